What follows belongs to an exercise in optimizing a design on an open flow for small area; a production flow would make more cautious choices.
In this exercise RTL edits were held to simulation tests only and were not proved equivalent to the original.
Runs are listed by start time; runs that overlapped did not see each other's results, and the first one shown may already differ from the original design.
Not every run is shown, and edits may drop behaviour that the tests do not exercise.

==> flow/run.sh <==
#!/bin/bash
# synth_recipe.tcl (not shown) runs the flow's synth.tcl, then flattens the netlist and writes it again
# the make line also repeats each setting of config.mk as NAME=value (left out here)
make -C /OpenROAD-flow-scripts/flow DESIGN_CONFIG=/design/flow/config.mk WORK_HOME=/design/flow/orfs CLKGATE_MAP_FILE= SYNTH_SCRIPT=/design/flow/synth_recipe.tcl finish
==> flow/config.mk <==
export PLATFORM = sky130hd
export DESIGN_NAME = Fx3HostInterface
export DESIGN_NICKNAME = Fx3HostInterface
export VERILOG_FILES = /design/flow/design.v
export SDC_FILE = /design/flow/constraint.sdc
export NUM_CORES = 4
export LEC_CHECK = 0
export CAP_MARGIN = 20
export CORE_MARGIN = 2
export CORE_UTILIZATION = 40
export SLEW_MARGIN = 20
==> flow/constraint.sdc <==
create_clock -name core_clock -period 10.0 [get_ports {ifclk}]
set_input_delay 2.0000 -clock core_clock [delete_from_list [all_inputs] [get_ports {ifclk}]]
set_output_delay 2.0000 -clock core_clock [all_outputs]
set_load 0.01 [all_outputs]
==> flow/design.v <==
module Fx3HostInterface
  (
   input wire 	     ifclk,
   input wire 	     resetb,
   input wire 	     fx3_hics_b,
   input 	     fx3_dma_rdy_b,
   output reg 	     fx3_sloe_b,
   output reg 	     fx3_slrd_b,
   output reg 	     fx3_slwr_b,
   output reg 	     fx3_pktend_b,
   output reg [1:0]  fx3_fifo_addr,
   input [31:0]      fx3_fd_in,
   output reg [31:0] fx3_fd_out,
   output 	     fx3_fd_oe,
   output [15:0]     di_term_addr,
   output reg [31:0] di_reg_addr,
   output [31:0]     di_len,
   output reg 	     di_read_mode,
   output reg 	     di_read_req,
   output reg 	     di_read,
   input wire 	     di_read_rdy,
   input [31:0]      di_reg_datao,
   output reg 	     di_write,
   input wire 	     di_write_rdy,
   output reg 	     di_write_mode,
   output [31:0]     di_reg_datai,
   input [15:0]      di_transfer_status
   );
   reg 	      slrd_b_internal;
   wire [31:0] transfer_len;
   reg  cmd_start;
   reg 	dma_rdy_b;
   wire dma_rdy = !dma_rdy_b;
   reg [31:0] fd_in, fd_out;
   reg [31:0] cmd_buf[0:3];
   reg 	      sloe_b_internal;
   assign fx3_fd_oe = sloe_b_internal;
   always @(posedge ifclk or negedge resetb) begin
      if(!resetb) begin
         dma_rdy_b <= 0;
         fd_in <= 0;
         cmd_start <= 1;
      end else begin
         dma_rdy_b <= fx3_dma_rdy_b;
         fd_in <= fx3_fd_in;
         cmd_start <= fx3_hics_b;
      end
   end
   parameter [1:0] WRITE_EP = 3;
   parameter [1:0] CMD_EP   = 2;
   parameter [1:0] READ_EP  = 0;
   parameter 
     IDLE          = 0,
     RCV_CMD       = 1,
     PROCESS_CMD   = 2,
     SEND_ACK      = 3;
   reg [1:0] state;
   reg [31:0] tcount;  
   wire [31:0] next_tcount = tcount + 4;
   reg [15:0] bcount;  
   wire [15:0] next_bcount = bcount + 4;
   parameter [15:0] READ_CMD = 16'hC301;
   parameter [15:0] WRITE_CMD= 16'hC302;
   wire [31:0] di_starting_reg_addr;
   wire [15:0] cmd             = cmd_buf[0][15:0];
   wire [15:0] buffer_length   = cmd_buf[0][31:16];
   assign di_term_addr         = cmd_buf[1][15:0];
   assign di_starting_reg_addr = cmd_buf[2];
   assign di_len               = cmd_buf[3];
   reg [15:0] checksum, status;
   reg 	      slrd_b_s, slrd_b_ss, slrd_b_sss;
   wire       write_in_process =  !fx3_slrd_b || !slrd_b_s || !slrd_b_ss || !slrd_b_sss || di_write;
   wire       latch_fd_in = !slrd_b_sss;
   wire [31:0] fifo_rdata;
   wire        fifo_full, fifo_empty;
   reg 	       pktend;
   reg 	       first_write;
   reg         di_read_s;
   always @(posedge ifclk or negedge resetb) begin
      if(!resetb) begin
         state            <= IDLE;
         di_read_mode     <= 0;
         di_write_mode    <= 0;
         di_write         <= 0;
         di_read          <= 0;
         di_read_req      <= 0;
         tcount           <= 0;
         bcount           <= 0;
	 di_reg_addr      <= 0;
         fx3_sloe_b       <= 0;  
         sloe_b_internal  <= 0;  
         fx3_slrd_b       <= 1;  
         slrd_b_internal  <= 1;  
         fx3_slwr_b       <= 1;  
         fx3_pktend_b     <= 1;
         pktend           <= 0;
         fx3_fifo_addr    <= 2'b11;
         fd_out           <= 0;
         fx3_fd_out       <= 0;
         checksum         <= 0;
         status           <= 0;
	 cmd_buf[0] <= 0;
	 cmd_buf[1] <= 0;
	 cmd_buf[2] <= 0;
	 cmd_buf[3] <= 0;
	 slrd_b_s   <= 1;
	 slrd_b_ss  <= 1;
	 slrd_b_sss <= 1;
	 first_write <= 1;
         di_read_s <= 0;
      end else begin
         di_read_s        <= di_read;
         di_read_mode     <= ((state == PROCESS_CMD) || (state == SEND_ACK)) && (cmd == READ_CMD);
         di_write_mode    <= ((state == PROCESS_CMD) || (state == SEND_ACK)) && (cmd == WRITE_CMD);
         status           <= di_transfer_status;
	 slrd_b_s  <= slrd_b_internal;
	 slrd_b_ss <= slrd_b_s;
	 slrd_b_sss <= slrd_b_ss;
         if(cmd_start) begin
            state         <= RCV_CMD;
            tcount        <= 0;
            bcount        <= 0;
            fx3_sloe_b    <= 0; 
            sloe_b_internal <= 0; 
            fx3_slrd_b    <= 1;  
            slrd_b_internal<= 1;  
            fx3_slwr_b    <= 1;  
            fx3_pktend_b  <= 1; 
            pktend        <= 0; 
            fx3_fifo_addr <= CMD_EP;
            checksum      <= 0;
            di_read_mode  <= 0;
            di_write_mode <= 0;
            di_write      <= 0;
            di_read       <= 0;
            di_read_req   <= 0;
	    di_reg_addr   <= 0;
            fd_out        <= 0;
            fx3_fd_out    <= 0;
	    cmd_buf[0]    <= 0;
	    cmd_buf[1]    <= 0;
	    cmd_buf[2]    <= 0;
	    cmd_buf[3]    <= 0;
            first_write   <= 1;
         end else begin
            case(state)
              IDLE: begin
                 fx3_sloe_b    <= 0;  
                 sloe_b_internal <= 0;  
                 fx3_slrd_b    <= 1;  
                 slrd_b_internal<= 1;  
                 fx3_slwr_b    <= 1;  
                 fx3_pktend_b  <= 1;  
                 pktend        <= 0;  
                 fx3_fifo_addr <= CMD_EP;
                 tcount        <= 0;
		 bcount        <= 0;
                 checksum      <= 0;
              end
              RCV_CMD: begin
                 if(tcount >= 16) begin  
		    if(!dma_rdy) begin  
                       state  <= PROCESS_CMD;
                       tcount <= 0;
		       bcount <= 0;
		       di_reg_addr <= di_starting_reg_addr;
		       if (cmd == WRITE_CMD) begin
			  fx3_fifo_addr  <= WRITE_EP;
		       end else begin
			  fx3_fifo_addr  <= READ_EP;
		       end
		    end
                 end else begin
                    if(dma_rdy && (bcount < 16)) begin
                       fx3_slrd_b <= 0;          
                       slrd_b_internal <= 0;          
		       bcount <= next_bcount;
                    end else begin
		       fx3_slrd_b <= 1;
		       slrd_b_internal <= 1;
		    end
                    if(latch_fd_in) begin
                       cmd_buf[tcount[3:2]] <= fd_in;  
                       tcount <= next_tcount;       
		    end
		 end
              end
              SEND_ACK: begin  
                 fx3_sloe_b    <= 1;  
                 sloe_b_internal <= 1;  
                 if (dma_rdy || (|tcount[1:0])) begin
                    fx3_slwr_b <= 0;  
                    tcount     <= tcount + 1;
                    case(tcount)
		      0: begin
			 fd_out <= { checksum, 16'hA50F };
			 fx3_fd_out <= { checksum, 16'hA50F };
		      end
		      1: begin
			 fd_out <= { 16'h0001, status   };
			 fx3_fd_out <= { 16'h0001, status   };
			 state        <= IDLE;
			 fx3_pktend_b <= 0;  
		      end
		      default:begin
			 fd_out <= 0;
			 fx3_fd_out <= 0;
		      end
                    endcase
		 end else begin  
                    fx3_slwr_b <= 1;
		 end
              end
              PROCESS_CMD: begin
                 case(cmd)
                    READ_CMD: begin
                       fx3_sloe_b     <= 1;      
                       sloe_b_internal <= 1;      
                       fx3_slwr_b     <= !di_read;                       
		       fx3_pktend_b   <= !pktend;
                       if(di_read) begin
                          fd_out      <= di_reg_datao;
                          fx3_fd_out  <= di_reg_datao;
                       end
                       if(di_read_s) begin
                          checksum <= checksum + fd_out[15:0] + fd_out[31:16];
                       end
                       if(!di_read_mode) begin  
                          di_read_req <= 1;
                          di_read     <= 0;
                       end else if(tcount >= di_len) begin  
                          di_read      <= 0;
                          di_read_req  <= 0;
			  pktend       <= 0;
			  if(!dma_rdy) begin
			     state  <= SEND_ACK;
			     bcount <= 0;
			     tcount <= 0;
			  end
                       end else begin
			  if(dma_rdy && (bcount < buffer_length) && di_read_rdy) begin
			     di_read <= 1;
			     bcount <= next_bcount;
			     tcount <= next_tcount;
                             di_reg_addr       <= di_reg_addr + 1;
                             di_read_req       <= (next_tcount < di_len) && (next_bcount < buffer_length);
			     if (next_tcount >= di_len && next_bcount < buffer_length) begin
				pktend <= 1;  
			     end
			  end else begin
			     di_read_req <= 0;
			     di_read     <= 0;
			     if(!dma_rdy) begin
				bcount <= 0;
			     end
			  end
                       end
                    end
                   WRITE_CMD: begin
                      fx3_sloe_b    <= 0;  
                      sloe_b_internal    <= 0;  
		      if(tcount >= di_len) begin
			 fx3_slrd_b <= 1;
			 slrd_b_internal <= 1;
			 if(fifo_empty && !dma_rdy && !write_in_process && di_write_rdy) begin
			    fx3_fifo_addr <= READ_EP;
			    state <= SEND_ACK;
			    tcount <= 0;
			    bcount <= 0;
			 end
		      end else if(dma_rdy && (bcount < buffer_length) && !fifo_full) begin
			 fx3_slrd_b <= 0;
			 slrd_b_internal <= 0;
			 bcount <= next_bcount;
			 tcount <= next_tcount;
                      end else begin
			 fx3_slrd_b <= 1;
			 slrd_b_internal <= 1;
			 if(!dma_rdy) begin
			    bcount <= 0;
			 end
		      end
		      if(latch_fd_in) begin
                         checksum <= checksum + fd_in[15:0];  
		      end
		      if(!fifo_empty && di_write_rdy) begin
			 di_write     <= 1;
			 if(!first_write) begin
			    di_reg_addr  <= di_reg_addr + 1;
			 end
			 first_write <= 0;
		      end else begin
			 di_write <= 0;
		      end
                   end
                   default: begin
                      state <= IDLE;
                   end
                 endcase
              end
            endcase
         end
      end
   end
   wire fifo_we = di_write_mode && latch_fd_in;
   fx3_fifo fx3_fifo
     (.clk   (ifclk),
      .resetb(di_write_mode),
      .we    (fifo_we),
      .wdata (fd_in),
      .re    (di_write),
      .rdata (di_reg_datai),  
      .full  (fifo_full),
      .empty (fifo_empty)
      );
endmodule
module fx3_fifo
  #(parameter LOG2_DEPTH=3)
  (
   input clk,
   input resetb,
   input we,
   input [31:0] wdata,
   input re,
   output [31:0] rdata,
   output full,
   output empty
   );
   reg [31:0] data[0:(1<<LOG2_DEPTH)-1];
   reg [LOG2_DEPTH-1:0] waddr, raddr, count;
   wire [LOG2_DEPTH-1:0] next_waddr = waddr + 1;
   wire [LOG2_DEPTH-1:0] next_raddr = raddr + 1;
   assign rdata = data[raddr];
   assign full = count > 1;
   assign empty = ((count == 0) || (count == 1 && re)) && !we;
   always@(posedge clk) begin
      if(!resetb) begin
	 waddr <= 0;
	 raddr <= 0;
	 count <= 0;
      end else begin
	 if(we) begin
	    data[waddr] <= wdata;
	       waddr <= next_waddr;
	 end
	 if(re) begin
	       raddr <= next_raddr;
	 end
	 if(we || re) begin
	    if(we && re) begin
	    end else if(re) begin
	       count <= count - 1;
	    end else begin
	       count <= count + 1;
	    end
	 end
      end
   end  
endmodule
==> results of run 1 <==
cell families after synthesis:
logic type	after synthesis
AND/OR/NAND/NOR	762
AO/OA/AOI/OAI	616
flip-flops	577
buffers and inverters	216
adder cells (fa/ha/maj)	156
multiplexers	106
XOR/XNOR	74
cell usage in the layout, fill, tap and decap left out, types with 31 or more instances in the layout:
cell / netlist / final
nand2_1: 293 / 293
xnor2_1: 46 / 46
mux4_2: 64 / 64
clkbuf_16: 0 / 61
dfrtp_1: 299 / 299
clkdlybuf4s50_1: 0 / 240
buf_4: 3 / 36
nor2_1: 182 / 174
nand3_1: 72 / 72
ha_1: 139 / 139
inv_1: 80 / 79
edfxtp_1: 256 / 256
mux2_2: 34 / 34
nor3_1: 33 / 31
a21oi_1: 139 / 134
o21ai_0: 222 / 222
area by class of cell:
type                       instances  share of cell area [%]
timing repair buffer             277                    7.84
antenna                            2                  0.0146
inverter                          82                   0.898
sequential                       577                    45.7
tap                              950                    3.47
clock inverter                    41                    1.41
multi-input combinational       1714                    35.8
clock buffer                      75                    4.81
critical path, stage by stage, from the launching register on:
cell and delay (ns):
dfxtp_4 0.53, buf_4 0.79, mux4_2 0.60, mux2_2 0.29, clkdlybuf4s50_1 0.49
state kept, by name, indices dropped and copies added, names as in the netlist, 2 cells and up, named ones only:
register and count:
fx3_fifo.waddr 3, fx3_fifo.raddr 3, checksum 16, cmd_buf 112
tcount 32, state 2, fx3_fifo.data 256, fx3_fifo.count 3
status 16, di_reg_addr 32, fx3_fifo_addr 2, bcount 16
fx3_fd_out 32, fd_in 32
worst min path at each step:
stage / startpoint / end / slack, ns / depth (start not counted)
after detailed placement: slrd_b_s$_DFF_PN1_ / slrd_b_ss$_DFF_PN1_ / 0.36 / 0
final: slrd_b_s$_DFF_PN1_ / slrd_b_ss$_DFF_PN1_ / 0.37 / 0
after global placement: slrd_b_s$_DFF_PN1_ / slrd_b_ss$_DFF_PN1_ / 0.36 / 0
after floorplan: slrd_b_ss$_DFF_PN1_ / slrd_b_sss$_DFF_PN1_ / 0.35 / 0
after global routing: slrd_b_ss$_DFF_PN1_ / slrd_b_sss$_DFF_PN1_ / 0.38 / 0
after CTS: slrd_b_s$_DFF_PN1_ / slrd_b_ss$_DFF_PN1_ / 0.37 / 0
layer usage:
layer  GRT usage [%]  vias to the layer above
met1            33.7                    10500
li1                -                     9699
met5               0                        -
met3            4.17                      134
met2            37.1                      735
met4            6.03                        2
metrics by stage:
stage	setup slack, ns	utilization (%)	std cells	cell area [sq um]	hold slack [ns]
CTS	4.44	48.1	3716	34200	0.373
finish	4.55	48.1	3718	34300	0.371
global placement	5.08	45.1	3600	32100	0.365
detailed placement	4.92	45.1	3600	32100	0.361
global route	4.32	48.1	3718	34300	0.376
floorplan	5.87	-	2507	28600	0.354
==> qor.yml, run 1 <==
worst_setup_path:
  critPathCaptureType: "primary output"
  required_ns: 8.00
  crit_arrival_ns: 3.45
  reg2regPathDepth: 17
  path_class: "flip-flop to primary output"
  r2r_end: "pktend$_DFFE_PN0P_"
  r2r_slack_ns: 4.81
  worstSetupStartpointType: "flip-flop"
  path_max_fanout: 50
  critPathCapture: "di_reg_datai[26]"
  r2r-start: "tcount[2]$_DFFE_PN0P_"
finish:
  nNetsFinal: 2955
  area_delta_synth_final_pct: 19.6
  fillers: 6384
  multi_input_area_sq_mm: 0.0123
  drive_above_1_share_pct: 11.1
  ff_latch_area_sq_mm: 0.0157
outcome:
  status: "complete, no violations"
global_routing:
  overflow: 0
  grt_pass1_vias: 20800
  grt_max_degree: 113
  grt_pass1_wl_mm: 133
  grt_usage_pct: 23.5
  antenna_found_initial: 3
timing:
  slew_viol_final: 0
  hold_viol: 0
  tightest_slew_ns: 1.06
  fin_crit_ns: 5.45
  rsz0062_at_grt: "no"
  clock_skew_ns: 0.0380
  tns_ns: 0
  fin_crit_sh_pct: 54.5
  setup_viol: 0
  relSlewSlack_pct: 29.1
  max_freq_ghz: 0.183
drt:
  drt_iter0_drc: 2120
  route.detailed.drc: 0
  wl_per_cell_um: 23.6
  wl_met2_mm: 40.7
  dr.pass1.iters: 8
  routed_wl_mm: 87.9
  drtAntennaViolNets: 0
  viasPerCell: 5.68
  wl_met3_mm: 5.59
  drt-met1-wl_mm: 39.6
  vias: 21100
  dr.max_layer_used: "met5"
die:
  die_w_um: 272
  dieHeight_um: 272
  num_rows: 98
  core_area_sq_mm: 0.0712
  die_area_sq_mm: 0.0738
  start_util_pct: 40.2
  ios: 242
synth:
  synth-simple-area-share_pct: 12.4
  syn-cell-area_sq_mm: 0.0286
  muxShareOfSynthArea_pct: 6.65
  synth_nets: 2749
  ys.flop_type: "dfrtp_1"
  synth_common_cells: "dfrtp_1 (299), nand2_1 (293), edfxtp_1 (256)"
  synth_top_area_share_pct: 26.8
  synth-edff-count: 256
  synth_cell_type_count: 93
  synth.area.top_cells: "edfxtp_1 (27%), dfrtp_1 (26%), ha_1 (6.1%)"
  synth-seq-cells: 577
  yosys.area_share.adder_pct: 7.26
  synth_compound_area_share_pct: 13.8
  syn_avg_cell_area_sq_um: 11.4
  syn_inst: 2507
  async_reset_ff_share_pct: 53.6
  yosys_warnings: 3
  yosysTopAreaCell: "edfxtp_1"
  yosysSeqAreaShare_pct: 54.7
  synth_xor_area_share_pct: 2.26
  post-synth-top-count-cell: "dfrtp_1"
  synth_top_family_by_area: "compound AO/OA/AOI/OAI gates"
hold_path:
  hp-class: "flip-flop to flip-flop"
clock_network:
  clk_pin_slew_ns: 0.06
  cts_tree: "built"
  clock_latency_ns: 0.66
  htreeDepth: 2
  cts_made_buffers: 61
  clockBufferDepth: 3
  ctsResizeCount: 0
  postCtsSetupBuffers: 0
  cts_sinks: 577
  cts_hold_buf: 0
  cts_root_buf: "clkbuf_16"
place:
  io_buffer_count: 241
  gp_congestion: 0.938
  dp.final_hpwl_mm: 62.1
flow_run:
  max_cap_violations: 0
Power of run 1 is not shown: the default activity estimate is doubtful for this run.
==> inputs of run 2 (changes only) <==
==> flow/design.v (replaced) <==
module Fx3HostInterface
  (
   input wire 	     ifclk,
   input wire 	     resetb,
   input wire 	     fx3_hics_b,
   input 	     fx3_dma_rdy_b,
   output reg 	     fx3_sloe_b,
   output reg 	     fx3_slrd_b,
   output reg 	     fx3_slwr_b,
   output reg 	     fx3_pktend_b,
   output reg [1:0]  fx3_fifo_addr,
   input [31:0]      fx3_fd_in,
   output reg [31:0] fx3_fd_out,
   output 	     fx3_fd_oe,
   output reg [15:0] di_term_addr,
   output reg [31:0] di_reg_addr,
   output reg [31:0] di_len,
   output reg 	     di_read_mode,
   output reg 	     di_read_req,
   output reg 	     di_read,
   input wire 	     di_read_rdy,
   input [31:0]      di_reg_datao,
   output reg 	     di_write,
   input wire 	     di_write_rdy,
   output reg 	     di_write_mode,
   output [31:0]     di_reg_datai,
   input [15:0]      di_transfer_status
   );
   localparam [2:0] IDLE = 3'd0, RCV_CMD = 3'd1, PROC = 3'd2, ACK0 = 3'd3, ACK1 = 3'd4;
   localparam [1:0] WRITE_EP = 3, CMD_EP = 2, READ_EP = 0;
   localparam [15:0] READ_CMD = 16'hC301, WRITE_CMD = 16'hC302;
   reg        cmd_start, dma_rdy_b;
   reg [2:0]  state;
   reg [29:0] tw;           
   reg [13:0] bw;           
   reg        is_rd, is_wr;  
   reg [15:0] blen;         
   reg [15:0] checksum;     
   reg        slrd_b_s, slrd_b_ss, slrd_b_sss;
   reg        pktend, first_write, di_read_s;
   reg        t_ge;         
   reg        b_lt;         
   reg [31:0] fdata [0:5];
   reg [2:0]  wp;           
   reg [2:0]  rp, cnt;
   wire dma_rdy = !dma_rdy_b;
   wire latch = !slrd_b_sss;
   wire [31:0] tcount = {tw, 2'b00};
   wire [15:0] bcount = {bw, 2'b00};
   wire [31:0] next_tcount = tcount + 32'd4;
   wire [15:0] next_bcount = bcount + 16'd4;
   wire [31:0] reg_addr_inc = di_reg_addr + 32'd1;
   assign fx3_fd_oe = fx3_sloe_b;
   assign di_reg_datai = fdata[rp];
   wire fifo_we = di_write_mode && latch;
   wire fifo_re = di_write;
   wire fifo_full = cnt > 3'd1;
   wire fifo_empty = ((cnt == 3'd0) || (cnt == 3'd1 && fifo_re)) && !fifo_we;
   wire write_in_process = !fx3_slrd_b || !slrd_b_s || !slrd_b_ss || !slrd_b_sss || di_write;
   wire cmd_we = (state == RCV_CMD) && !tw[2] && latch;
   reg [2:0]  state_n;
   reg [29:0] tw_n;
   reg [13:0] bw_n;
   reg        sloe_n, slrd_n, slwr_n, pktend_b_n, pktend_n, first_write_n;
   reg [1:0]  fifo_addr_n;
   reg        rmode_n, wmode_n, dwrite_n, dread_n, dreq_n;
   reg [31:0] reg_addr_n, fd_out_n, len_n;
   reg [15:0] term_n, cks_base;
   reg        cks_add;
   reg [31:0] t_cmp_a;
   reg [15:0] b_cmp_a;
   wire [15:0] cks_sum = checksum + (is_wr ? fx3_fd_in[15:0] : fx3_fd_out[15:0])
                                  + (is_wr ? 16'd0 : fx3_fd_out[31:16]);
   wire t_ge_n = {tw_n, 2'b00} >= len_n;
   wire b_lt_n = {bw_n, 2'b00} < blen_n;
   reg [15:0] blen_n;
   always @* begin
      state_n = state;
      tw_n = tw;
      bw_n = bw;
      sloe_n = fx3_sloe_b;
      slrd_n = fx3_slrd_b;
      slwr_n = fx3_slwr_b;
      pktend_b_n = fx3_pktend_b;
      pktend_n = pktend;
      first_write_n = first_write;
      fifo_addr_n = fx3_fifo_addr;
      rmode_n = ((state == PROC) || (state == ACK0) || (state == ACK1)) && is_rd;
      wmode_n = ((state == PROC) || (state == ACK0) || (state == ACK1)) && is_wr;
      dwrite_n = di_write;
      dread_n = di_read;
      dreq_n = di_read_req;
      reg_addr_n = di_reg_addr;
      fd_out_n = fx3_fd_out;
      len_n = di_len;
      term_n = di_term_addr;
      cks_base = checksum;
      cks_add = 1'b0;
      if (cmd_start) begin
         state_n = RCV_CMD;
         tw_n = 0;
         bw_n = 0;
         sloe_n = 0;
         slrd_n = 1;
         slwr_n = 1;
         pktend_b_n = 1;
         pktend_n = 0;
         fifo_addr_n = CMD_EP;
         cks_base = 0;
         rmode_n = 0;
         wmode_n = 0;
         dwrite_n = 0;
         dread_n = 0;
         dreq_n = 0;
         reg_addr_n = 0;
         fd_out_n = 0;
         len_n = 0;
         term_n = 0;
         first_write_n = 1;
      end else begin
         case (state)
           IDLE: begin
              sloe_n = 0;
              slrd_n = 1;
              slwr_n = 1;
              pktend_b_n = 1;
              pktend_n = 0;
              fifo_addr_n = CMD_EP;
              tw_n = 0;
              bw_n = 0;
              cks_base = 0;
           end
           RCV_CMD: begin
              if (tw[2]) begin
                 if (!dma_rdy) begin
                    state_n = PROC;
                    tw_n = 0;
                    bw_n = 0;
                    reg_addr_n = fdata[2];
                    fifo_addr_n = is_wr ? WRITE_EP : READ_EP;
                 end
              end else begin
                 if (dma_rdy && !bw[2]) begin
                    slrd_n = 0;
                    bw_n = bw + 14'd1;
                 end else begin
                    slrd_n = 1;
                 end
                 if (latch) begin
                    tw_n = tw + 30'd1;
                    if (tw[1:0] == 2'd1) term_n = fdata[1][15:0];
                    if (tw[1:0] == 2'd3) len_n = fdata[3];
                 end
              end
           end
           ACK0: begin
              sloe_n = 1;
              if (dma_rdy) begin
                 slwr_n = 0;
                 fd_out_n = {checksum, 16'hA50F};
                 cks_base = di_transfer_status;
                 state_n = ACK1;
              end else begin
                 slwr_n = 1;
              end
           end
           ACK1: begin
              sloe_n = 1;
              slwr_n = 0;
              fd_out_n = {16'h0001, checksum};
              state_n = IDLE;
              pktend_b_n = 0;
           end
           PROC: begin
              if (is_rd) begin
                 sloe_n = 1;
                 slwr_n = !di_read;
                 pktend_b_n = !pktend;
                 if (di_read) fd_out_n = di_reg_datao;
                 if (di_read_s) cks_add = 1'b1;
                 if (!di_read_mode) begin
                    dreq_n = 1;
                    dread_n = 0;
                 end else if (t_ge) begin
                    dread_n = 0;
                    dreq_n = 0;
                    pktend_n = 0;
                    if (!dma_rdy) begin
                       state_n = ACK0;
                       bw_n = 0;
                       tw_n = 0;
                    end
                 end else begin
                    if (dma_rdy && b_lt && di_read_rdy) begin
                       dread_n = 1;
                       bw_n = bw + 14'd1;
                       tw_n = tw + 30'd1;
                       reg_addr_n = reg_addr_inc;
                       dreq_n = !t_ge_n && b_lt_n;
                       if (t_ge_n && b_lt_n) pktend_n = 1;
                    end else begin
                       dreq_n = 0;
                       dread_n = 0;
                       if (!dma_rdy) bw_n = 0;
                    end
                 end
              end else if (is_wr) begin
                 sloe_n = 0;
                 if (t_ge) begin
                    slrd_n = 1;
                    if (fifo_empty && !dma_rdy && !write_in_process && di_write_rdy) begin
                       fifo_addr_n = READ_EP;
                       state_n = ACK0;
                       tw_n = 0;
                       bw_n = 0;
                    end
                 end else if (dma_rdy && b_lt && !fifo_full) begin
                    slrd_n = 0;
                    bw_n = bw + 14'd1;
                    tw_n = tw + 30'd1;
                 end else begin
                    slrd_n = 1;
                    if (!dma_rdy) bw_n = 0;
                 end
                 if (!fifo_empty && di_write_rdy) begin
                    dwrite_n = 1;
                    if (!first_write) reg_addr_n = reg_addr_inc;
                    first_write_n = 0;
                 end else begin
                    dwrite_n = 0;
                 end
              end else begin
                 state_n = IDLE;
              end
           end
           default: ;
         endcase
      end
   end
   wire latch_n   = !slrd_b_ss;
   wire early_cmd = !fx3_hics_b && (state_n == RCV_CMD) && !tw_n[2] && latch_n;
   wire early_fifo = wmode_n && latch_n;
   wire early_cks = !fx3_hics_b && (state_n == PROC) && is_wr && latch_n;
   wire [1:0] early_idx = tw_n[1:0];
   always @* begin
      blen_n = blen;
      if (early_cmd && early_idx == 2'd0) blen_n = fx3_fd_in[31:16];
   end
   wire [15:0] cks_n = (early_cks || cks_add) ? cks_sum : cks_base;
   wire [2:0] wp_n = !wmode_n ? 3'd0 : (latch_n ? ((wp == 3'd5) ? 3'd0 : wp + 3'd1) : wp);
   wire [2:0] rp_inc = (rp == 3'd5) ? 3'd0 : rp + 3'd1;
   integer i;
   always @(posedge ifclk) begin
      for (i = 0; i < 6; i = i + 1)
        if ((early_fifo && wp == i) || (early_cmd && early_idx == i))
          fdata[i] <= fx3_fd_in;
      if (early_cmd && early_idx == 2'd0) begin
         is_rd <= fx3_fd_in[15:0] == READ_CMD;
         is_wr <= fx3_fd_in[15:0] == WRITE_CMD;
      end
      blen <= blen_n;
      tw <= tw_n;
      bw <= bw_n;
      checksum <= cks_n;
      t_ge <= t_ge_n;
      b_lt <= b_lt_n;
      di_read_s <= di_read;
      first_write <= first_write_n;
      wp <= wp_n;
      rp <= !di_write_mode ? 3'd0 : (fifo_re ? rp_inc : rp);
      cnt <= !di_write_mode ? 3'd0 : (cnt + {2'b00, fifo_we} - {2'b00, fifo_re});
   end
   always @(posedge ifclk or negedge resetb) begin
      if (!resetb) begin
         dma_rdy_b <= 0;
         cmd_start <= 1;
         state <= IDLE;
         di_read_mode <= 0;
         di_write_mode <= 0;
         di_write <= 0;
         di_read <= 0;
         di_read_req <= 0;
         di_reg_addr <= 0;
         fx3_sloe_b <= 0;
         fx3_slrd_b <= 1;
         fx3_slwr_b <= 1;
         fx3_pktend_b <= 1;
         pktend <= 0;
         fx3_fifo_addr <= 2'b11;
         fx3_fd_out <= 0;
         di_len <= 0;
         di_term_addr <= 0;
         slrd_b_s <= 1;
         slrd_b_ss <= 1;
         slrd_b_sss <= 1;
      end else begin
         dma_rdy_b <= fx3_dma_rdy_b;
         cmd_start <= fx3_hics_b;
         state <= state_n;
         di_read_mode <= rmode_n;
         di_write_mode <= wmode_n;
         di_write <= dwrite_n;
         di_read <= dread_n;
         di_read_req <= dreq_n;
         di_reg_addr <= reg_addr_n;
         fx3_sloe_b <= sloe_n;
         fx3_slrd_b <= slrd_n;
         fx3_slwr_b <= slwr_n;
         fx3_pktend_b <= pktend_b_n;
         pktend <= pktend_n;
         fx3_fifo_addr <= fifo_addr_n;
         fx3_fd_out <= fd_out_n;
         di_len <= len_n;
         di_term_addr <= term_n;
         slrd_b_s <= fx3_slrd_b;
         slrd_b_ss <= slrd_b_s;
         slrd_b_sss <= slrd_b_ss;
      end
   end
endmodule
==> run 2 against run 1 <==
Net effect:
- still clean on timing, DRC and antenna
- synthesized cell count shrank 17%
- sequential share of layout area shrank 3.0 points
- worst hold slack lost 0.0075 ns
- maximum frequency shrank 15%
- non-clock buffer count grew 7
==> qor.yml, run 2 <==
outcome:
  status: "complete, no violations"  # unchanged
synth:
  synth-simple-area-share_pct: 15.2  # was 12.4%
  synth.area.top_cells: "edfxtp_1 (30%), dfrtp_1 (15%), dfxtp_1 (6.9%)"  # was edfxtp_1 (27%), dfrtp_1 (26%), ha_1 (6.1%)
  synth_xor_area_share_pct: 0.915  # was 2.26%
  synth-edff-count: 210  # was 256
  syn_inst: 2078  # was 2507
  yosys.area_share.adder_pct: 5.60  # was 7.26%
  syn-cell-area_sq_mm: 0.0211  # was 0.0286 sq mm
  syn_avg_cell_area_sq_um: 10.1  # was 11.4 sq um
  synth_top_area_share_pct: 29.9  # was 26.8%
  synth_nets: 2248  # was 2749
  synth_compound_area_share_pct: 18.5  # was 13.8%
  synth_top_family_by_area: "compound AO/OA/AOI/OAI gates"  # unchanged
  synth_common_cells: "nor2_1 (214), edfxtp_1 (210), nand2_1 (181)"  # was dfrtp_1 (299), nand2_1 (293), edfxtp_1 (256)
  synth-seq-cells: 415  # was 577
  ys.flop_type: "edfxtp_1"  # was dfrtp_1
  post-synth-top-count-cell: "nor2_1"  # was dfrtp_1
  yosysSeqAreaShare_pct: 52.6  # was 54.7%
  yosys_warnings: 2  # was 3
  muxShareOfSynthArea_pct: 3.35  # was 6.65%
  async_reset_ff_share_pct: 31.8  # was 53.6%
  yosysTopAreaCell: "edfxtp_1"  # unchanged
  synth_cell_type_count: 85  # was 93
timing:
  fin_crit_ns: 6.38  # was 5.45 ns
  fin_crit_sh_pct: 63.8  # was 54.5%
  tns_ns: 0  # unchanged
  relSlewSlack_pct: 30.4  # was 29.1%
  max_freq_ghz: 0.157  # was 0.183 GHz
  hold_viol: 0  # unchanged
  rsz0062_at_grt: "no"  # unchanged
  setup_viol: 0  # unchanged
  slew_viol_final: 0  # unchanged
  clock_skew_ns: 0.0251  # was 0.0380 ns
  tightest_slew_ns: 1.04  # was 1.06 ns
drt:
  drtAntennaViolNets: 0  # unchanged
  viasPerCell: 5.92  # was 5.68
  routed_wl_mm: 74.8  # was 87.9 mm
  wl_per_cell_um: 24.7  # was 23.6 um
  route.detailed.drc: 0  # unchanged
  vias: 17900  # was 21100
  dr.pass1.iters: 5  # was 8
  drt_iter0_drc: 1771  # was 2120
die:
  core_area_sq_mm: 0.0523  # was 0.0712 sq mm
  start_util_pct: 40.2  # about the same
  ios: 242  # unchanged
  die_area_sq_mm: 0.0545  # was 0.0738 sq mm
  num_rows: 84  # was 98
  die_w_um: 233  # was 272 um
  dieHeight_um: 233  # was 272 um
finish:
  largest_reg_flops: 192  # was 256
  drive_above_1_share_pct: 9.18  # was 11.1%
  top_register: "fdata"  # was fx3_fifo.data
  area_delta_synth_final_pct: 23.1  # was 19.6%
  most-common-layout-cells: "clkdlybuf4s50_1 (240), nor2_1 (213), edfxtp_1 (210)"  # was dfrtp_1 (299), nand2_1 (293), edfxtp_1 (256)
  final_common_cell: "clkdlybuf4s50_1"  # was dfrtp_1
  nNetsFinal: 2463  # was 2955
worst_setup_path:
  path_max_fanout: 66  # was 50
  crit_arrival_ns: 4.38  # was 3.45 ns
  critPathSlowestCell: "nor3_2"  # was buf_4
  required_ns: 8.00  # about the same
  critPathCaptureType: "primary output"  # unchanged
  crit_path_max_incr_delay_ns: 1.12  # was 0.79 ns
  path_class: "flip-flop to primary output"  # unchanged
  cp_top_family: "buffers and inverters"  # unchanged
  worstSetupStartpointType: "flip-flop"  # unchanged
  path_cells: "clkinv_2, nor3_2, buf_4, a221oi_1, nor2_1, clkdlybuf4s50_1"  # was buf_4, mux4_2, mux2_2, clkdlybuf4s50_1
  crit_buf_inv: 3  # was 2
global_routing:
  grt_pass1_vias: 17500  # was 20800
  antenna_found_initial: 1  # was 3
  overflow: 0  # unchanged
  grt_usage_pct: 27.2  # was 23.5%
  grt_max_degree: 81  # was 113
  grt_pass1_wl_mm: 111  # was 133 mm
place:
  gp_congestion: 0.934  # was 0.938
  dp.final_hpwl_mm: 53.2  # was 62.1 mm
  io_buffer_count: 241  # unchanged
clock_network:
  clockBufferDepth: 3  # unchanged
  clock_latency_ns: 0.59  # was 0.66 ns
  clk_pin_slew_ns: 0.06  # about the same
  cts_hold_buf: 0  # unchanged
  cts_tree: "built"  # unchanged
  htreeDepth: 2  # unchanged
  postCtsSetupBuffers: 0  # unchanged
  cts_made_buffers: 47  # was 61
  ctsResizeCount: 0  # unchanged
  cts_root_buf: "clkbuf_16"  # unchanged
  cts_sinks: 415  # was 577
flow_run:
  max_cap_violations: 0  # unchanged
hold_path:
  hp-class: "flip-flop to flip-flop"  # unchanged
[run 2: cell types whose count changed in the layout (fill, tap and decap cells not counted), moves of 43 or more]
cell | before | now
o21ai_0 | 222 | 150
edfxtp_1 | 256 | 210
ha_1 | 139 | 66
a22oi_1 | 5 | 48
dfxtp_1 | 10 | 73
dfrtp_1 | 299 | 123
nand2_1 | 293 | 181
mux4_2 | 64 | 0
[run 2: layout make-up]
class	instances	area [sq um]
Timing Repair Buffer	284	2760
Sequential cell	415	11100
Clock inverter	22	279
Antenna cell	2	5.00
Multi-Input combinational cell	1456	9280
Tap cell	688	861
Fill cell	4824	26400
Inverter	89	335
Clock buffer	66	1330
[run 2: cell families (layout without fill, tap and decap cells)]
family | after synthesis | after routing
xor+xnor | 22 | 22
other cells | 0 | 2
mux | 68 | 68
simple gates | 680 | 680
flops | 415 | 415
compound gates | 602 | 602
buf+inv | 207 | 461
fa+ha+maj | 84 | 84
[run 2: routing by layer]
layer / global-route usage (%) / wire length (um) / share of wire, % / vias to the layer above
met5: 0 / 11 / 0.015 / -
met4: 8.94 / 2340 / 3.1 / 2
met3: 5.09 / 5730 / 7.7 / 125
met2: 44.5 / 35200 / 47 / 805
met1: 36.4 / 31400 / 42 / 8829
li1: - / - / - / 8135
[run 2: final timing paths]
| path | start | slack, ns | cells after the start | end |
|---|---|---|---|---|
| setup / recovery | rp[2]$_SDFFE_PN0P_ | 3.62 | 6 | di_reg_datai[2] |
| hold / removal | slrd_b_s$_DFF_PN1_ | 0.36 | 0 | slrd_b_ss$_DFF_PN1_ |
| setup reg to reg | state[1]$_DFF_PN0_ | 4.51 | 16 | di_read_req$_DFFE_PN0P_ |
| hold reg to reg | slrd_b_s$_DFF_PN1_ | 0.36 | 0 | slrd_b_ss$_DFF_PN1_ |
| max in group asynchronous | resetb | 7.18 | 2 | state[0]$_DFF_PN0_ |
| min in group asynchronous | resetb | 1.46 | 1 | di_len[13]$_DFF_PN0_ |
[run 2: stage by stage]
step | cells | setup WS, ns | hold WS [ns] | util, % | cell area, sq um
6_report | 3022 | 3.62 | 0.364 | 49.5 | 25900
5_1_grt | 3020 | 3.36 | 0.370 | 49.5 | 25900
4_1_cts | 3019 | 3.78 | 0.362 | 49.5 | 25900
3_5_place_dp | 2931 | 3.24 | 0.363 | 46.4 | 24300
3_3_place_gp | 2931 | 3.42 | 0.367 | 46.4 | 24300
2_1_floorplan | 2078 | 4.35 | 0.351 | - | 21100
Power of run 2 is not shown: the default activity estimate is doubtful for this run.
==> inputs of run 3 (changes only) <==
==> flow/flow/run.sh (new file) <==
#!/bin/bash
set -uo pipefail
bash standard.sh \
  "BUFFER_PORTS_ARGS=-buffer_cell sky130_fd_sc_hd__buf_1" \
  "CTS_ARGS=-sink_clustering_enable -repair_clock_nets -dont_use_dummy_load -buf_list {sky130_fd_sc_hd__clkbuf_4 sky130_fd_sc_hd__clkbuf_8}" \
  finish > flow.log 2>&1
==> flow/standard.sh (new file) <==
#!/bin/bash
# synth_recipe.tcl (not shown) runs the flow's synth.tcl, then flattens the netlist and writes it again
# the make line also repeats each setting of config.mk as NAME=value (left out here)
make -C /OpenROAD-flow-scripts/flow DESIGN_CONFIG=/design/flow/config.mk WORK_HOME=/design/flow/orfs CLKGATE_MAP_FILE= SYNTH_SCRIPT=/design/flow/synth_recipe.tcl "${@:-finish}"
--- a/flow/config.mk
+++ b/flow/config.mk
@@ -7,5 +7,5 @@
 export LEC_CHECK = 0
-export CAP_MARGIN = 20
+export CAP_MARGIN = 0
 export CORE_MARGIN = 2
-export CORE_UTILIZATION = 40
-export SLEW_MARGIN = 20
+export CORE_UTILIZATION = 60
+export SLEW_MARGIN = 0
removed: flow/run.sh
==> run 3 against run 2 <==
Net effect:
- still clean
- first-iteration DRC count up 17%
- synthesized cell count unchanged
- utilization up 18 points
- wire length down 8.4%
- clock skew up 0.033 ns
- global-route usage up 10 points
- final cell count down 8.7%
- area after synthesis unchanged
- clock-buffer cell count up 5
- design area down 9.8%
- critical path type is now flip-flop to flip-flop
- critical endpoint is now di_read_req$_DFFE_PN0P_
==> qor.yml, run 3 <==
outcome:
  status: "complete, no violations"  # unchanged
flow_run:
  max_cap_violations: 0  # unchanged
drt:
  vias: 18400  # was 17900
  drt_iter0_drc: 2069  # was 1771
  viasPerCell: 6.67  # was 5.92
  routed_wl_mm: 68.5  # was 74.8 mm
  wl_per_cell_um: 24.8  # was 24.7 um
  drtAntennaViolNets: 0  # unchanged
  dr.pass1.iters: 7  # was 5
  route.detailed.drc: 0  # unchanged
clock_network:
  clock_latency_ns: 0.63  # was 0.59 ns
  cts_hold_buf: 0  # unchanged
  clk_pin_slew_ns: 0.06  # about the same
  ctsResizeCount: 0  # unchanged
  cts_made_buffers: 71  # was 47
  postCtsSetupBuffers: 0  # unchanged
  cts_root_buf: "clkbuf_8"  # was clkbuf_16
  cts_tree: "built"  # unchanged
  cts_sinks: 415  # unchanged
  clockBufferDepth: 3  # unchanged
  htreeDepth: 3  # was 2
global_routing:
  grt_usage_pct: 37.3  # was 27.2%
  grt_max_degree: 76  # was 81
  antenna_found_initial: 0  # was 1
  overflow: 0  # unchanged
  gr-usage-met1_pct: 53.6  # was 36.4%
  gr-usage-met3_pct: 5.58  # was 5.09%
  top_usage_layer: "met2"  # unchanged
  grt_pass1_vias: 17200  # was 17500
  met2_usage_pct: 56.7  # was 44.5%
  grt_pass1_wl_mm: 103  # was 111 mm
finish:
  diodes: 0  # was 2
  drive_above_1_share_pct: 8.89  # was 9.18%
  nNetsFinal: 2477  # was 2463
  most-common-layout-cells: "buf_1 (240), nor2_1 (213), edfxtp_1 (210)"  # was clkdlybuf4s50_1 (240), nor2_1 (213), edfxtp_1 (210)
  final_common_cell: "buf_1"  # was clkdlybuf4s50_1
  largest_reg_flops: 192  # unchanged
  area_delta_synth_final_pct: 11.1  # was 23.1%
  fin_area_sq_mm: 0.0234  # was 0.0259 sq mm
  top_register: "fdata"  # unchanged
synth:
  post-synth-top-count-cell: "nor2_1"  # unchanged
  synth-edff-count: 210  # unchanged
  synth_common_cells: "nor2_1 (214), edfxtp_1 (210), nand2_1 (181)"  # unchanged
  ys.flop_type: "edfxtp_1"  # unchanged
  async_reset_ff_share_pct: 31.8  # unchanged
  yosys_warnings: 2  # unchanged
  yosysSeqAreaShare_pct: 52.6  # unchanged
  syn_avg_cell_area_sq_um: 10.1  # unchanged
  synth_nets: 2248  # unchanged
  yosysTopAreaCell: "edfxtp_1"  # unchanged
  synth_top_area_share_pct: 29.9  # unchanged
  synth.area.top_cells: "edfxtp_1 (30%), dfrtp_1 (15%), dfxtp_1 (6.9%)"  # unchanged
  syn-cell-area_sq_mm: 0.0211  # unchanged
  synth-seq-cells: 415  # unchanged
  synth_cell_type_count: 85  # unchanged
  syn_inst: 2078  # unchanged
timing:
  clock_skew_ns: 0.0582  # was 0.0251 ns
  tightest_slew_ns: 1.22  # was 1.04 ns
  rsz0062_at_grt: "no"  # unchanged
  tns_ns: 0  # unchanged
  slew_viol_final: 0  # unchanged
  fin_crit_ns: 6.00  # was 6.38 ns
  setup_viol: 0  # unchanged
  max_freq_ghz: 0.167  # was 0.157 GHz
  relSlewSlack_pct: 18.0  # was 30.4%
  hold_viol: 0  # unchanged
  fin_crit_sh_pct: 60.0  # was 63.8%
worst_setup_path:
  reg2regPathDepth: 15  # was 16
  cp_top_family: "simple AND/OR/NAND/NOR gates"  # was buffers and inverters
  crit_arrival_ns: 6.51  # was 4.38 ns
  path_class: "flip-flop to flip-flop"  # was flip-flop to primary output
  r2r_slack_ns: 4.00  # was 4.51 ns
  crit_path_max_incr_delay_ns: 1.02  # was 1.12 ns
  worstSetupStartpointType: "flip-flop"  # unchanged
  critPathSlowestCell: "nor3b_1"  # was nor3_2
  critPathCaptureType: "flip-flop"  # was primary output
  required_ns: 10.51  # was 8.00 ns
  path_cells: "nor3b_1, nand2_1, nand2_1, nor3_1, a311oi_1, ha_1, a21oi_1, nor2_1, o221ai_1, a21oi_1, nor4_1, o31ai_1, nor3_1, o211ai_2, a211oi_1"  # was clkinv_2, nor3_2, buf_4, a221oi_1, nor2_1, clkdlybuf4s50_1
  cp.depth: 15  # was 6
  path_max_fanout: 17  # was 66
  crit_buf_inv: 0  # was 3
place:
  gp_congestion: 0.990  # was 0.934
  dp.final_hpwl_mm: 48.3  # was 53.2 mm
  io_buffer_count: 241  # unchanged
  place_area_sq_mm: 0.0224  # was 0.0243 sq mm
die:
  num_rows: 68  # was 84
  core_area_sq_mm: 0.0345  # was 0.0523 sq mm
  start_util_pct: 61.0  # was 40.2%
  die_area_sq_mm: 0.0366  # was 0.0545 sq mm
  die_w_um: 191  # was 233 um
  ios: 242  # unchanged
  dieHeight_um: 191  # was 233 um
hold_path:
  hold_path_depth: 0  # unchanged
  hp-class: "flip-flop to flip-flop"  # unchanged
-- run 3: cell types whose count changed in the layout (fill, tap and decap cells not counted), sizes merged --
cell / change
clkdlybuf4s50: -240
diode: -2
inv: -2
clkinv: -14
clkbuf: +6
buf: +229
bufinv: -6
-- run 3: through the flow --
step,hold WS (ns),instances,utilization (%),setup WS [ns]
2_1_floorplan,0.351,2078,-,4.35
3_3_place_gp,0.353,2689,64.9,3.96
3_5_place_dp,0.360,2689,64.9,3.77
4_1_cts,0.366,2760,67.7,4.25
5_1_grt,0.374,2760,67.7,3.87
6_report,0.366,2760,67.7,4.00
-- run 3: layout make-up --
| type | instances | area, sq um |
|---|---|---|
| fillers | 2776 | 11100 |
| repair buffers | 274 | 1160 |
| well taps | 455 | 569 |
| multi-input cells | 1456 | 9280 |
| clock buffers | 71 | 977 |
| flip-flops and latches | 415 | 11100 |
| inverters | 89 | 334 |
-- run 3: cells by family (layout without fill, tap and decap cells) --
logic type               count (synthesis)  in the layout  share of synthesized area, %
flip-flops                             415            415                          52.6
AO/OA/AOI/OAI                          602            602                          18.5
XOR/XNOR                                22             22                         0.915
AND/OR/NAND/NOR                        680            680                          15.2
buffers and inverters                  207            434                          3.82
adder cells (fa/ha/maj)                 84             84                          5.60
multiplexers                            68             68                          3.35
-- run 3: worst register-to-register path, cell delays in order, from the launching register on --
cell and delay [ns]:
dfrtp_1 0.74, nor3b_1 1.02, nand2_1 0.62, nand2_1 0.54, nor3_1 0.27, a311oi_1 0.59
ha_1 0.35, a21oi_1 0.15, nor2_1 0.05, o221ai_1 0.17, a21oi_1 0.10, nor4_1 0.42
o31ai_1 0.24, nor3_1 0.28, o211ai_2 0.14, a211oi_1 0.24
-- run 3: per-layer routing --
layer | up-vias | wire [um]
li1 | 8125 | -
met1 | 8959 | 28400
met2 | 1122 | 30400
met3 | 191 | 6680
met4 | 0 | 2980
met5 | - | 0
-- run 3: path summary, 6_finish.rpt --
| check | from | endpoint |
|---|---|---|
| setup / recovery | state[0]$_DFF_PN0_ | di_read_req$_DFFE_PN0P_ |
| hold / removal | slrd_b_s$_DFF_PN1_ | slrd_b_ss$_DFF_PN1_ |
| setup reg to reg | state[0]$_DFF_PN0_ | di_read_req$_DFFE_PN0P_ |
| hold reg to reg | slrd_b_s$_DFF_PN1_ | slrd_b_ss$_DFF_PN1_ |
| max in group asynchronous | resetb | di_len[2]$_DFF_PN0_ |
| min in group asynchronous | resetb | di_write_mode$_DFF_PN0_ |
Power of run 3 is not shown: the default activity estimate is doubtful for this run.
==> inputs of run 4 (changes only) <==
--- a/flow/design.v
+++ b/flow/design.v
@@ -33,4 +33,4 @@
    reg [2:0]  state;
-   reg [29:0] tw;           
-   reg [13:0] bw;           
+   reg [32:2] tleft;
+   reg [16:2] bleft;
    reg        is_rd, is_wr;  
@@ -40,16 +40,12 @@
    reg        pktend, first_write, di_read_s;
-   reg        t_ge;         
-   reg        b_lt;         
    reg [31:0] fdata [0:5];
-   reg [2:0]  wp;           
-   reg [2:0]  rp, cnt;
+   reg [5:0]  wp;           
+   reg [5:0]  rp;           
+   reg [2:0]  cnt;
    wire dma_rdy = !dma_rdy_b;
    wire latch = !slrd_b_sss;
-   wire [31:0] tcount = {tw, 2'b00};
-   wire [15:0] bcount = {bw, 2'b00};
-   wire [31:0] next_tcount = tcount + 32'd4;
-   wire [15:0] next_bcount = bcount + 16'd4;
-   wire [31:0] reg_addr_inc = di_reg_addr + 32'd1;
    assign fx3_fd_oe = fx3_sloe_b;
-   assign di_reg_datai = fdata[rp];
+   assign di_reg_datai = ({32{rp[0]}} & fdata[0]) | ({32{rp[1]}} & fdata[1]) |
+                         ({32{rp[2]}} & fdata[2]) | ({32{rp[3]}} & fdata[3]) |
+                         ({32{rp[4]}} & fdata[4]) | ({32{rp[5]}} & fdata[5]);
    wire fifo_we = di_write_mode && latch;
@@ -59,6 +55,43 @@
    wire write_in_process = !fx3_slrd_b || !slrd_b_s || !slrd_b_ss || !slrd_b_sss || di_write;
-   wire cmd_we = (state == RCV_CMD) && !tw[2] && latch;
+   reg         t_16, t_len, t_dec, b_16, b_len, b_dec;
+   reg [32:2] tleft_dec;
+   reg [16:2] bleft_dec;
+   reg [31:0] reg_addr_inc;
+   reg        ripple_c;
+   integer    k;
+   always @* begin
+      ripple_c = t_dec;
+      for (k = 2; k <= 32; k = k + 1) begin
+         tleft_dec[k] = tleft[k] ^ ripple_c;
+         ripple_c = ripple_c & !tleft[k];
+      end
+   end
+   reg        ripple_b;
+   always @* begin
+      ripple_b = b_dec;
+      for (k = 2; k <= 16; k = k + 1) begin
+         bleft_dec[k] = bleft[k] ^ ripple_b;
+         ripple_b = ripple_b & !bleft[k];
+      end
+   end
+   reg        ripple_a;
+   always @* begin
+      ripple_a = ra_inc;
+      for (k = 0; k < 32; k = k + 1) begin
+         reg_addr_inc[k] = di_reg_addr[k] ^ ripple_a;
+         ripple_a = ripple_a & di_reg_addr[k];
+      end
+   end
+   wire len_huge  = (&di_len[31:2]) && (|di_len[1:0]);   
+   wire blen_huge = (&blen[15:2]) && (|blen[1:0]);       
+   wire rcv_done = !(|tleft[4:2]);                       
+   wire rcv_room = |bleft[4:2];                          
+   wire t_small = tleft[31:3] == 29'd0;
+   wire t_ge  = !len_huge && (tleft[32] || (t_small && !tleft[2] && di_len[1:0] == 2'd0));  
+   wire nt_ge = !len_huge && (tleft[32] || (t_small && (!tleft[2] || di_len[1:0] == 2'd0)));  
+   wire b_small = bleft[15:3] == 13'd0;
+   wire b_lt  = blen_huge || !(bleft[16] || (b_small && !bleft[2] && blen[1:0] == 2'd0));    
+   wire nb_lt = blen_huge || !(bleft[16] || (b_small && (!bleft[2] || blen[1:0] == 2'd0)));  
    reg [2:0]  state_n;
-   reg [29:0] tw_n;
-   reg [13:0] bw_n;
+   reg        ra_inc, ra_load, rd_issue;
    reg        sloe_n, slrd_n, slwr_n, pktend_b_n, pktend_n, first_write_n;
@@ -66,16 +99,9 @@
    reg        rmode_n, wmode_n, dwrite_n, dread_n, dreq_n;
-   reg [31:0] reg_addr_n, fd_out_n, len_n;
+   reg [31:0] fd_out_n, len_n;
    reg [15:0] term_n, cks_base;
    reg        cks_add;
-   reg [31:0] t_cmp_a;
-   reg [15:0] b_cmp_a;
-   wire [15:0] cks_sum = checksum + (is_wr ? fx3_fd_in[15:0] : fx3_fd_out[15:0])
-                                  + (is_wr ? 16'd0 : fx3_fd_out[31:16]);
-   wire t_ge_n = {tw_n, 2'b00} >= len_n;
-   wire b_lt_n = {bw_n, 2'b00} < blen_n;
-   reg [15:0] blen_n;
    always @* begin
       state_n = state;
-      tw_n = tw;
-      bw_n = bw;
+      t_16 = 0; t_len = 0; t_dec = 0;
+      b_16 = 0; b_len = 0; b_dec = 0;
       sloe_n = fx3_sloe_b;
@@ -92,3 +118,2 @@
       dreq_n = di_read_req;
-      reg_addr_n = di_reg_addr;
       fd_out_n = fx3_fd_out;
@@ -98,6 +123,9 @@
       cks_add = 1'b0;
+      ra_inc = 1'b0;
+      ra_load = 1'b0;
+      rd_issue = 1'b0;
       if (cmd_start) begin
          state_n = RCV_CMD;
-         tw_n = 0;
-         bw_n = 0;
+         t_16 = 1;
+         b_16 = 1;
          sloe_n = 0;
@@ -114,3 +142,2 @@
          dreq_n = 0;
-         reg_addr_n = 0;
          fd_out_n = 0;
@@ -128,4 +155,2 @@
               fifo_addr_n = CMD_EP;
-              tw_n = 0;
-              bw_n = 0;
               cks_base = 0;
@@ -133,8 +158,8 @@
            RCV_CMD: begin
-              if (tw[2]) begin
+              if (rcv_done) begin
                  if (!dma_rdy) begin
                     state_n = PROC;
-                    tw_n = 0;
-                    bw_n = 0;
-                    reg_addr_n = fdata[2];
+                    t_len = 1;
+                    b_len = 1;
+                    ra_load = 1'b1;
                     fifo_addr_n = is_wr ? WRITE_EP : READ_EP;
@@ -142,5 +167,5 @@
               end else begin
-                 if (dma_rdy && !bw[2]) begin
+                 if (dma_rdy && rcv_room) begin
                     slrd_n = 0;
-                    bw_n = bw + 14'd1;
+                    b_dec = 1;
                  end else begin
@@ -149,5 +174,5 @@
                  if (latch) begin
-                    tw_n = tw + 30'd1;
-                    if (tw[1:0] == 2'd1) term_n = fdata[1][15:0];
-                    if (tw[1:0] == 2'd3) len_n = fdata[3];
+                    t_dec = 1;
+                    if (tleft[3:2] == 2'd3) term_n = fdata[3][15:0];
+                    if (tleft[3:2] == 2'd1) len_n = fdata[1];
                  end
@@ -187,7 +212,3 @@
                     pktend_n = 0;
-                    if (!dma_rdy) begin
-                       state_n = ACK0;
-                       bw_n = 0;
-                       tw_n = 0;
-                    end
+                    if (!dma_rdy) state_n = ACK0;
                  end else begin
@@ -195,7 +216,6 @@
                        dread_n = 1;
-                       bw_n = bw + 14'd1;
-                       tw_n = tw + 30'd1;
-                       reg_addr_n = reg_addr_inc;
-                       dreq_n = !t_ge_n && b_lt_n;
-                       if (t_ge_n && b_lt_n) pktend_n = 1;
+                       b_dec = 1;
+                       t_dec = 1;
+                       ra_inc = 1'b1;
+                       rd_issue = 1'b1;    
                     end else begin
@@ -203,3 +223,3 @@
                        dread_n = 0;
-                       if (!dma_rdy) bw_n = 0;
+                       if (!dma_rdy) b_len = 1;
                     end
@@ -213,4 +233,2 @@
                        state_n = ACK0;
-                       tw_n = 0;
-                       bw_n = 0;
                     end
@@ -218,7 +236,7 @@
                     slrd_n = 0;
-                    bw_n = bw + 14'd1;
-                    tw_n = tw + 30'd1;
+                    b_dec = 1;
+                    t_dec = 1;
                  end else begin
                     slrd_n = 1;
-                    if (!dma_rdy) bw_n = 0;
+                    if (!dma_rdy) b_len = 1;
                  end
@@ -226,3 +244,3 @@
                     dwrite_n = 1;
-                    if (!first_write) reg_addr_n = reg_addr_inc;
+                    if (!first_write) ra_inc = 1'b1;
                     first_write_n = 0;
@@ -239,14 +257,28 @@
    end
-   wire latch_n   = !slrd_b_ss;
-   wire early_cmd = !fx3_hics_b && (state_n == RCV_CMD) && !tw_n[2] && latch_n;
+   wire [32:2] tleft_n = t_16 ? 31'd4 : t_len ? {1'b0, di_len[31:2]} : tleft_dec;
+   wire [16:2] bleft_n = b_16 ? 15'd4 : b_len ? {1'b0, blen[15:2]} : bleft_dec;
+   wire [31:0] reg_addr_n = cmd_start ? 32'd0 : ra_load ? fdata[2] : reg_addr_inc;
+   wire dreq_f   = rd_issue ? (!nt_ge && nb_lt) : dreq_n;
+   wire pktend_f = (rd_issue && nt_ge && nb_lt) || pktend_n;
+   wire latch_n    = !slrd_b_ss;
+   wire early_cmd  = !fx3_hics_b && (state_n == RCV_CMD) && (|tleft_n[4:2]) && latch_n;
    wire early_fifo = wmode_n && latch_n;
-   wire early_cks = !fx3_hics_b && (state_n == PROC) && is_wr && latch_n;
-   wire [1:0] early_idx = tw_n[1:0];
+   wire early_cks  = !fx3_hics_b && (state_n == PROC) && is_wr && latch_n;
+   wire [1:0] early_idx = tleft_n[3:2];
+   wire early_w0   = early_cmd && (tleft_n[4] == 1'b1);    
+   wire [15:0] cks_a = fx3_fd_out[15:0] | ({16{is_wr}} & fx3_fd_in[15:0]);
+   wire [15:0] cks_b = fx3_fd_out[31:16];
+   reg  [15:0] cks_sum, cs_s, cs_c;
+   reg         cks_c;
    always @* begin
-      blen_n = blen;
-      if (early_cmd && early_idx == 2'd0) blen_n = fx3_fd_in[31:16];
+      cs_s = checksum ^ cks_a ^ cks_b;
+      cs_c = {(checksum[14:0] & cks_a[14:0]) | (checksum[14:0] & cks_b[14:0]) | (cks_a[14:0] & cks_b[14:0]), 1'b0};
+      cks_c = 1'b0;
+      for (k = 0; k < 16; k = k + 1) begin
+         cks_sum[k] = cs_s[k] ^ cs_c[k] ^ cks_c;
+         cks_c = (cs_s[k] & cs_c[k]) | (cs_s[k] & cks_c) | (cs_c[k] & cks_c);
+      end
    end
    wire [15:0] cks_n = (early_cks || cks_add) ? cks_sum : cks_base;
-   wire [2:0] wp_n = !wmode_n ? 3'd0 : (latch_n ? ((wp == 3'd5) ? 3'd0 : wp + 3'd1) : wp);
-   wire [2:0] rp_inc = (rp == 3'd5) ? 3'd0 : rp + 3'd1;
+   wire [5:0] wp_n = !wmode_n ? 6'd1 : (latch_n ? {wp[4:0], wp[5]} : wp);
    integer i;
@@ -254,5 +286,6 @@
       for (i = 0; i < 6; i = i + 1)
-        if ((early_fifo && wp == i) || (early_cmd && early_idx == i))
+        if ((early_fifo && wp[i]) || (early_cmd && !early_w0 && early_idx == i))
           fdata[i] <= fx3_fd_in;
-      if (early_cmd && early_idx == 2'd0) begin
+      if (early_w0) begin
+         blen  <= fx3_fd_in[31:16];
          is_rd <= fx3_fd_in[15:0] == READ_CMD;
@@ -260,8 +293,5 @@
       end
-      blen <= blen_n;
-      tw <= tw_n;
-      bw <= bw_n;
+      tleft <= tleft_n;
+      bleft <= bleft_n;
       checksum <= cks_n;
-      t_ge <= t_ge_n;
-      b_lt <= b_lt_n;
       di_read_s <= di_read;
@@ -269,3 +299,3 @@
       wp <= wp_n;
-      rp <= !di_write_mode ? 3'd0 : (fifo_re ? rp_inc : rp);
+      rp <= !di_write_mode ? 6'd1 : (fifo_re ? {rp[4:0], rp[5]} : rp);
       cnt <= !di_write_mode ? 3'd0 : (cnt + {2'b00, fifo_we} - {2'b00, fifo_re});
@@ -303,3 +333,3 @@
          di_read <= dread_n;
-         di_read_req <= dreq_n;
+         di_read_req <= dreq_f;
          di_reg_addr <= reg_addr_n;
@@ -309,3 +339,3 @@
          fx3_pktend_b <= pktend_b_n;
-         pktend <= pktend_n;
+         pktend <= pktend_f;
          fx3_fifo_addr <= fifo_addr_n;
==> flow/flow/run.sh (replaced) <==
#!/bin/bash
set -uo pipefail
bash standard.sh \
  "BUFFER_PORTS_ARGS=-buffer_cell sky130_fd_sc_hd__buf_1" \
  "CTS_ARGS=-sink_clustering_enable -repair_clock_nets -dont_use_dummy_load -buf_list {sky130_fd_sc_hd__clkbuf_4 sky130_fd_sc_hd__clkbuf_8} -sink_clustering_buffer sky130_fd_sc_hd__clkbuf_8 -root_buf sky130_fd_sc_hd__clkbuf_4 -tree_buf sky130_fd_sc_hd__clkbuf_4 -sink_clustering_size 16 -sink_clustering_max_diameter 50" \
  finish > flow.log 2>&1
--- a/flow/config.mk
+++ b/flow/config.mk
@@ -9,3 +9,3 @@
 export CORE_MARGIN = 2
-export CORE_UTILIZATION = 60
+export CORE_UTILIZATION = 65
 export SLEW_MARGIN = 0
==> run 4 against run 3 <==
Net effect:
- still clean
- area after synthesis fell by 13%
- clock-buffer cell count fell by 33
- register-to-register slack got worse by 2.7 ns
- synthesized cell count fell by 28%
- worst hold slack improved by 0.011 ns
- utilization rose by 4.8 points
- critical endpoint is now checksum[15]$_DFFE_PP_
- largest cell class unchanged
==> qor.yml, run 4 <==
timing:
  tns_ns: 0  # unchanged
  setup_ws_ns: 0.864  # was 4.00 ns
  fin_crit_sh_pct: 91.4  # was 60.0%
  clock_skew_ns: 0.115  # was 0.0582 ns
  setup_viol: 0  # unchanged
  fin_crit_ns: 9.14  # was 6.00 ns
  hold_viol: 0  # unchanged
  rsz0062_at_grt: "no"  # unchanged
  relSlewSlack_pct: 13.3  # was 18.0%
  tightest_slew_ns: 1.30  # was 1.22 ns
  slew_viol_final: 0  # unchanged
  max_freq_ghz: 0.109  # was 0.167 GHz
die:
  start_util_pct: 66.2  # was 61.0%
  core_area_sq_mm: 0.0278  # was 0.0345 sq mm
  num_rows: 61  # was 68
  die_w_um: 172  # was 191 um
  die_area_sq_mm: 0.0296  # was 0.0366 sq mm
  ios: 242  # unchanged
  dieHeight_um: 172  # was 191 um
clock_network:
  cts_sinks: 421  # was 415
  cts_hold_buf: 0  # unchanged
  cts_tree: "built"  # unchanged
  htreeDepth: 2  # was 3
  postCtsSetupBuffers: 0  # unchanged
  clk_pin_slew_ns: 0.07  # was 0.06 ns
  clockBufferDepth: 3  # unchanged
  cts_made_buffers: 38  # was 71
  cts_root_buf: "clkbuf_4"  # was clkbuf_8
  ctsResizeCount: 0  # unchanged
  clock_latency_ns: 0.75  # was 0.63 ns
synth:
  synth_common_cells: "edfxtp_1 (226), nand2_1 (157), dfrtp_1 (123)"  # was nor2_1 (214), edfxtp_1 (210), nand2_1 (181)
  synth.area.top_cells: "edfxtp_1 (37%), dfrtp_1 (17%), dfxtp_1 (6.9%)"  # was edfxtp_1 (30%), dfrtp_1 (15%), dfxtp_1 (6.9%)
  post-synth-top-count-cell: "edfxtp_1"  # was nor2_1
  synth_top_area_share_pct: 36.9  # was 29.9%
  synth-edff-count: 226  # was 210
  synth_cell_type_count: 77  # was 85
  async_reset_ff_share_pct: 31.4  # was 31.8%
  syn_inst: 1503  # was 2078
  synth_nets: 1697  # was 2248
  syn_avg_cell_area_sq_um: 12.2  # was 10.1 sq um
  yosysTopAreaCell: "edfxtp_1"  # unchanged
  ys.flop_type: "edfxtp_1"  # unchanged
  syn-cell-area_sq_mm: 0.0184  # was 0.0211 sq mm
  yosysSeqAreaShare_pct: 61.8  # was 52.6%
  yosys_warnings: 2  # unchanged
  synth-seq-cells: 421  # was 415
finish:
  multi_input_area_sq_mm: 0.00631  # was 0.00928 sq mm
  top_register: "fdata"  # unchanged
  final_common_cell: "buf_1"  # unchanged
  fin_area_sq_mm: 0.0202  # was 0.0234 sq mm
  largest_reg_flops: 192  # unchanged
  nNetsFinal: 1911  # was 2477
  area_delta_synth_final_pct: 9.62  # was 11.1%
  fillers: 2029  # was 2776
  most-common-layout-cells: "buf_1 (240), edfxtp_1 (226), nand2_1 (157)"  # was buf_1 (240), nor2_1 (213), edfxtp_1 (210)
  ff_latch_area_sq_mm: 0.0114  # was 0.0111 sq mm
  drive_above_1_share_pct: 5.83  # was 8.89%
  fin_cells: 2094  # was 2760
worst_setup_path:
  r2r-start: "cmd_start$_DFF_PN1_"  # was state[0]$_DFF_PN0_
  crit_arrival_ns: 9.57  # was 6.51 ns
  path_max_fanout: 2  # was 17
  reg2regPathDepth: 36  # was 15
  worstSetupStartpointType: "input pin"  # was flip-flop
  required_ns: 10.43  # was 10.51 ns
  r2r_slack_ns: 1.25  # was 4.00 ns
  path_class: "input pin to flip-flop"  # was flip-flop to flip-flop
  critPathCaptureType: "flip-flop"  # unchanged
  r2r_end: "di_reg_addr[31]$_DFF_PN0_"  # was di_read_req$_DFFE_PN0P_
drt:
  viasPerCell: 6.24  # was 6.67
  vias: 13100  # was 18400
  drt_iter0_drc: 1293  # was 2069
  route.detailed.drc: 0  # unchanged
  drtAntennaViolNets: 0  # unchanged
  dr.pass1.iters: 5  # was 7
  routed_wl_mm: 47.3  # was 68.5 mm
  wl_per_cell_um: 22.6  # was 24.8 um
global_routing:
  overflow: 0  # unchanged
  grt_pass1_wl_mm: 71.6  # was 103 mm
  grt_pass1_vias: 12700  # was 17200
  antenna_found_initial: 2  # was 0
  grt_usage_pct: 32.3  # was 37.3%
  grt_max_degree: 94  # was 76
hold_path:
  hp-start: "slrd_b_s$_DFF_PN1_"  # unchanged
  hold_path_depth: 0  # unchanged
  hp-class: "flip-flop to flip-flop"  # unchanged
  holdPathEnd: "slrd_b_ss$_DFF_PN1_"  # unchanged
place:
  preCtsSetupSlack_ns: 0.123  # was 3.77 ns
  dp.final_hpwl_mm: 32.1  # was 48.3 mm
  place_area_sq_mm: 0.0197  # was 0.0224 sq mm
  dpl.cell_count: 2055  # was 2689
  io_buffer_count: 241  # unchanged
  gp_congestion: 0.876  # was 0.990
outcome:
  status: "complete, no violations"  # unchanged
flow_run:
  max_cap_violations: 0  # unchanged
[run 4: cell count changes after synthesis, sizes merged, moves of 22 or more]
cell	previous run	this run
a21oi	140	102
a221oi	34	12
a22oi	48	108
a31oi	48	1
clkbuf	104	77
nand2	181	157
nor2	214	76
nor3	56	13
o21ai	153	27
or2	33	0
[run 4: final cells by class]
class	count	share of cell area (%)
well taps	378	2.35
clock buffers	38	2.44
multi-input cells	882	31.3
repair buffers	267	5.48
inverters	107	1.99
diodes	1	0.0124
flip-flops and latches	421	56.4
[run 4: how the worst max path moves through the flow]
| stage | start | slack [ns] | to | cells after the start |
|---|---|---|---|---|
| after floorplan | fx3_fd_in[1] | 0.51 | checksum[15]$_DFFE_PP_ | 20 |
| after global placement | fx3_fd_in[1] | 0.26 | checksum[15]$_DFFE_PP_ | 21 |
| after detailed placement | fx3_fd_in[1] | 0.12 | checksum[15]$_DFFE_PP_ | 21 |
| after CTS | fx3_fd_in[1] | 0.83 | checksum[15]$_DFFE_PP_ | 21 |
| after global routing | fx3_fd_in[1] | 0.55 | checksum[15]$_DFFE_PP_ | 21 |
| final | fx3_fd_in[1] | 0.86 | checksum[15]$_DFFE_PP_ | 21 |
[run 4: kinds of logic (layout without fill, tap and decap cells)]
family	Yosys count	count (layout)	synth area share [%]
flops	421	421	61.8
compound gates	372	372	14.1
simple gates	361	361	9.18
buf+inv	200	412	4.21
fa+ha+maj	108	108	8.53
mux	33	33	1.82
xor+xnor	8	8	0.381
other cells	0	1	0
[run 4: critical path, stage by stage]
cell and delay (ns):
buf_1 0.09, a21o_1 0.18, fa_1 0.44, ha_1 0.22, fa_1 0.45, fa_1 0.46
fa_1 0.47, fa_1 0.46, fa_1 0.47, fa_1 0.47, fa_1 0.47, fa_1 0.47
fa_1 0.47, fa_1 0.46, fa_1 0.46, fa_1 0.46, fa_1 0.46, xnor2_1 0.19
xnor2_1 0.16, xnor2_1 0.10, a22o_1 0.17
[run 4: per-stage QoR]
step | utilization [%] | hold WS [ns]
6_report | 72.5 | 0.376
3_3_place_gp | 70.8 | 0.355
5_1_grt | 72.5 | 0.376
2_1_floorplan | - | 0.353
4_1_cts | 72.5 | 0.377
3_5_place_dp | 70.8 | 0.359
[run 4: metal layers]
metal / up-vias / part of all wire, % / track usage, %
met5: - / 0.027 / 0
met4: 2 / 2.9 / 10.1
met2: 578 / 50 / 54.6
met1: 6510 / 40 / 43.5
met3: 89 / 7.7 / 4.94
li1: 5898 / - / -
Power of run 4 is not shown: the default activity estimate is doubtful for this run.
==> inputs of run 5 (changes only) <==
--- a/flow/design.v
+++ b/flow/design.v
@@ -28,3 +28,3 @@
    );
-   localparam [2:0] IDLE = 3'd0, RCV_CMD = 3'd1, PROC = 3'd2, ACK0 = 3'd3, ACK1 = 3'd4;
+   localparam [2:0] IDLE = 3'd0, RCV_CMD = 3'd4, PROC = 3'd2, ACK0 = 3'd3, ACK1 = 3'd1;
    localparam [1:0] WRITE_EP = 3, CMD_EP = 2, READ_EP = 0;
==> run 5 against run 4 <==
Net effect:
- critical path depth is the same
- utilization up 0.33 points
- wire length down 1.5%
- global-route usage is 0.42 points higher
- maximum frequency rose by 0.37%
- final cell count shrank 4.2%
- first-iteration DRC count rose by 8.8%
- non-clock buffer count shrank 1
- sequential share of layout area up 1.3 points
- die area is 2.3% lower
- still clean on timing, DRC and antenna
==> qor.yml, run 5 <==
timing:
  slew_viol_final: 0  # unchanged
  setup_viol: 0  # unchanged
  rsz0062_at_grt: "no"  # unchanged
  max_freq_ghz: 0.110  # was 0.109 GHz
  clock_skew_ns: 0.0568  # was 0.115 ns
  tns_ns: 0  # unchanged
  tightest_slew_ns: 1.26  # was 1.30 ns
  relSlewSlack_pct: 15.4  # was 13.3%
  fin_crit_ns: 9.10  # was 9.14 ns
  hold_viol: 0  # unchanged
  fin_crit_sh_pct: 91.0  # was 91.4%
worst_setup_path:
  required_ns: 10.45  # was 10.43 ns
  path_class: "input pin to flip-flop"  # unchanged
  path_max_fanout: 2  # unchanged
  r2r_slack_ns: 1.69  # was 1.25 ns
  cp.depth: 21  # unchanged
  critPathCaptureType: "flip-flop"  # unchanged
  reg2regPathDepth: 37  # was 36
  crit_arrival_ns: 9.56  # was 9.57 ns
  path_cells: "buf_1, a21o_1, fa_1, ha_1, fa_1, fa_1, fa_1, fa_1, fa_1, fa_1, fa_1, fa_1, fa_1, fa_1, fa_1, fa_1, fa_1, xnor2_1, xnor2_1, xnor2_1, a22o_1"  # unchanged
  critPathSlowestCell: "fa_1"  # unchanged
  critPathCapture: "checksum[15]$_DFFE_PP_"  # unchanged
  startpoint: "fx3_fd_in[1]"  # unchanged
  worstSetupStartpointType: "input pin"  # unchanged
  crit_path_max_incr_delay_ns: 0.47  # about the same
  r2r_end: "di_reg_addr[30]$_DFF_PN0_"  # was di_reg_addr[31]$_DFF_PN0_
  crit_buf_inv: 1  # unchanged
  critical_path.most_common_cell: "fa_1"  # unchanged
  cp_top_family: "adder cells"  # unchanged
  r2r-start: "state[0]$_DFF_PN0_"  # was cmd_start$_DFF_PN1_
synth:
  post-synth-top-count-cell: "edfxtp_1"  # unchanged
  syn_avg_cell_area_sq_um: 12.4  # was 12.2 sq um
  yosysSeqAreaShare_pct: 63.3  # was 61.8%
  ys.flop_type: "edfxtp_1"  # unchanged
  synth_nets: 1636  # was 1697
  synth_xor_area_share_pct: 0.439  # was 0.381%
  syn-cell-area_sq_mm: 0.0179  # was 0.0184 sq mm
  yosys.area_share.adder_pct: 8.74  # was 8.53%
  synth_top_family_by_area: "compound AO/OA/AOI/OAI gates"  # unchanged
  synth-edff-count: 226  # unchanged
  synth_compound_area_share_pct: 14.3  # was 14.1%
  async_reset_ff_share_pct: 31.4  # unchanged
  synth-simple-area-share_pct: 8.39  # was 9.18%
  synth_common_cells: "edfxtp_1 (226), nand2_1 (167), dfrtp_1 (123)"  # was edfxtp_1 (226), nand2_1 (157), dfrtp_1 (123)
  yosysTopAreaCell: "edfxtp_1"  # unchanged
  synth.area.top_cells: "edfxtp_1 (38%), dfrtp_1 (17%), dfxtp_1 (7.0%)"  # was edfxtp_1 (37%), dfrtp_1 (17%), dfxtp_1 (6.9%)
  synth_cell_type_count: 65  # was 77
  synth-seq-cells: 421  # unchanged
  muxShareOfSynthArea_pct: 0.732  # was 1.82%
  synth_top_area_share_pct: 37.8  # was 36.9%
  syn_inst: 1442  # was 1503
  yosys_warnings: 2  # unchanged
global_routing:
  grt_pass1_wl_mm: 70.7  # was 71.6 mm
  overflow: 0  # unchanged
  antenna_found_initial: 2  # unchanged
  grt_pass1_vias: 12300  # was 12700
  grt_max_degree: 83  # was 94
  grt_usage_pct: 32.7  # was 32.3%
clock_network:
  cts_sinks: 421  # unchanged
  cts_root_buf: "clkbuf_4"  # unchanged
  cts_hold_buf: 0  # unchanged
  clk_pin_slew_ns: 0.10  # was 0.07 ns
  cts_made_buffers: 39  # was 38
  ctsResizeCount: 0  # unchanged
  postCtsSetupBuffers: 0  # unchanged
  clockBufferDepth: 3  # unchanged
  htreeDepth: 2  # unchanged
  clock_latency_ns: 0.71  # was 0.75 ns
  cts_tree: "built"  # unchanged
finish:
  nNetsFinal: 1860  # was 1911
  most-common-layout-cells: "buf_1 (240), edfxtp_1 (226), nand2_1 (167)"  # was buf_1 (240), edfxtp_1 (226), nand2_1 (157)
  drive_above_1_share_pct: 5.71  # was 5.83%
  top_register: "fdata"  # unchanged
  largest_reg_flops: 192  # unchanged
  final_common_cell: "buf_1"  # unchanged
  area_delta_synth_final_pct: 9.73  # was 9.62%
hold_path:
  hp-class: "flip-flop to flip-flop"  # unchanged
die:
  start_util_pct: 66.4  # was 66.2%
  dieHeight_um: 170  # was 172 um
  die_w_um: 170  # was 172 um
  core_area_sq_mm: 0.0270  # was 0.0278 sq mm
  num_rows: 60  # was 61
  ios: 242  # unchanged
  die_area_sq_mm: 0.0290  # was 0.0296 sq mm
flow_run:
  max_cap_violations: 0  # unchanged
place:
  io_buffer_count: 241  # unchanged
  dp.final_hpwl_mm: 30.7  # was 32.1 mm
  gp_congestion: 0.883  # was 0.876
drt:
  routed_wl_mm: 46.6  # was 47.3 mm
  drtAntennaViolNets: 0  # unchanged
  viasPerCell: 6.39  # was 6.24
  wl_per_cell_um: 23.2  # was 22.6 um
  route.detailed.drc: 0  # unchanged
  vias: 12800  # was 13100
  dr.pass1.iters: 6  # was 5
  drt_iter0_drc: 1407  # was 1293
outcome:
  status: "complete, no violations"  # unchanged
run 5: cell families after synthesis:
family | Yosys count
adder cells (fa/ha/maj) | 108
flip-flops | 421
multiplexers | 13
XOR/XNOR | 9
buffers and inverters | 191
AND/OR/NAND/NOR | 330
AO/OA/AOI/OAI | 370
run 5: layout make-up:
cell class | instances | area [sq um]
sequential | 421 | 11400
multi-input combinational | 830 | 5890
antenna | 2 | 5.00
tap | 341 | 427
fill | 1917 | 7330
timing repair buffer | 266 | 1100
clock buffer | 39 | 505
inverter | 108 | 405
run 5: per-layer routing:
| metal | track usage [%] | vias to the layer above | part of all wire [%] |
|---|---|---|---|
| met4 | 9.48 | 0 | 2.0 |
| li1 | - | 5696 | - |
| met3 | 6.58 | 72 | 10 |
| met2 | 49.8 | 741 | 46 |
| met1 | 48.4 | 6316 | 42 |
| met5 | 0 | - | 0 |
run 5: per-stage QoR:
stage,utilization (%),cell area (sq um),setup slack [ns],instances,hold slack (ns)
after floorplan,-,17900,0.496,1442,0.352
after global placement,71.0,19200,0.159,1966,0.356
after detailed placement,71.0,19200,0.103,1966,0.359
after CTS,72.9,19700,0.857,2005,0.373
after global routing,72.9,19700,0.635,2006,0.381
final,72.9,19700,0.898,2007,0.373
run 5: worst min path at each step:
stage / start / end / cells past startpoint
floorplan: slrd_b_ss$_DFF_PN1_ / slrd_b_sss$_DFF_PN1_ / 0
global placement: slrd_b_s$_DFF_PN1_ / slrd_b_ss$_DFF_PN1_ / 0
detailed placement: slrd_b_s$_DFF_PN1_ / slrd_b_ss$_DFF_PN1_ / 0
CTS: slrd_b_s$_DFF_PN1_ / slrd_b_ss$_DFF_PN1_ / 0
global route: slrd_b_s$_DFF_PN1_ / slrd_b_ss$_DFF_PN1_ / 0
finish: slrd_b_s$_DFF_PN1_ / slrd_b_ss$_DFF_PN1_ / 0
Power of run 5 is not shown: the default activity estimate is doubtful for this run.
==> inputs of run 6 (changes only) <==
--- a/flow/flow/run.sh
+++ b/flow/flow/run.sh
@@ -2,3 +2,10 @@
 set -uo pipefail
+HERE=$(pwd)
+mkdir -p "$HERE/rst"
+python3 "$HERE/flow/filter_lib.py" "$FLOW_HOME/platforms/sky130hd/lib/sky130_fd_sc_hd__tt_025C_1v80.lib" "$HERE/rst/cells.lib" > "$HERE/filter_lib.log" 2>&1
+export RST_LIB="$HERE/rst/cells.lib"
+export RST_DIR="$HERE/rst"
+export PATH="$PATH:/OpenROAD-flow-scripts/tools/install/yosys/bin"
 bash standard.sh \
+  "POST_FLOORPLAN_TCL=$HERE/flow/restructure.tcl" \
   "BUFFER_PORTS_ARGS=-buffer_cell sky130_fd_sc_hd__buf_1" \
==> flow/flow/filter_lib.py (new file) <==
#!/usr/bin/env python3
# Copy a liberty file without the cells the platform marks don't-use (and
# without fill/tap/decap/diode cells), so that ABC inside OpenROAD's
# restructure cannot pick them.  usage: filter_lib.py IN OUT
import re, sys
drop = re.compile(r'sky130_fd_sc_hd__(lpflow_|probe|fill_|tap|decap|diode|clkdlybuf|dlygate|dlymetal|conb)')
src = open(sys.argv[1]).read()
out = []
i = 0
pat = re.compile(r'\n\s*cell\s*\(\s*"?([A-Za-z0-9_]+)"?\s*\)\s*\{')
while True:
    m = pat.search(src, i)
    if not m:
        out.append(src[i:])
        break
    # find the matching close brace of this cell group
    depth = 0
    j = m.end() - 1
    while True:
        c = src[j]
        if c == '{':
            depth += 1
        elif c == '}':
            depth -= 1
            if depth == 0:
                break
        j += 1
    out.append(src[i:m.start()])
    if not drop.match(m.group(1)):
        out.append(src[m.start():j + 1])
    i = j + 1
open(sys.argv[2], 'w').write(''.join(out))
==> flow/flow/restructure.tcl (new file) <==
# POST_FLOORPLAN hook: drop the buffers ABC put in during synthesis, then
# re-map the combinational logic for area with OpenROAD's restructure (ABC).
# Registers are not touched.
remove_buffers
report_design_area
restructure -liberty_file $::env(RST_LIB) -target area \
  -tiehi_port {sky130_fd_sc_hd__conb_1 HI} -tielo_port {sky130_fd_sc_hd__conb_1 LO} \
  -work_dir $::env(RST_DIR) -abc_logfile $::env(RST_DIR)/abc.log
report_design_area
==> run 6 against run 5 <==
Net effect:
- still clean
- final cell count is 9.4% higher
- wire length is 9.1% higher
- clock skew is 0.016 ns higher
- worst hold slack worse by 0.0028 ns
- via count is 12% higher
- clock-buffer cell count stayed put
- sequential cell count stayed put
- synthesized cell count stayed put
- maximum frequency is 4.1% higher
- global-route usage is 2.3 points higher
==> qor.yml, run 6 <==
drt:
  wl_per_cell_um: 23.2  # about the same
  dr.pass1.iters: 9  # was 6
  route.detailed.drc: 0  # unchanged
  routed_wl_mm: 50.8  # was 46.6 mm
  drtAntennaViolNets: 0  # unchanged
  drt_iter0_drc: 1817  # was 1407
  vias: 14300  # was 12800
  viasPerCell: 6.53  # was 6.39
worst_setup_path:
  crit_arrival_ns: 9.41  # was 9.56 ns
  crit_path_max_incr_delay_ns: 0.58  # was 0.47 ns
  required_ns: 10.66  # was 10.45 ns
  r2r-start: "di_len[24]$_DFFE_PN0P_"  # was state[0]$_DFF_PN0_
  r2r_slack_ns: 1.25  # was 1.69 ns
  path_max_fanout: 4  # was 2
  r2r_end: "tleft[32]$_SDFF_PP0_"  # was di_reg_addr[30]$_DFF_PN0_
  worstSetupStartpointType: "flip-flop"  # was input pin
  path_class: "flip-flop to flip-flop"  # was input pin to flip-flop
  critical_path.most_common_cell: "nor2_1"  # was fa_1
  reg2regPathDepth: 61  # was 37
  critPathSlowestCell: "or4_1"  # was fa_1
  critPathCaptureType: "flip-flop"  # unchanged
clock_network:
  clock_latency_ns: 0.72  # was 0.71 ns
  clk_pin_slew_ns: 0.10  # about the same
  htreeDepth: 2  # unchanged
  cts_sinks: 421  # unchanged
  cts_tree: "built"  # unchanged
  cts_made_buffers: 39  # unchanged
  cts_root_buf: "clkbuf_4"  # unchanged
  clockBufferDepth: 3  # unchanged
  cts_hold_buf: 0  # unchanged
timing:
  hold_viol: 0  # unchanged
  max_freq_ghz: 0.114  # was 0.110 GHz
  tightest_slew_ns: 1.20  # was 1.26 ns
  fin_crit_sh_pct: 87.5  # was 91.0%
  rsz0062_at_grt: "no"  # unchanged
  fin_crit_ns: 8.75  # was 9.10 ns
  setup_viol: 0  # unchanged
  tns_ns: 0  # unchanged
  clock_skew_ns: 0.0726  # was 0.0568 ns
  relSlewSlack_pct: 19.8  # was 15.4%
  slew_viol_final: 0  # unchanged
die:
  core_area_sq_mm: 0.0270  # unchanged
  die_w_um: 170  # unchanged
  num_rows: 60  # unchanged
  dieHeight_um: 170  # unchanged
  die_area_sq_mm: 0.0290  # unchanged
  start_util_pct: 66.4  # unchanged
  ios: 242  # unchanged
synth:
  yosys_warnings: 2  # unchanged
  ys.flop_type: "edfxtp_1"  # unchanged
  synth_cell_type_count: 65  # unchanged
  synth.area.top_cells: "edfxtp_1 (38%), dfrtp_1 (17%), dfxtp_1 (7.0%)"  # unchanged
  synth_top_area_share_pct: 37.8  # unchanged
  synth-seq-cells: 421  # unchanged
  post-synth-top-count-cell: "edfxtp_1"  # unchanged
  syn-cell-area_sq_mm: 0.0179  # unchanged
  syn_inst: 1442  # unchanged
  async_reset_ff_share_pct: 31.4  # unchanged
  synth-edff-count: 226  # unchanged
  synth_common_cells: "edfxtp_1 (226), nand2_1 (167), dfrtp_1 (123)"  # unchanged
  yosysSeqAreaShare_pct: 63.3  # unchanged
  yosysTopAreaCell: "edfxtp_1"  # unchanged
  syn_avg_cell_area_sq_um: 12.4  # unchanged
  synth_nets: 1636  # unchanged
finish:
  most-common-layout-cells: "buf_1 (240), edfxtp_1 (226), clkinv_1 (212)"  # was buf_1 (240), edfxtp_1 (226), nand2_1 (167)
  top_register: "fdata"  # unchanged
  largest_reg_flops: 192  # unchanged
  drive_above_1_share_pct: 5.29  # was 5.71%
  nNetsFinal: 1940  # was 1860
  area_delta_synth_final_pct: 9.42  # was 9.73%
  final_common_cell: "buf_1"  # unchanged
hold_path:
  hold_path_depth: 0  # unchanged
  hp-class: "flip-flop to flip-flop"  # unchanged
  holdPathEnd: "slrd_b_ss$_DFF_PN1_"  # unchanged
  hp-start: "slrd_b_s$_DFF_PN1_"  # unchanged
place:
  dp.final_hpwl_mm: 33.5  # was 30.7 mm
  gp_congestion: 0.908  # was 0.883
  io_buffer_count: 241  # unchanged
outcome:
  status: "complete, no violations"  # unchanged
global_routing:
  grt_pass1_vias: 13200  # was 12300
  overflow: 0  # unchanged
  grt_usage_pct: 35.0  # was 32.7%
  grt_max_degree: 70  # was 83
  grt_pass1_wl_mm: 76.4  # was 70.7 mm
  antenna_found_initial: 1  # was 2
flow_run:
  max_cap_violations: 0  # unchanged
run 6: cell count changes in the layout (fill, tap and decap cells not counted), moves of 21 or more:
cell       delta
ha_1         -79
clkinv_1    +212
a22oi_1      -71
fa_1         -29
nand2_1      -94
a2bb2oi_1    +26
nor2_1      +131
o22ai_1     +116
o21ai_0      +39
inv_1       -108
a22o_1       -47
a21oi_1      +22
a222oi_1     +31
o22a_1       +21
run 6: logic make-up (layout without fill, tap and decap cells):
| family | count (synthesis) | after routing | synth area share [%] |
|---|---|---|---|
| mux | 13 | 0 | 0.732 |
| compound gates | 370 | 521 | 14.3 |
| buf+inv | 191 | 521 | 4.13 |
| fa+ha+maj | 108 | 0 | 8.74 |
| xor+xnor | 9 | 0 | 0.439 |
| flops | 421 | 421 | 63.3 |
| simple gates | 330 | 389 | 8.39 |
| other cells | 0 | 2 | 0 |
run 6: how the worst max path moves through the flow:
stage,end,slack (ns),from
after floorplan,checksum[15]$_DFFE_PP_,0.50,fx3_fd_in[1]
after global placement,tleft[32]$_SDFF_PP0_,1.04,state[1]$_DFF_PN0_
after detailed placement,tleft[32]$_SDFF_PP0_,0.45,state[1]$_DFF_PN0_
after CTS,tleft[32]$_SDFF_PP0_,0.47,state[1]$_DFF_PN0_
after global routing,tleft[32]$_SDFF_PP0_,0.03,di_len[25]$_DFFE_PN0P_
final,tleft[32]$_SDFF_PP0_,1.25,di_len[24]$_DFFE_PN0P_
run 6: area by class of cell:
type | count | area, sq um
multi-input cells | 910 | 5420
well taps | 341 | 427
repair buffers | 268 | 1110
diodes | 2 | 5.00
flip-flops and latches | 421 | 11400
clock buffers | 39 | 505
inverters | 214 | 811
fillers | 1992 | 7390
run 6: per-layer routing:
layer | track usage, % | wire length, um
met5 | 0 | 0
met4 | 12.1 | 1510
met3 | 7.33 | 5780
met2 | 54.1 | 23200
met1 | 49.9 | 20400
run 6: critical path, delay by kind of cell (launching register included):
| kind | cells | cell delay [ns] |
|---|---|---|
| AO/OA/AOI/OAI | 4 | 0.48 |
| AND/OR/NAND/NOR | 33 | 5.38 |
| flip-flops | 1 | 0.41 |
| buffers and inverters | 24 | 2.35 |
run 6: repair_timing:
action | CTS | global route
gates resized for setup | 0 | 15
endpoints found under the hold margin | 0 | 0
endpoints found under the setup margin | 0 | 5
buffers inserted | 0 | 1
run 6: per-stage QoR:
stage | cells | util, % | setup WS (ns) | area, sq um | hold WS [ns]
5_1_grt | 2195 | 72.7 | 0.0295 | 19600 | 0.375
6_report | 2195 | 72.7 | 1.25 | 19600 | 0.371
3_5_place_dp | 2153 | 70.5 | 0.446 | 19100 | 0.360
2_1_floorplan | 1442 | - | 0.496 | 17900 | 0.352
4_1_cts | 2192 | 72.4 | 0.466 | 19600 | 0.370
3_3_place_gp | 2153 | 70.5 | 1.04 | 19100 | 0.359
Power of run 6 is not shown: the default activity estimate is doubtful for this run.
==> inputs of run 7 (changes only) <==
--- a/flow/design.v
+++ b/flow/design.v
@@ -12,3 +12,3 @@
    input [31:0]      fx3_fd_in,
-   output reg [31:0] fx3_fd_out,
+   output [31:0]     fx3_fd_out,
    output 	     fx3_fd_oe,
@@ -47,2 +47,4 @@
    assign fx3_fd_oe = fx3_sloe_b;
+   reg        fd_valid;
+   assign fx3_fd_out = {32{fd_valid}} & fdata[0];
    assign di_reg_datai = ({32{rp[0]}} & fdata[0]) | ({32{rp[1]}} & fdata[1]) |
@@ -99,5 +101,6 @@
    reg        rmode_n, wmode_n, dwrite_n, dread_n, dreq_n;
-   reg [31:0] fd_out_n, len_n;
+   reg [31:0] len_n;
+   reg        fo_ack0, fo_ack1, fo_rd;
    reg [15:0] term_n, cks_base;
-   reg        cks_add;
+   reg        cks_add, cks_clr, cks_ld;
    always @* begin
@@ -118,3 +121,5 @@
       dreq_n = di_read_req;
-      fd_out_n = fx3_fd_out;
+      fo_ack0 = 1'b0;
+      fo_ack1 = 1'b0;
+      fo_rd = 1'b0;
       len_n = di_len;
@@ -123,2 +128,4 @@
       cks_add = 1'b0;
+      cks_clr = 1'b0;
+      cks_ld = 1'b0;
       ra_inc = 1'b0;
@@ -137,2 +144,3 @@
          cks_base = 0;
+         cks_clr = 1'b1;
          rmode_n = 0;
@@ -142,3 +150,2 @@
          dreq_n = 0;
-         fd_out_n = 0;
          len_n = 0;
@@ -156,2 +163,3 @@
               cks_base = 0;
+              cks_clr = 1'b1;
            end
@@ -184,4 +192,5 @@
                  slwr_n = 0;
-                 fd_out_n = {checksum, 16'hA50F};
+                 fo_ack0 = 1'b1;
                  cks_base = di_transfer_status;
+                 cks_ld = 1'b1;
                  state_n = ACK1;
@@ -194,3 +203,3 @@
               slwr_n = 0;
-              fd_out_n = {16'h0001, checksum};
+              fo_ack1 = 1'b1;
               state_n = IDLE;
@@ -203,3 +212,3 @@
                  pktend_b_n = !pktend;
-                 if (di_read) fd_out_n = di_reg_datao;
+                 if (di_read) fo_rd = 1'b1;
                  if (di_read_s) cks_add = 1'b1;
@@ -268,4 +277,4 @@
    wire early_w0   = early_cmd && (tleft_n[4] == 1'b1);    
-   wire [15:0] cks_a = fx3_fd_out[15:0] | ({16{is_wr}} & fx3_fd_in[15:0]);
-   wire [15:0] cks_b = fx3_fd_out[31:16];
+   wire [15:0] cks_a = ({16{cks_add}} & fdata[0][15:0]) | ({16{early_cks}} & fx3_fd_in[15:0]);
+   wire [15:0] cks_b = {16{cks_add}} & fdata[0][31:16];
    reg  [15:0] cks_sum, cs_s, cs_c;
@@ -281,3 +290,3 @@
    end
-   wire [15:0] cks_n = (early_cks || cks_add) ? cks_sum : cks_base;
+   wire [15:0] cks_n = cks_clr ? 16'd0 : cks_ld ? di_transfer_status : cks_sum;
    wire [5:0] wp_n = !wmode_n ? 6'd1 : (latch_n ? {wp[4:0], wp[5]} : wp);
@@ -285,5 +294,13 @@
    always @(posedge ifclk) begin
-      for (i = 0; i < 6; i = i + 1)
+      for (i = 1; i < 6; i = i + 1)
         if ((early_fifo && wp[i]) || (early_cmd && !early_w0 && early_idx == i))
           fdata[i] <= fx3_fd_in;
+      if (fo_ack0)
+        fdata[0] <= {checksum, 16'hA50F};
+      else if (fo_ack1)
+        fdata[0] <= {16'h0001, checksum};
+      else if (fo_rd)
+        fdata[0] <= di_reg_datao;
+      else if (early_fifo && wp[0])
+        fdata[0] <= fx3_fd_in;
       if (early_w0) begin
@@ -319,3 +336,3 @@
          fx3_fifo_addr <= 2'b11;
-         fx3_fd_out <= 0;
+         fd_valid <= 0;
          di_len <= 0;
@@ -341,3 +358,3 @@
          fx3_fifo_addr <= fifo_addr_n;
-         fx3_fd_out <= fd_out_n;
+         fd_valid <= !cmd_start && (fd_valid || fo_ack0 || fo_ack1 || fo_rd);
          di_len <= len_n;
==> flow/flow/run.sh (replaced) <==
#!/bin/bash
set -uo pipefail
bash standard.sh \
  "BUFFER_PORTS_ARGS=-buffer_cell sky130_fd_sc_hd__buf_1" \
  "CTS_ARGS=-sink_clustering_enable -repair_clock_nets -dont_use_dummy_load -buf_list {sky130_fd_sc_hd__clkbuf_4 sky130_fd_sc_hd__clkbuf_8} -sink_clustering_buffer sky130_fd_sc_hd__clkbuf_8 -root_buf sky130_fd_sc_hd__clkbuf_4 -tree_buf sky130_fd_sc_hd__clkbuf_4 -sink_clustering_size 16 -sink_clustering_max_diameter 50" \
  finish > flow.log 2>&1
removed: flow/flow/filter_lib.py
removed: flow/flow/restructure.tcl
==> run 7 against run 6 <==
Net effect:
- sequential share of layout area fell by 5.1 points
- via count fell by 8.0%
- critical path type is now input pin to flip-flop
- highest routed layer unchanged
- clock-buffer cell count decreased by 4
- design area down 1.0%
- critical path depth is 33 lower
- first-iteration DRC count is 15% lower
- maximum frequency decreased by 9.7%
==> qor.yml, run 7 <==
worst_setup_path:
  crit_arrival_ns: 10.24  # was 9.41 ns
  crit_path_max_incr_delay_ns: 0.48  # was 0.58 ns
  startpoint: "di_write_rdy"  # was di_len[24]$_DFFE_PN0P_
  critical_path.most_common_cell: "fa_2"  # was nor2_1
  path_max_fanout: 2  # was 4
  cp_top_family: "adder cells"  # was simple AND/OR/NAND/NOR gates
  r2r-start: "tleft[3]$_DFF_P_"  # was di_len[24]$_DFFE_PN0P_
  critPathSlowestCell: "fa_1"  # was or4_1
  required_ns: 10.55  # was 10.66 ns
  critPathCaptureType: "flip-flop"  # unchanged
  crit_buf_inv: 1  # was 24
  worstSetupStartpointType: "input pin"  # was flip-flop
  path_class: "input pin to flip-flop"  # was flip-flop to flip-flop
drt:
  viasPerCell: 6.39  # was 6.53
  drt_iter0_drc: 1546  # was 1817
  wl_met3_mm: 4.74  # was 5.78 mm
  wl_per_cell_um: 24.8  # was 23.2 um
  route.detailed.drc: 0  # unchanged
  drt-met1-wl_mm: 19.9  # was 20.4 mm
  dr.pass1.iters: 6  # was 9
  routed_wl_mm: 51.3  # was 50.8 mm
  drtAntennaViolNets: 0  # unchanged
  wl_met2_mm: 23.8  # was 23.2 mm
  vias: 13200  # was 14300
  dr.max_layer_used: "met4"  # unchanged
clock_network:
  htreeDepth: 2  # unchanged
  cts_sinks: 390  # was 421
  cts_hold_buf: 0  # unchanged
  cts_tree: "built"  # unchanged
  cts_made_buffers: 35  # was 39
  clock_latency_ns: 0.70  # was 0.72 ns
  clk_pin_slew_ns: 0.08  # was 0.10 ns
  clockBufferDepth: 3  # unchanged
  cts_root_buf: "clkbuf_4"  # unchanged
synth:
  synth-seq-cells: 390  # was 421
  yosysSeqAreaShare_pct: 58.2  # was 63.3%
  post-synth-top-count-cell: "nand2_1"  # was edfxtp_1
  syn-cell-area_sq_mm: 0.0177  # was 0.0179 sq mm
  yosysTopAreaCell: "edfxtp_1"  # unchanged
  synth.area.top_cells: "edfxtp_1 (33%), dfrtp_1 (13%), dfxtp_1 (11%)"  # was edfxtp_1 (38%), dfrtp_1 (17%), dfxtp_1 (7.0%)
  async_reset_ff_share_pct: 25.9  # was 31.4%
  syn_inst: 1492  # was 1442
  synth_nets: 1687  # was 1636
  synth-edff-count: 194  # was 226
  yosys.area_share.adder_pct: 8.96  # was 8.74%
  synth_xor_area_share_pct: 0.347  # was 0.439%
  synth_cell_type_count: 83  # was 65
  synth_compound_area_share_pct: 14.1  # was 14.3%
  ys.flop_type: "edfxtp_1"  # unchanged
  synth_common_cells: "nand2_1 (199), edfxtp_1 (194), a22oi_1 (101)"  # was edfxtp_1 (226), nand2_1 (167), dfrtp_1 (123)
  yosys_warnings: 2  # unchanged
  syn_avg_cell_area_sq_um: 11.8  # was 12.4 sq um
  synth_top_area_share_pct: 33.0  # was 37.8%
  muxShareOfSynthArea_pct: 2.66  # was 0.732%
  synth-simple-area-share_pct: 12.0  # was 8.39%
  synth_top_family_by_area: "compound AO/OA/AOI/OAI gates"  # unchanged
place:
  place_area_sq_mm: 0.0190  # was 0.0191 sq mm
  io_buffer_count: 241  # unchanged
  dp.final_hpwl_mm: 36.6  # was 33.5 mm
  gp_congestion: 0.929  # was 0.908
die:
  start_util_pct: 65.9  # was 66.4%
  dieHeight_um: 169  # was 170 um
  core_area_sq_mm: 0.0268  # was 0.0270 sq mm
  die_w_um: 169  # was 170 um
  die_area_sq_mm: 0.0285  # was 0.0290 sq mm
  ios: 242  # unchanged
  num_rows: 60  # unchanged
finish:
  fin_area_sq_mm: 0.0194  # was 0.0196 sq mm
  ff_latch_area_sq_mm: 0.0103  # was 0.0114 sq mm
  area_delta_synth_final_pct: 10.1  # was 9.42%
  drive_above_1_share_pct: 8.01  # was 5.29%
  nNetsFinal: 1920  # was 1940
  final_common_cell: "buf_1"  # unchanged
  largest_reg_flops: 192  # unchanged
  multi_input_area_sq_mm: 0.00679  # was 0.00542 sq mm
  fin_util_pct: 72.5  # was 72.7%
  most-common-layout-cells: "buf_1 (240), nand2_1 (199), edfxtp_1 (194)"  # was buf_1 (240), edfxtp_1 (226), clkinv_1 (212)
  fillers: 2043  # was 1992
  reg_top3: "fdata: 192 flops, di_len: 32 flops, di_reg_addr: 32 flops"
  top_register: "fdata"  # unchanged
hold_path:
  hp-start: "slrd_b_s$_DFF_PN1_"  # unchanged
  hp-class: "flip-flop to flip-flop"  # unchanged
timing:
  fin_crit_ns: 9.68  # was 8.75 ns
  rsz0062_at_grt: "no"  # unchanged
  relSlewSlack_pct: 20.7  # was 19.8%
  fin_crit_sh_pct: 96.8  # was 87.5%
  clock_skew_ns: 0.0761  # was 0.0726 ns
  setup_viol: 0  # unchanged
  hold_viol: 0  # unchanged
  max_freq_ghz: 0.103  # was 0.114 GHz
  slew_viol_final: 0  # unchanged
  tns_ns: 0  # unchanged
  worst_hold_slack_ns: 0.371  # about the same
  tightest_slew_ns: 1.19  # was 1.20 ns
flow_run:
  max_cap_violations: 0  # unchanged
global_routing:
  grt_pass1_vias: 12800  # was 13200
  antenna_found_initial: 1  # unchanged
  grt_pass1_wl_mm: 76.2  # was 76.4 mm
  grt_usage_pct: 36.2  # was 35.0%
  overflow: 0  # unchanged
  grt_max_degree: 66  # was 70
outcome:
  status: "complete, no violations"  # unchanged
run 7: cell types whose count changed after synthesis, moves of 12 or more:
cell / change
a211oi_1: +16
a221oi_1: -12
and2_1: +44
dfrtp_1: -31
dfxtp_1: +32
edfxtp_1: -32
inv_1: -39
mux2i_1: +35
nand2_1: +32
nor2_1: +13
run 7: per-layer routing:
| layer | GRT usage (%) | vias up |
|---|---|---|
| met3 | 5.38 | 148 |
| met5 | 0 | - |
| met1 | 49.4 | 6438 |
| met4 | 16.9 | 0 |
| li1 | - | 5853 |
| met2 | 57.9 | 760 |
run 7: final timing paths:
kind	endpoint	slack, ns	cells past startpoint
min in group asynchronous	di_term_addr[3]$_DFFE_PN0P_	1.29	1
max in group asynchronous	di_len[12]$_DFFE_PN0P_	7.33	2
setup / recovery	checksum[15]$_SDFF_PP0_	0.32	28
hold / removal	slrd_b_ss$_DFF_PN1_	0.37	0
hold reg to reg	slrd_b_ss$_DFF_PN1_	0.37	0
setup reg to reg	checksum[15]$_SDFF_PP0_	0.69	27
run 7: worst reg2reg max path, cell delays in order (launching register included):
cell     delay, ns
dfxtp_1       0.38
nor2_1        0.37
nand4_1       0.33
o31ai_4       0.46
nand4_1       0.21
nor2b_4       0.19
a22o_1        0.24
fa_1          0.44
ha_1          0.22
fa_1          0.46
fa_2          0.42
fa_2          0.42
fa_1          0.48
fa_2          0.41
fa_1          0.47
fa_2          0.42
fa_2          0.40
fa_2          0.40
fa_2          0.40
fa_2          0.41
fa_2          0.41
fa_1          0.44
xor2_1        0.18
xnor2_1       0.20
nor3_1        0.08
and3_1        0.21
a21oi_1       0.11
nand2_1       0.06
run 7: per-stage QoR:
| step | instances | worst slack (ns) |
|---|---|---|
| after global placement | 2028 | -0.272 |
| after floorplan | 1492 | 0.0453 |
| final | 2065 | 0.318 |
| after global routing | 2065 | 0.00715 |
| after detailed placement | 2028 | -0.399 |
| after CTS | 2063 | 0.293 |
run 7: kinds of logic after synthesis:
| logic type | count (synthesis) |
|---|---|
| DFF | 390 |
| adders and majority gates | 109 |
| muxes | 47 |
| and+or+nand+nor | 428 |
| xor gates and xnor gates | 7 |
| AOI/OAI and AO/OA | 353 |
| buffers and inverters | 158 |
run 7: repair_timing:
item,4_1_cts,5_1_grt
gates resized for setup,0,2
buffers inserted,0,1
setup endpoints to repair,0,1
run 7: cell type report:
type	instances	area share [%]
Tap cell	341	2.20
Inverter	70	1.36
Timing Repair Buffer	284	6.33
Clock buffer	35	2.32
Multi-Input combinational cell	944	35.0
Antenna cell	1	0.0129
Sequential cell	390	52.8
Power of run 7 is not shown: the default activity estimate is doubtful for this run.
==> inputs of run 8 (changes only) <==
--- a/flow/flow/run.sh
+++ b/flow/flow/run.sh
@@ -2,3 +2,10 @@
 set -uo pipefail
+HERE=$(pwd)
+mkdir -p "$HERE/rst"
+python3 "$HERE/flow/filter_lib.py" "$FLOW_HOME/platforms/sky130hd/lib/sky130_fd_sc_hd__tt_025C_1v80.lib" "$HERE/rst/cells.lib" > "$HERE/filter_lib.log" 2>&1
+export RST_LIB="$HERE/rst/cells.lib"
+export RST_DIR="$HERE/rst"
+export PATH="$PATH:/OpenROAD-flow-scripts/tools/install/yosys/bin"
 bash standard.sh \
+  "POST_FLOORPLAN_TCL=$HERE/flow/restructure.tcl" \
   "BUFFER_PORTS_ARGS=-buffer_cell sky130_fd_sc_hd__buf_1" \
==> flow/flow/filter_lib.py (new file) <==
#!/usr/bin/env python3
# Copy a liberty file without the cells the platform marks don't-use (and
# without fill/tap/decap/diode cells), so that ABC inside OpenROAD's
# restructure cannot pick them.  usage: filter_lib.py IN OUT
import re, sys
drop = re.compile(r'sky130_fd_sc_hd__(lpflow_|probe|fill_|tap|decap|diode|clkdlybuf|dlygate|dlymetal|conb)')
src = open(sys.argv[1]).read()
out = []
i = 0
pat = re.compile(r'\n\s*cell\s*\(\s*"?([A-Za-z0-9_]+)"?\s*\)\s*\{')
while True:
    m = pat.search(src, i)
    if not m:
        out.append(src[i:])
        break
    # find the matching close brace of this cell group
    depth = 0
    j = m.end() - 1
    while True:
        c = src[j]
        if c == '{':
            depth += 1
        elif c == '}':
            depth -= 1
            if depth == 0:
                break
        j += 1
    out.append(src[i:m.start()])
    if not drop.match(m.group(1)):
        out.append(src[m.start():j + 1])
    i = j + 1
open(sys.argv[2], 'w').write(''.join(out))
==> flow/flow/restructure.tcl (new file) <==
# POST_FLOORPLAN hook: drop the buffers ABC put in during synthesis, then
# re-map the combinational logic for area with OpenROAD's restructure (ABC).
# Registers are not touched.
remove_buffers
report_design_area
restructure -liberty_file $::env(RST_LIB) -target area \
  -tiehi_port {sky130_fd_sc_hd__conb_1 HI} -tielo_port {sky130_fd_sc_hd__conb_1 LO} \
  -work_dir $::env(RST_DIR) -abc_logfile $::env(RST_DIR)/abc.log
report_design_area
==> run 8 against run 7 <==
Net effect:
- design area decreased by 1.6%
- wire length grew 8.6%
- die area did not move
- final cell count grew 9.0%
- register-to-register slack improved by 0.33 ns
- first-iteration DRC count up 22%
- maximum frequency up 7.8%
- clock-buffer cell count grew 2
- non-clock buffer count shrank 12
- synthesized cell count did not move
- still clean
- critical path depth increased by 34
==> qor.yml, run 8 <==
worst_setup_path:
  crit_arrival_ns: 9.65  # was 10.24 ns
  critPathSlowestCell: "or4_1"  # was fa_1
  r2r_slack_ns: 1.02  # was 0.69 ns
  reg2regPathDepth: 62  # was 27
  worstSetupStartpointType: "flip-flop"  # was input pin
  required_ns: 10.67  # was 10.55 ns
  crit_path_max_incr_delay_ns: 0.57  # was 0.48 ns
  path_max_fanout: 3  # was 2
  r2r-start: "di_len[27]$_DFFE_PN0P_"  # was tleft[3]$_DFF_P_
  r2r_end: "tleft[32]$_SDFF_PP0_"  # was checksum[15]$_SDFF_PP0_
  path_class: "flip-flop to flip-flop"  # was input pin to flip-flop
  critical_path.most_common_cell: "clkinv_1"  # was fa_2
  critPathCaptureType: "flip-flop"  # unchanged
global_routing:
  grt_pass1_vias: 13900  # was 12800
  antenna_found_initial: 3  # was 1
  grt_usage_pct: 38.8  # was 36.2%
  grt_max_degree: 60  # was 66
  grt_pass1_wl_mm: 82.4  # was 76.2 mm
  overflow: 0  # unchanged
timing:
  slew_viol_final: 0  # unchanged
  fin_crit_sh_pct: 89.8  # was 96.8%
  worst_hold_slack_ns: 0.376  # was 0.371 ns
  max_freq_ghz: 0.111  # was 0.103 GHz
  clock_skew_ns: 0.0989  # was 0.0761 ns
  hold_viol: 0  # unchanged
  setup_viol: 0  # unchanged
  tightest_slew_ns: 1.10  # was 1.19 ns
  relSlewSlack_pct: 26.6  # was 20.7%
  fin_crit_ns: 8.98  # was 9.68 ns
synth:
  syn_avg_cell_area_sq_um: 11.8  # unchanged
  yosys_warnings: 2  # unchanged
  synth_common_cells: "nand2_1 (199), edfxtp_1 (194), a22oi_1 (101)"  # unchanged
  yosysSeqAreaShare_pct: 58.2  # unchanged
  synth-edff-count: 194  # unchanged
  synth.area.top_cells: "edfxtp_1 (33%), dfrtp_1 (13%), dfxtp_1 (11%)"  # unchanged
  async_reset_ff_share_pct: 25.9  # unchanged
  ys.flop_type: "edfxtp_1"  # unchanged
  syn_inst: 1492  # unchanged
  synth-seq-cells: 390  # unchanged
  yosysTopAreaCell: "edfxtp_1"  # unchanged
  synth_top_area_share_pct: 33.0  # unchanged
  syn-cell-area_sq_mm: 0.0177  # unchanged
  synth_nets: 1687  # unchanged
  post-synth-top-count-cell: "nand2_1"  # unchanged
  synth_cell_type_count: 83  # unchanged
die:
  die_w_um: 169  # unchanged
  die_area_sq_mm: 0.0285  # unchanged
  dieHeight_um: 169  # unchanged
  start_util_pct: 65.9  # unchanged
  num_rows: 60  # unchanged
  ios: 242  # unchanged
  core_area_sq_mm: 0.0268  # unchanged
place:
  gp_congestion: 0.945  # was 0.929
  io_buffer_count: 241  # unchanged
  place_area_sq_mm: 0.0186  # was 0.0190 sq mm
  dp.final_hpwl_mm: 38.4  # was 36.6 mm
drt:
  vias: 14900  # was 13200
  routed_wl_mm: 55.7  # was 51.3 mm
  dr.max_layer_used: "met5"  # was met4
  drtAntennaViolNets: 0  # unchanged
  wl_met2_mm: 24.7  # was 23.8 mm
  wl_met3_mm: 7.03  # was 4.74 mm
  drt_iter0_drc: 1887  # was 1546
  wl_per_cell_um: 24.7  # was 24.8 um
  viasPerCell: 6.61  # was 6.39
  drt-met1-wl_mm: 21.6  # was 19.9 mm
  route.detailed.drc: 0  # unchanged
  dr.pass1.iters: 6  # unchanged
clock_network:
  clk_pin_slew_ns: 0.10  # was 0.08 ns
  clockBufferDepth: 3  # unchanged
  cts_tree: "built"  # unchanged
  cts_made_buffers: 37  # was 35
  cts_root_buf: "clkbuf_4"  # unchanged
  cts_hold_buf: 0  # unchanged
  htreeDepth: 2  # unchanged
  clock_latency_ns: 0.74  # was 0.70 ns
  cts_sinks: 390  # unchanged
finish:
  fillers: 2029  # was 2043
  area_delta_synth_final_pct: 8.33  # was 10.1%
  fin_area_sq_mm: 0.0191  # was 0.0194 sq mm
  nNetsFinal: 1996  # was 1920
  ff_latch_area_sq_mm: 0.0103  # about the same
  most-common-layout-cells: "clkinv_1 (275), buf_1 (240), edfxtp_1 (194)"  # was buf_1 (240), nand2_1 (199), edfxtp_1 (194)
  multi_input_area_sq_mm: 0.00577  # was 0.00679 sq mm
  largest_reg_flops: 192  # unchanged
  reg_top3: "fdata: 192 flops, di_len: 32 flops, di_reg_addr: 32 flops"  # unchanged
  drive_above_1_share_pct: 5.66  # was 8.01%
  top_register: "fdata"  # unchanged
  final_common_cell: "clkinv_1"  # was buf_1
hold_path:
  holdPathEnd: "slrd_b_ss$_DFF_PN1_"  # unchanged
  hp-start: "slrd_b_s$_DFF_PN1_"  # unchanged
  hold_path_depth: 0  # unchanged
  hp-class: "flip-flop to flip-flop"  # unchanged
outcome:
  status: "complete, no violations"  # unchanged
flow_run:
  max_cap_violations: 0  # unchanged
## run 8: cell count changes in the layout (fill, tap and decap cells not counted), moves of 69 or more
cell      delta
clkinv_1   +275
nand2_1    -163
nor2_1      +96
a22oi_1     -80
ha_1        -80
inv_1       -69
## run 8: cells by family (layout without fill, tap and decap cells)
logic type / Yosys count / count (layout) / share of synthesized area, %
multiplexers: 47 / 0 / 2.66
AO/OA/AOI/OAI: 353 / 593 / 14.1
flip-flops: 390 / 390 / 58.2
buffers and inverters: 158 / 584 / 3.77
XOR/XNOR: 7 / 2 / 0.347
adder cells (fa/ha/maj): 109 / 0 / 8.96
other: 0 / 2 / 0
AND/OR/NAND/NOR: 428 / 339 / 12.0
## run 8: routing by layer
metal | vias up | GRT usage, %
met2 | 912 | 58.7
met4 | 2 | 16.7
met3 | 144 | 9.33
met1 | 7195 | 54.1
li1 | 6635 | -
met5 | - | 0
## run 8: timing repair
action | in CTS | in global routing
gates resized for setup | 0 | 16
setup endpoints to repair | 0 | 6
setup buffers | 0 | 2
endpoints found under the hold margin | 0 | 0
## run 8: stage by stage
step	instances	setup WS (ns)	setup TNS (ns)	utilization, %
2_1_floorplan	1492	0.0453	0	-
3_3_place_gp	2210	0.711	0	69.3
3_5_place_dp	2210	0.440	0	69.3
4_1_cts	2247	0.541	0	71.1
5_1_grt	2251	-0.0136	-0.0136	71.4
6_report	2251	1.02	0	71.4
## run 8: worst max-delay path by stage
stage               slack, ns  cells past startpoint                    from                      end
floorplan                0.05                     27            di_write_rdy  checksum[15]$_SDFF_PP0_
global placement         0.71                     44            di_write_rdy  checksum[15]$_SDFF_PP0_
detailed placement       0.44                     44            di_write_rdy  checksum[15]$_SDFF_PP0_
CTS                      0.54                     62  di_len[11]$_DFFE_PN0P_     tleft[32]$_SDFF_PP0_
global route            -0.01                     62  di_len[28]$_DFFE_PN0P_     tleft[32]$_SDFF_PP0_
finish                   1.02                     62  di_len[27]$_DFFE_PN0P_     tleft[32]$_SDFF_PP0_
## run 8: worst max-delay path, delay by kind of cell, from the launching register on
family	cells	cell delay, ns
simple gates	32	5.07
buf+inv	25	2.75
compound gates	5	0.69
flops	1	0.39
## run 8: layout make-up
type | count | area share [%]
inverters | 275 | 5.40
clock buffers | 37 | 2.50
repair buffers | 272 | 5.97
flip-flops and latches | 390 | 53.7
diodes | 2 | 0.0262
well taps | 341 | 2.23
multi-input cells | 934 | 30.2
Power of run 8 is not shown: the default activity estimate is doubtful for this run.
==> inputs of run 9 (changes only) <==
--- a/flow/design.v
+++ b/flow/design.v
@@ -37,3 +37,3 @@
    reg [15:0] blen;         
-   reg [15:0] checksum;     
+   reg [15:0] checksum;
    reg        slrd_b_s, slrd_b_ss, slrd_b_sss;
@@ -48,3 +48,3 @@
    reg        fd_valid;
-   assign fx3_fd_out = {32{fd_valid}} & fdata[0];
+   assign fx3_fd_out = (state == ACK1) ? {checksum, 16'hA50F} : ({32{fd_valid}} & fdata[0]);
    assign di_reg_datai = ({32{rp[0]}} & fdata[0]) | ({32{rp[1]}} & fdata[1]) |
@@ -102,5 +102,5 @@
    reg [31:0] len_n;
-   reg        fo_ack0, fo_ack1, fo_rd;
-   reg [15:0] term_n, cks_base;
-   reg        cks_add, cks_clr, cks_ld;
+   reg        fo_ack0, fo_rd;
+   reg [15:0] term_n;
+   reg        cks_add, cks_clr;
    always @* begin
@@ -122,3 +122,2 @@
       fo_ack0 = 1'b0;
-      fo_ack1 = 1'b0;
       fo_rd = 1'b0;
@@ -126,6 +125,4 @@
       term_n = di_term_addr;
-      cks_base = checksum;
       cks_add = 1'b0;
       cks_clr = 1'b0;
-      cks_ld = 1'b0;
       ra_inc = 1'b0;
@@ -143,3 +140,2 @@
          fifo_addr_n = CMD_EP;
-         cks_base = 0;
          cks_clr = 1'b1;
@@ -162,4 +158,3 @@
               fifo_addr_n = CMD_EP;
-              cks_base = 0;
-              cks_clr = 1'b1;
+                   cks_clr = 1'b1;
            end
@@ -193,4 +188,2 @@
                  fo_ack0 = 1'b1;
-                 cks_base = di_transfer_status;
-                 cks_ld = 1'b1;
                  state_n = ACK1;
@@ -203,3 +196,2 @@
               slwr_n = 0;
-              fo_ack1 = 1'b1;
               state_n = IDLE;
@@ -274,3 +266,4 @@
    wire early_fifo = wmode_n && latch_n;
-   wire early_cks  = !fx3_hics_b && (state_n == PROC) && is_wr && latch_n;
+   wire early_cks  = !fx3_hics_b && !cmd_start && is_wr && latch_n &&
+                     ((state == PROC) || ((state == RCV_CMD) && rcv_done && !dma_rdy));
    wire [1:0] early_idx = tleft_n[3:2];
@@ -290,3 +283,3 @@
    end
-   wire [15:0] cks_n = cks_clr ? 16'd0 : cks_ld ? di_transfer_status : cks_sum;
+   wire [15:0] cks_n = cks_clr ? 16'd0 : cks_sum;
    wire [5:0] wp_n = !wmode_n ? 6'd1 : (latch_n ? {wp[4:0], wp[5]} : wp);
@@ -298,5 +291,3 @@
       if (fo_ack0)
-        fdata[0] <= {checksum, 16'hA50F};
-      else if (fo_ack1)
-        fdata[0] <= {16'h0001, checksum};
+        fdata[0] <= {16'h0001, di_transfer_status};    
       else if (fo_rd)
@@ -358,3 +349,3 @@
          fx3_fifo_addr <= fifo_addr_n;
-         fd_valid <= !cmd_start && (fd_valid || fo_ack0 || fo_ack1 || fo_rd);
+         fd_valid <= !cmd_start && (fd_valid || fo_ack0 || fo_rd);
          di_len <= len_n;
==> run 9 against run 8 <==
Net effect:
- still clean
- maximum frequency rose by 5.2%
- global-route usage shrank 1.6 points
- worst setup slack gained 0.45 ns
- first-iteration DRC count grew 8.9%
- die area shrank 0.78%
- clock-buffer cell count increased by 2
- register-to-register slack improved by 0.45 ns
- via count down 0.48%
- worst hold slack got worse by 0.0059 ns
==> qor.yml, run 9 <==
outcome:
  status: "complete, no violations"  # unchanged
finish:
  top_register: "fdata"  # unchanged
  fin_util_pct: 70.5  # was 71.4%
  ff_latch_area_sq_mm: 0.0103  # about the same
  most-common-layout-cells: "buf_1 (240), nor2_1 (228), edfxtp_1 (194)"  # was clkinv_1 (275), buf_1 (240), edfxtp_1 (194)
  drive_above_1_share_pct: 4.68  # was 5.66%
  area_delta_synth_final_pct: 7.57  # was 8.33%
  multi_input_area_sq_mm: 0.00602  # was 0.00577 sq mm
  fin_area_sq_mm: 0.0188  # was 0.0191 sq mm
  final_common_cell: "buf_1"  # was clkinv_1
  reg_top3: "fdata: 192 flops, di_len: 32 flops, di_reg_addr: 32 flops"  # unchanged
  largest_reg_flops: 192  # unchanged
  nNetsFinal: 1970  # was 1996
  fillers: 2104  # was 2029
worst_setup_path:
  startpoint: "di_len[15]$_DFFE_PN0P_"  # was di_len[27]$_DFFE_PN0P_
  r2r-start: "di_len[15]$_DFFE_PN0P_"  # was di_len[27]$_DFFE_PN0P_
  crit_buf_inv: 0  # was 25
  crit_path_max_incr_delay_ns: 0.56  # was 0.57 ns
  reg2regPathDepth: 31  # was 62
  critical_path.most_common_cell: "or2_0"  # was clkinv_1
  path_class: "flip-flop to flip-flop"  # unchanged
  cp_top_family: "simple AND/OR/NAND/NOR gates"  # unchanged
  critPathCaptureType: "flip-flop"  # unchanged
  crit_arrival_ns: 9.07  # was 9.65 ns
  cp.depth: 31  # was 62
  path_max_fanout: 5  # was 3
  r2r_slack_ns: 1.47  # was 1.02 ns
  required_ns: 10.54  # was 10.67 ns
  r2r_end: "tleft[32]$_SDFF_PP0_"  # unchanged
  critPathSlowestCell: "or4b_1"  # was or4_1
  critPathCapture: "tleft[32]$_SDFF_PP0_"  # unchanged
  worstSetupStartpointType: "flip-flop"  # unchanged
global_routing:
  gr-usage-met1_pct: 52.6  # was 54.1%
  gr-usage-met3_pct: 8.16  # was 9.33%
  grt_usage_pct: 37.3  # was 38.8%
  overflow: 0  # unchanged
  top_usage_layer: "met2"  # unchanged
  grt_pass1_wl_mm: 79.6  # was 82.4 mm
  antenna_found_initial: 2  # was 3
  grt_max_degree: 83  # was 60
  grt_pass1_vias: 13700  # was 13900
  met2_usage_pct: 56.7  # was 58.7%
timing:
  relSlewSlack_pct: 12.5  # was 26.6%
  max_freq_ghz: 0.117  # was 0.111 GHz
  rsz0062_at_grt: "no"
  slew_viol_final: 0  # unchanged
  fin_crit_sh_pct: 85.3  # was 89.8%
  tns_ns: 0  # unchanged
  setup_viol: 0  # unchanged
  tightest_slew_ns: 1.31  # was 1.10 ns
  fin_crit_ns: 8.53  # was 8.98 ns
  hold_viol: 0  # unchanged
  clock_skew_ns: 0.0738  # was 0.0989 ns
synth:
  post-synth-top-count-cell: "edfxtp_1"  # was nand2_1
  yosysSeqAreaShare_pct: 58.6  # was 58.2%
  syn-cell-area_sq_mm: 0.0175  # was 0.0177 sq mm
  syn_inst: 1469  # was 1492
  yosysTopAreaCell: "edfxtp_1"  # unchanged
  synth_top_area_share_pct: 33.3  # was 33.0%
  ys.flop_type: "edfxtp_1"  # unchanged
  synth_nets: 1664  # was 1687
  synth.area.top_cells: "edfxtp_1 (33%), dfrtp_1 (13%), dfxtp_1 (11%)"  # unchanged
  synth_cell_type_count: 71  # was 83
  synth_common_cells: "edfxtp_1 (194), nand2_1 (136), a22oi_1 (112)"  # was nand2_1 (199), edfxtp_1 (194), a22oi_1 (101)
  synth-edff-count: 194  # unchanged
  synth-seq-cells: 390  # unchanged
  yosys_warnings: 2  # unchanged
  async_reset_ff_share_pct: 25.9  # unchanged
  syn_avg_cell_area_sq_um: 11.9  # was 11.8 sq um
clock_network:
  ctsResizeCount: 0  # unchanged
  clk_pin_slew_ns: 0.10  # about the same
  cts_root_buf: "clkbuf_4"  # unchanged
  htreeDepth: 2  # unchanged
  cts_hold_buf: 0  # unchanged
  cts_made_buffers: 39  # was 37
  clockBufferDepth: 3  # unchanged
  cts_sinks: 390  # unchanged
  clock_latency_ns: 0.71  # was 0.74 ns
  cts_tree: "built"  # unchanged
  postCtsSetupBuffers: 0  # unchanged
place:
  io_buffer_count: 241  # unchanged
  dp.final_hpwl_mm: 36.1  # was 38.4 mm
  gp_congestion: 0.937  # was 0.945
  place_area_sq_mm: 0.0183  # was 0.0186 sq mm
die:
  num_rows: 60  # unchanged
  die_w_um: 168  # was 169 um
  core_area_sq_mm: 0.0267  # was 0.0268 sq mm
  ios: 242  # unchanged
  dieHeight_um: 168  # was 169 um
  start_util_pct: 65.5  # was 65.9%
  die_area_sq_mm: 0.0283  # was 0.0285 sq mm
drt:
  route.detailed.drc: 0  # unchanged
  routed_wl_mm: 53.6  # was 55.7 mm
  viasPerCell: 6.66  # was 6.61
  dr.pass1.iters: 6  # unchanged
  wl_per_cell_um: 24.1  # was 24.7 um
  drtAntennaViolNets: 0  # unchanged
  vias: 14800  # was 14900
  drt_iter0_drc: 2055  # was 1887
flow_run:
  max_cap_violations: 0  # unchanged
hold_path:
  hp-class: "flip-flop to flip-flop"  # unchanged
run 9: metrics by stage:
step,worst slack (ns),hold slack [ns],cells
4_1_cts,1.53,0.371,2223
6_report,1.47,0.370,2224
2_1_floorplan,0.552,0.352,1469
3_5_place_dp,1.56,0.362,2184
5_1_grt,0.772,0.373,2224
3_3_place_gp,1.90,0.358,2184
run 9: logic make-up after synthesis:
logic type	count (synthesis)	synth area share, %
AND/OR/NAND/NOR	388	10.8
multiplexers	44	2.51
adder cells (fa/ha/maj)	109	9.03
XOR/XNOR	8	0.400
flip-flops	390	58.6
AO/OA/AOI/OAI	341	14.3
buffers and inverters	189	4.34
run 9: per-layer routing:
| layer | up-vias | part of all wire (%) |
|---|---|---|
| li1 | 6584 | - |
| met1 | 7195 | 40 |
| met2 | 901 | 45 |
| met3 | 135 | 12 |
| met4 | 2 | 3.8 |
| met5 | - | 0.022 |
run 9: worst min path at each step:
stage,start,end,slack [ns],cells past startpoint
finish,slrd_b_s$_DFF_PN1_,slrd_b_ss$_DFF_PN1_,0.37,0
global route,slrd_b_s$_DFF_PN1_,slrd_b_ss$_DFF_PN1_,0.37,0
CTS,slrd_b_s$_DFF_PN1_,slrd_b_ss$_DFF_PN1_,0.37,0
detailed placement,slrd_b_s$_DFF_PN1_,slrd_b_ss$_DFF_PN1_,0.36,0
global placement,slrd_b_s$_DFF_PN1_,slrd_b_ss$_DFF_PN1_,0.36,0
floorplan,slrd_b_ss$_DFF_PN1_,slrd_b_sss$_DFF_PN1_,0.35,0
run 9: worst reg2reg max path: cells and delay by family (launching register included):
family,cells,cell delay [ns]
AO/OA/AOI/OAI,5,1.21
AND/OR/NAND/NOR,26,6.78
flip-flops,1,0.40
run 9: layout make-up:
type	instances	share of cell area, %
Sequential cell	390	54.5
Antenna cell	1	0.0133
Multi-Input combinational cell	1049	32.0
Tap cell	341	2.26
Inverter	140	2.79
Timing Repair Buffer	264	5.74
Clock buffer	39	2.68
Power of run 9 is not shown: the default activity estimate is doubtful for this run.

==> separate check: timing with driven ports <==
In the flow no input, the clock included, has a driving cell. The finished layouts below were timed again as built, in two steps. Step 1 sets driving cells, clkbuf_16 on the clock port and buf_2 on the other inputs (assumed; they add their load-dependent delay and slew). Step 2 adds t to the input delays and takes it off the output delays; t is the mean of the earliest and latest rising clock arrival at the registers after step 1. Input paths then give back, and output paths get back, about the clock's delay inside the block. Three values: ideal, step 1, step 2; two values: the first two.
| run | t (ns) | setup WS [ns] | worst register clock-pin slew, ns | worst data-port slew with drivers (ns) | pins driven straight from the clock port |
|---|---|---|---|---|---|
| run 1 | 0.699 | 4.548 / 4.487 / 4.810 | 0.07 / 0.07 | 0.09 | 1 |
| run 2 | 0.637 | 3.616 / 3.556 / 3.159 | 0.06 / 0.06 | 0.07 | 1 |
| run 3 | 0.656 | 3.996 / 3.996 / 3.602 | 0.06 / 0.06 | 0.06 | 1 |
| run 4 | 0.741 | 0.864 / 0.894 / 0.153 | 0.10 / 0.10 | 0.07 | 1 |
| run 5 | 0.734 | 0.898 / 0.923 / 0.190 | 0.10 / 0.10 | 0.05 | 1 |
| run 6 | 0.734 | 1.255 / 1.255 / 0.831 | 0.10 / 0.10 | 0.06 | 1 |
| run 7 | 0.716 | 0.318 / 0.343 / -0.372 | 0.10 / 0.10 | 0.07 | 1 |
| run 8 | 0.735 | 1.021 / 1.021 / 0.529 | 0.10 / 0.10 | 0.09 | 1 |
| run 9 | 0.721 | 1.468 / 1.468 / 1.282 | 0.10 / 0.10 | 0.08 | 1 |
With both steps, setup timing fails in run 7, where it was met with ideal ports. The setup slack of run 4, which loses most, moves by +0.030 ns with the drivers and by -0.711 ns with both steps.
